Source: an optimization exercise on an open RTL-to-GDS flow (aim: small area). Production flows keep margins and buffers that such runs may drop.
Where RTL was checked, it was by simulation tests only, not by an equivalence proof against the original.
The runs stand in the order in which they began. Some may have run side by side, so a run need not build on the results above it, and the first need not be the original design.
Not every run is shown, and edits may drop behaviour that the tests do not exercise.
Function not checked in runs 6, 7, 12, 13 and 15: the RTL went through the layout flow alone.

### flow/design.v
module PCaddconstant(r, c);
    input [3:0] r;
    output [7:0] c;
    assign c = {~r, r};
endmodule
module PSsubstitutionlayer(sin, sout);
    input [319:0] sin;
    output [319:0] sout;
    wire [63:0] x0 = sin[319:256], x1 = sin[255:192], x2 = sin[191:128],
                x3 = sin[127:64], x4 = sin[63:0];
    wire [63:0] a0 = x0 ^ x4, a1 = x1, a2 = x2 ^ x1, a3 = x3, a4 = x4 ^ x3;
    wire [63:0] c0 = a0 ^ (~a1 & a2);
    wire [63:0] c1 = a1 ^ (~a2 & a3);
    wire [63:0] c2 = a2 ^ (~a3 & a4);
    wire [63:0] c3 = a3 ^ (~a4 & a0);
    wire [63:0] c4 = a4 ^ (~a0 & a1);
    assign sout = {c0 ^ c4, c1 ^ c0, ~c2, c3 ^ c2, c4};
endmodule
module PLlineardiffusion(sin, sout);
    input [319:0] sin;
    output [319:0] sout;
    wire [63:0] x0 = sin[319:256], x1 = sin[255:192], x2 = sin[191:128],
                x3 = sin[127:64], x4 = sin[63:0];
    wire [63:0] b0 = x0 ^ {x0[18:0], x0[63:19]} ^ {x0[27:0], x0[63:28]};
    wire [63:0] b1 = x1 ^ {x1[60:0], x1[63:61]} ^ {x1[38:0], x1[63:39]};
    wire [63:0] b2 = x2 ^ {x2[0:0],  x2[63:1]}  ^ {x2[5:0],  x2[63:6]};
    wire [63:0] b3 = x3 ^ {x3[9:0],  x3[63:10]} ^ {x3[16:0], x3[63:17]};
    wire [63:0] b4 = x4 ^ {x4[6:0],  x4[63:7]}  ^ {x4[40:0], x4[63:41]};
    assign sout = {b0, b1, b2, b3, b4};
endmodule
module Permutation(sin, sout);
    input [319:0] sin;
    output [319:0] sout;
    wire [319:0] d;
    PSsubstitutionlayer P2(sin, d);
    PLlineardiffusion P3(d, sout);
endmodule
module counter(clk, rst, count);
    input clk, rst;
    output reg [6:0] count;
    always @(posedge clk)
        if (rst)
            count <= 7'd1;
        else if (count != 7'd101)
            count <= count + 7'd1;
endmodule
module Ascon_Encryption(K,N,A,P,Encryption,C,T,clk,rst,count,Decryption,Tin,Hashing);
    input [127:0] K, N, Tin;
    input [255:0] A, P;
    input Encryption, Decryption, Hashing, clk, rst;
    input [6:0] count;
    output [255:0] C;
    output [127:0] T;
    localparam [63:0]  IV   = 64'h80400c0600000000;
    localparam [63:0]  PAD  = 64'h8000000000000000;
    localparam [319:0] HIV  = 320'hee9398aadb67f03d8bb21831c60f1002b48a92db98d5da6243189921b8f8e3e8348fa5c9d525e140;
    reg [319:0] s;
    reg [255:0] C1;
    reg [3:0] r;
    assign C = C1;
    assign T = s[127:0];
    wire aead = Encryption | Decryption;
    wire [6:0] c = count;
    wire ld   = c == 7'd1;
    wire sA0  = aead & (c == 7'd13);
    wire sA1  = aead & (c == 7'd19);
    wire sA2  = aead & (c == 7'd25);
    wire sA3  = aead & (c == 7'd31);
    wire sP0  = aead & (c == 7'd43) | Hashing & ld;
    wire sP1  = aead & (c == 7'd49) | Hashing & (c == 7'd13);
    wire sP2  = aead & (c == 7'd55) | Hashing & (c == 7'd25);
    wire sP3  = aead & (c == 7'd61) | Hashing & (c == 7'd37);
    wire sPad = aead & ((c == 7'd37) | (c == 7'd67)) | Hashing & (c == 7'd49);
    wire drep = Decryption & ((c == 7'd43) | (c == 7'd49) | (c == 7'd55) | (c == 7'd61));
    wire kK   = aead & ((c == 7'd13) | (c == 7'd79));
    wire kF   = aead & (c == 7'd67);
    wire kT   = aead & ((c == 7'd80) | (c == 7'd81));
    wire dsep = aead & (c == 7'd43);
    wire byp  = (c >= 7'd97) | aead & (c >= 7'd79);
    wire z    = |s[127:0];
    wire clr  = Decryption & (c == 7'd81) & z;
    wire [3:0] en;
    assign en[0] = aead & (c == 7'd43) | Hashing & (c == 7'd61) | clr;
    assign en[1] = aead & (c == 7'd49) | Hashing & (c == 7'd73) | clr;
    assign en[2] = aead & (c == 7'd55) | Hashing & (c == 7'd85) | clr;
    assign en[3] = aead & (c == 7'd61) | Hashing & (c == 7'd97) | clr;
    wire six  = aead & (c >= 7'd12) & (c < 7'd66);
    wire [63:0] din = {64{sA0}} & A[255:192] | {64{sA1}} & A[191:128] |
                      {64{sA2}} & A[127:64]  | {64{sA3}} & A[63:0] |
                      {64{sP0}} & P[255:192] | {64{sP1}} & P[191:128] |
                      {64{sP2}} & P[127:64]  | {64{sP3}} & P[63:0] |
                      {64{sPad}} & PAD;
    wire [63:0] s0 = s[319:256], s1 = s[255:192], s2 = s[191:128], s3 = s[127:64], s4 = s[63:0];
    wire [63:0] y  = (s0 & {64{~clr}}) ^ din;
    wire [63:0] u0 = ld ? ((Hashing ? HIV[319:256] : IV) ^ din) : (drep ? din : y);
    wire [63:0] u1 = ld ? (Hashing ? HIV[255:192] : K[127:64]) : s1 ^ ({64{kF}} & K[127:64]);
    wire [63:0] u2 = ld ? (Hashing ? HIV[191:128] : K[63:0])   : s2 ^ ({64{kF}} & K[63:0]);
    wire [63:0] u3 = ld ? (Hashing ? HIV[127:64]  : N[127:64]) :
                     s3 ^ ({64{kK}} & K[127:64] | {64{kT}} & Tin[127:64]);
    wire [63:0] u4 = ld ? (Hashing ? HIV[63:0]    : N[63:0]) :
                     s4 ^ ({64{kK}} & K[63:0] | {64{kT}} & Tin[63:0]) ^ {63'd0, dsep};
    wire [7:0] rc;
    PCaddconstant P1(r, rc);
    wire [319:0] u = {u0, u1, u2 ^ {56'd0, rc}, u3, u4};
    wire [319:0] v;
    Permutation P4(u, v);
    always @(posedge clk) begin
        s[319:128] <= v[319:128];
        s[127:0]   <= byp ? {u3, u4} : v[127:0];
        if (rst)
            r <= 4'd0;
        else if (r == 4'd11)
            r <= six ? 4'd6 : 4'd0;
        else
            r <= r + 4'd1;
        if (en[0]) C1[255:192] <= y;
        if (en[1]) C1[191:128] <= y;
        if (en[2]) C1[127:64]  <= y;
        if (en[3]) C1[63:0]    <= y;
    end
endmodule
module Ascon_Encryption_upper(clk,rst,Encryption,C,T,Decryption,Hashing,K,N,A,P,Tin);
    input clk, rst, Encryption, Decryption, Hashing;
    input [127:0] K, N, Tin;
    input [255:0] A, P;
    output [255:0] C;
    output [127:0] T;
    wire [6:0] count;
    counter c1(clk, rst, count);
    Ascon_Encryption A1(K, N, A, P, Encryption, C, T, clk, rst, count, Decryption, Tin, Hashing);
endmodule
### flow/run.sh
#!/bin/bash
# synth_recipe.tcl (not shown) runs the flow's synth.tcl, then flattens the netlist and writes it again
# the make line also repeats each setting of config.mk as NAME=value (left out here)
make -C /OpenROAD-flow-scripts/flow DESIGN_CONFIG=/design/flow/config.mk WORK_HOME=/design/flow/orfs CLKGATE_MAP_FILE= SYNTH_SCRIPT=/design/flow/synth_recipe.tcl finish
### flow/config.mk
export PLATFORM = sky130hd
export DESIGN_NAME = Ascon_Encryption_upper
export DESIGN_NICKNAME = Ascon_Encryption_upper
export VERILOG_FILES = /design/flow/design.v
export SDC_FILE = /design/flow/constraint.sdc
export NUM_CORES = 4
export LEC_CHECK = 0
export CAP_MARGIN = 20
export CORE_MARGIN = 2
export CORE_UTILIZATION = 30
export PLACE_DENSITY = 0.45
export SLEW_MARGIN = 20
### flow/constraint.sdc
create_clock -name core_clock -period 10.0 [get_ports {clk}]
set_input_delay 2.0000 -clock core_clock [delete_from_list [all_inputs] [get_ports {clk}]]
set_output_delay 2.0000 -clock core_clock [all_outputs]
set_load 0.01 [all_outputs]
==> results of run 1 <==
-- metal layers --
metal	global-route usage [%]	up-vias
met5	0	-
li1	-	18610
met4	26.2	74
met3	16.9	765
met1	54.8	22729
met2	70.5	3164
-- stage by stage --
stage	instances	setup slack, ps	cell area, sq um
finish	7776	2630	61900
global route	7727	2620	61800
CTS	7681	2900	61700
detailed placement	7544	2220	59100
global placement	7544	2210	59000
floorplan	4522	4480	43900
-- final timing paths --
kind / to / cells past startpoint / start
worst max-delay path: A1.s[59] / 13 / Decryption
worst min-delay path: A1.r[1] / 2 / A1.r[3]
worst max register to register: A1.s[244] / 11 / A1.s[105]
worst min register to register: A1.r[1] / 2 / A1.r[3]
-- layout by cell type (no fill, tap or decap), types with 91 or more instances in the layout --
master	synthesis	layout
clkdlybuf4s50_1	0	1283
xnor2_1	890	867
xor2_1	376	373
dfxtp_1	331	331
nand2_1	300	295
edfxtp_1	256	256
o21ai_0	250	247
a22oi_1	196	196
buf_4	137	190
nor2_1	171	167
ha_1	132	132
mux2i_1	127	127
nand3_1	101	99
inv_1	95	95
diode_2	0	93
a222oi_1	91	91
-- critical path: stages --
cell	delay [ps]
clkdlybuf4s50_1	560
or2_4	450
nand4_1	430
nand2_4	410
buf_4	400
a22o_1	290
a211oi_1	620
xor2_1	970
xnor2_1	290
nor2_1	90
xnor2_1	740
xor3_1	570
o21ai_0	140
-- sequential cells by signal, summed over array words and instances, names as in the netlist --
register  flops
A1.s        320
A1.r          4
A1.C1       256
c1.count      7
-- cell type report --
type	instances	area [sq um]	share of cell area (%)
Timing Repair Buffer	1481	14400	23.3
Inverter	95	357	0.576
Sequential cell	587	14300	23.1
Multi-Input combinational cell	3466	27600	44.6
Clock inverter	39	492	0.794
Tap cell	1917	2400	3.87
Clock buffer	98	2090	3.37
Antenna cell	93	233	0.376
-- logic make-up (layout without fill, tap and decap cells) --
group           after synthesis  after routing
xor+xnor                   1336           1336
compound gates              961            961
simple gates                843            843
flops                       587            587
buf+inv                     469           1713
fa+ha+maj                   192            192
mux                         134            134
other cells                   0             93
==> run_results.csv, run 1 <==
group,metric,value,unit
sta,period_minus_slack,7370,ps
sta,relSlewSlack,8.42,%
detailed_routing,topRoutingLayerUsed,"met5",
logic_synthesis,synth.area.mux_share,3.11,%
detailed_routing,firstDrtPassIters,11,
floorplan,die-height,387,um
detailed_routing,avgViaCountPerCell,5.83,
logic_synthesis,synth_nets,5555,
logic_synthesis,synth_edf_count,256,
logic_synthesis,synth_seq_cells,587,
sta,rsz0062_at_grt,"false",
logic_synthesis,synthArstFlopShare,0,%
placement,port_buffers,1284,
logic_synthesis,synth.most_common_cell,"xnor2_1",
logic_synthesis,synth_top_area_share,17.7,%
logic_synthesis,syn-cell-area,43900,sq um
cells_and_area,fin_nets,6740,
clock_network,htreeDepth,3,
sta,tns,0,ps
logic_synthesis,synthXorXnorAreaFrac,28.7,%
critical_path,crit_fanout,37,
clock_network,cts_buffer_depth,3,
logic_synthesis,ys_top_cells_by_count,"xnor2_1 (890), xor2_1 (376), dfxtp_1 (331)",
logic_synthesis,yosys.area.top_type,"xnor2_1",
logic_synthesis,yosysUniqueCellTypes,91,
logic_synthesis,synthCells,4522,
detailed_routing,remaining_drc_errors,0,
outcome,status,"complete, no violations",
critical_path,crit_required,10620,ps
placement,dp_hpwl,302,mm
critical_path,r2r_setup_slack,2770,ps
floorplan,ios,1285,
cells_and_area,areaGrowthSynthToFinish,40.9,%
detailed_routing,wl_met2,156,mm
sta,holdWs,528,ps
sta,tightest_slew,1360,ps
logic_synthesis,ys.warnings.count,2,
detailed_routing,drtIter0Drc,6606,
sta,fmax,0.136,GHz
logic_synthesis,yosysSeqAreaShare,32.6,%
logic_synthesis,synthTopCellsByArea,"xnor2_1 (18%), edfxtp_1 (17%), dfxtp_1 (15%)",
critical_path,cp-start-kind,"primary input",
clock_network,clkSinkCount,587,
placement,gp_congestion,1.06,
critical_path,worst_setup_path_end_kind,"flop",
critical_path,worstPathArrival,7980,ps
clock_network,cts-root-buf,"clkbuf_16",
global_route,first_global_vias,42227,
sta,clock-skew-final,26.6,ps
floorplan,dieWidth,387,um
sta,final-max-slew-violation-count,0,
sta,hold_viol_final,0,
detailed_routing,wirelength,357,mm
clock_network,cts_buffers,76,
sta,period_share,73.7,%
logic_synthesis,synthFlopType,"dfxtp_1",
clock_network,ctsHoldBuffers,0,
logic_synthesis,synthSimpleGateAreaFrac,9.40,%
detailed_routing,met1Wirelength,134,mm
logic_synthesis,synth-compound-area-share,15.6,%
critical_path,crit_type,"in -> reg",
detailed_routing,antenna_left,0,
detailed_routing,vias,45342,
clock_network,cts_tree,"yes",
flow_run,max-cap-violations,0,
cells_and_area,num-fill-cells,14497,
global_route,antenna_found_initial,166,
floorplan,die-area,150000,sq um
clock_network,insertion_delay,700,ps
clock_network,cts_setup_buffers,0,
hold_path,hold_class,"reg -> reg",
clock_network,clk_pin_slew_worst_paths,60,ps
sta,setup_viol,0,
logic_synthesis,synth_top_family_by_area,"XOR/XNOR gates",
cells_and_area,postLayoutCoreUtil,42.5,%
global_route,grt_pass1_wl,449,mm
cells_and_area,drive_above_1_share,7.08,%
floorplan,std_cell_rows,140,
detailed_routing,wl_met3,42.5,mm
logic_synthesis,synth_area_per_cell,9.72,sq um
clock_network,cts_resized,0,
global_route,grt_usage,45.8,%
global_route,grt_start_max_net_pins,120,
detailed_routing,wire_per_inst,45.9,um
floorplan,core,146000,sq um
logic_synthesis,synth_fa_ha_area_share,5.12,%
floorplan,start_util,30.2,%
global_route,grt-ovfl-total,0,
Power of run 1 is not shown: the default activity estimate is doubtful for this run.
==> inputs of run 2 (changes only) <==
==> flow/flow/run.sh (new file) <==
#!/bin/bash
set -euo pipefail
W=$(pwd)
export FLOW_WORK="$W"
export MY_ABC_SCRIPT="$W/flow/abc_area.script"
export BUFFER_PORTS_ARGS="-buffer_cell sky130_fd_sc_hd__buf_1"
bash standard.sh SYNTH_SCRIPT="$W/flow/synth.tcl" \
  "BUFFER_PORTS_ARGS=-buffer_cell sky130_fd_sc_hd__buf_1" finish > "$W/flow_standard.log" 2>&1
==> flow/flow/abc_area.script (new file) <==
&get -n
&st
&dch
&nf -R 1000
&put
topo
==> flow/flow/synth.tcl (new file) <==
proc abc {args} {
  set i [lsearch -exact $args -script]
  if {$i >= 0} { set args [lreplace $args $i [expr {$i+1}] -script $::env(MY_ABC_SCRIPT)] }
  yosys abc {*}$args
}
source $::env(FLOW_WORK)/synth_recipe.tcl
==> flow/standard.sh (new file) <==
#!/bin/bash
# synth_recipe.tcl (not shown) runs the flow's synth.tcl, then flattens the netlist and writes it again
# the make line also repeats each setting of config.mk as NAME=value (left out here)
make -C /OpenROAD-flow-scripts/flow DESIGN_CONFIG=/design/flow/config.mk WORK_HOME=/design/flow/orfs CLKGATE_MAP_FILE= SYNTH_SCRIPT=/design/flow/synth_recipe.tcl "${@:-finish}"
--- a/flow/config.mk
+++ b/flow/config.mk
@@ -9,4 +9,4 @@
 export CORE_MARGIN = 2
-export CORE_UTILIZATION = 30
-export PLACE_DENSITY = 0.45
+export CORE_UTILIZATION = 60
+export PLACE_DENSITY = 0.7
 export SLEW_MARGIN = 20
removed: flow/run.sh
==> run_results.csv, run 2 <==
group,metric,value,unit
floorplan,die-height,261,um
logic_synthesis,synth_top_area_share,19.3,%
floorplan,dieWidth,261,um
floorplan,std_cell_rows,94,
logic_synthesis,yosysSeqAreaShare,36.0,%
outcome,status,"stopped before the end",
outcome,haltStage,"I/O pin placement",
logic_synthesis,synthArstFlopShare,0,%
logic_synthesis,ys_top_cells_by_count,"xnor2_1 (858), xor2_1 (479), nand2_1 (431)",
outcome,error_line,"[ERROR PPL-0024] Number of IO pins (1285) exceeds maximum number of available positions (940). Increase the die perimeter from 1045.98um to 1747.60um.",
logic_synthesis,yosysUniqueCellTypes,45,
logic_synthesis,synth_area_per_cell,9.59,sq um
logic_synthesis,synthFlopType,"dfxtp_1",
logic_synthesis,synth.most_common_cell,"xnor2_1",
logic_synthesis,synth_edf_count,256,
logic_synthesis,ys.warnings.count,2,
logic_synthesis,synth_seq_cells,587,
logic_synthesis,synthTopCellsByArea,"edfxtp_1 (19%), xnor2_1 (19%), dfxtp_1 (17%)",
logic_synthesis,yosys.area.top_type,"edfxtp_1",
logic_synthesis,synth_nets,5182,
floorplan,start_util,60.5,%
logic_synthesis,syn-cell-area,39800,sq um
logic_synthesis,synthCells,4149,
-- run 2: cell count changes after synthesis, moves of 45 or more --
cell	previous run	this run
a21oi_1	64	298
a22o_1	78	4
a32oi_1	71	0
buf_2	86	0
clkbuf_1	123	0
inv_1	95	0
mux2i_1	127	82
nand2_1	300	431
nand3_1	101	28
nor2_1	171	268
o21ai_0	250	202
xnor3_1	56	0
xor2_1	376	479
-- run 2: kinds of logic after synthesis --
kind of cell	count (synthesis)	synth area share (%)
and+or+nand+nor	858	8.99
muxes	89	2.26
adders and majority gates	155	4.73
DFF	587	36.0
buffers and inverters	163	2.75
AOI/OAI and AO/OA	960	15.9
xor gates and xnor gates	1337	29.4
==> inputs of run 3 (changes only) <==
==> flow/flow/run.sh (replaced) <==
#!/bin/bash
set -euo pipefail
W=$(pwd)
export FLOW_WORK="$W"
export MY_ABC_SCRIPT="$W/flow/abc_area.script"
export BUFFER_PORTS_ARGS="-buffer_cell sky130_fd_sc_hd__buf_1"
export PLACE_PINS_ARGS="-min_distance 1 -min_distance_in_tracks"
bash standard.sh SYNTH_SCRIPT="$W/flow/synth.tcl" \
  "BUFFER_PORTS_ARGS=-buffer_cell sky130_fd_sc_hd__buf_1" \
  "PLACE_PINS_ARGS=-min_distance 1 -min_distance_in_tracks" finish > "$W/flow_standard.log" 2>&1
==> run_results.csv, run 3 <==
group,metric,value,unit
logic_synthesis,synthSimpleGateAreaFrac,8.99,%
logic_synthesis,ys.warnings.count,2,
logic_synthesis,synthFlopType,"dfxtp_1",
clock_network,cts-root-buf,"clkbuf_16",
logic_synthesis,yosys.area.top_type,"edfxtp_1",
logic_synthesis,ys_top_cells_by_count,"xnor2_1 (858), xor2_1 (479), nand2_1 (431)",
logic_synthesis,synth.area.mux_share,2.26,%
clock_network,cts_buffer_depth,3,
placement,gp_congestion,1.16,
clock_network,cts_resized,0,
clock_network,clkSinkCount,587,
logic_synthesis,synth_nets,5182,
global_route,grt_usage,63.6,%
outcome,error_line,"[ERROR GRT-0116] Global routing finished with congestion. Check the congestion regions in the DRC Viewer.",
logic_synthesis,yosysSeqAreaShare,36.0,%
floorplan,dieWidth,261,um
clock_network,htreeDepth,3,
global_route,grt-ovfl-total,32,
placement,dp_hpwl,165,mm
global_route,grt_start_max_net_pins,129,
logic_synthesis,synthCells,4149,
logic_synthesis,synth_edf_count,256,
global_route,grt_pass1_wl,304,mm
clock_network,ctsHoldBuffers,0,
floorplan,start_util,60.5,%
outcome,status,"stopped before the end",
clock_network,cts_setup_buffers,0,
logic_synthesis,synth_top_family_by_area,"XOR/XNOR gates",
logic_synthesis,synth_seq_cells,587,
clock_network,cts_buffers,66,
placement,port_buffers,1284,
logic_synthesis,synthArstFlopShare,0,%
logic_synthesis,synth_area_per_cell,9.59,sq um
global_route,first_global_vias,41429,
logic_synthesis,synth_top_area_share,19.3,%
logic_synthesis,synthXorXnorAreaFrac,29.4,%
logic_synthesis,synth-compound-area-share,15.9,%
outcome,haltStage,"global routing",
floorplan,die-height,261,um
floorplan,std_cell_rows,94,
logic_synthesis,synth_fa_ha_area_share,4.73,%
logic_synthesis,yosysUniqueCellTypes,45,
logic_synthesis,syn-cell-area,39800,sq um
logic_synthesis,synth.most_common_cell,"xnor2_1",
logic_synthesis,synthTopCellsByArea,"edfxtp_1 (19%), xnor2_1 (19%), dfxtp_1 (17%)",
floorplan,ios,1285,
## run 3: cell families after synthesis
| group | Yosys count |
|---|---|
| AOI/OAI and AO/OA | 960 |
| xor gates and xnor gates | 1337 |
| muxes | 89 |
| adders and majority gates | 155 |
| DFF | 587 |
| and+or+nand+nor | 858 |
| buffers and inverters | 163 |
## run 3: layer usage
layer	overflow	GRT usage, %
met5	0	7.50
met4	6	60.0
met3	1	34.9
met2	24	84.4
met1	1	70.9
## run 3: worst min path at each step
stage,start,endpoint,slack [ps],depth (start not counted)
2_1_floorplan,A1.r[0],A1.r[0],460,1
3_3_place_gp,c1.count[1],c1.count[1],530,2
3_5_place_dp,c1.count[1],c1.count[1],530,2
4_1_cts,c1.count[1],c1.count[1],560,2
## run 3: through the flow
stage	hold WS (ps)	setup WS [ps]	area (sq um)	utilization, %	std cells
after global placement	526	2150	45600	69.3	6251
after detailed placement	530	2120	45600	69.4	6251
after CTS	559	2720	47900	72.8	6371
after floorplan	461	271	39800	-	4149
==> inputs of run 4 (changes only) <==
--- a/flow/config.mk
+++ b/flow/config.mk
@@ -9,4 +9,4 @@
 export CORE_MARGIN = 2
-export CORE_UTILIZATION = 60
-export PLACE_DENSITY = 0.7
+export CORE_UTILIZATION = 45
+export PLACE_DENSITY = 0.6
 export SLEW_MARGIN = 20
==> run_results.csv, run 4 <==
group,metric,value,unit
critical_path,crit_start,"Decryption",
detailed_routing,vias,41620,
critical_path,worst_setup_path_end_kind,"flop",
sta,fmax,0.132,GHz
logic_synthesis,synth_fa_ha_area_share,4.73,%
critical_path,r2r-end,"A1.s[31]",
clock_network,htreeDepth,3,
detailed_routing,wirelength,224,mm
cells_and_area,layout_commonest_cell,"buf_1",
critical_path,cp-endpoint,"A1.s[31]",
detailed_routing,wire_per_inst,33.4,um
logic_synthesis,synthArstFlopShare,0,%
sta,setup_viol,0,
sta,clock-skew-final,51.8,ps
logic_synthesis,ys.warnings.count,2,
critical_path,worstPathArrival,8020,ps
floorplan,start_util,45.2,%
global_route,grt-ovfl-total,0,
sta,tns,0,ps
logic_synthesis,yosys.area.top_type,"edfxtp_1",
clock_network,ctsHoldBuffers,0,
detailed_routing,firstDrtPassIters,22,
global_route,grt_pass1_wl,297,mm
cells_and_area,areaGrowthSynthToFinish,22.2,%
logic_synthesis,synthSimpleGateAreaFrac,8.99,%
critical_path,r2r_setup_slack,2630,ps
critical_path,crit_required,10460,ps
cells_and_area,ff_latch_area,14300,sq um
sta,setup_ws,2440,ps
clock_network,cts_buffers,69,
logic_synthesis,synthCells,4149,
cells_and_area,num-fill-cells,8461,
sta,tightest_slew,1290,ps
logic_synthesis,synth_top_area_share,19.3,%
floorplan,die-area,90800,sq um
placement,gp_congestion,1.14,
flow_run,max-cap-violations,0,
global_route,grt_start_max_net_pins,175,
logic_synthesis,synthFlopType,"dfxtp_1",
cells_and_area,top_register,"A1.s",
global_route,antenna_found_initial,32,
detailed_routing,antenna_left,0,
logic_synthesis,yosysUniqueCellTypes,45,
sta,rsz0062_at_grt,"false",
critical_path,crit_fanout,22,
clock_network,cts_tree,"yes",
floorplan,std_cell_rows,109,
logic_synthesis,yosysSeqAreaShare,36.0,%
logic_synthesis,syn-cell-area,39800,sq um
global_route,first_global_vias,37151,
detailed_routing,remaining_drc_errors,0,
logic_synthesis,synth.area.mux_share,2.26,%
critical_path,regToRegStartpoint,"A1.s[17]",
placement,place_ws,2160,ps
sta,hold_viol_final,0,
clock_network,cts-root-buf,"clkbuf_16",
global_route,grt_usage,47.1,%
cells_and_area,postLayoutCoreUtil,55.3,%
floorplan,dieWidth,301,um
cells_and_area,fin_nets,6508,
floorplan,die-height,301,um
critical_path,reg2reg_depth,15,
cells_and_area,multi_input_area,24600,sq um
hold_path,min_from,"c1.count[1]",
logic_synthesis,synth.most_common_cell,"xnor2_1",
logic_synthesis,synth_seq_cells,587,
cells_and_area,drive_above_1_share,4.30,%
hold_path,min_path_cells,2,
detailed_routing,drtIter0Drc,6500,
logic_synthesis,synthTopCellsByArea,"edfxtp_1 (19%), xnor2_1 (19%), dfxtp_1 (17%)",
hold_path,hold_class,"reg -> reg",
sta,final-max-slew-violation-count,0,
cells_and_area,largest_reg_flops,320,
sta,period_minus_slack,7560,ps
clock_network,clk_pin_slew_worst_paths,60,ps
floorplan,ios,1285,
clock_network,cts_setup_buffers,0,
logic_synthesis,synth_edf_count,256,
sta,period_share,75.6,%
logic_synthesis,synth-compound-area-share,15.9,%
sta,relSlewSlack,13.4,%
logic_synthesis,synth_nets,5182,
clock_network,clkSinkCount,587,
cells_and_area,top_regs,"A1.s x320, A1.C1 x256, c1.count x7",
critical_path,crit_type,"in -> reg",
logic_synthesis,synth_top_family_by_area,"XOR/XNOR gates",
cells_and_area,most-common-layout-cells,"buf_1 (1284), xnor2_1 (848), xor2_1 (478), nand2_1 (425), dfxtp_1 (331)",
outcome,status,"complete, no violations",
floorplan,core,88000,sq um
placement,dp_hpwl,181,mm
clock_network,insertion_delay,670,ps
clock_network,cts_buffer_depth,3,
clock_network,cts_resized,0,
detailed_routing,avgViaCountPerCell,6.19,
placement,port_buffers,1284,
logic_synthesis,synthXorXnorAreaFrac,29.4,%
logic_synthesis,synth_area_per_cell,9.59,sq um
critical_path,cp-start-kind,"primary input",
logic_synthesis,ys_top_cells_by_count,"xnor2_1 (858), xor2_1 (479), nand2_1 (431)",
[run 4: worst max-delay path: stages]
cell	delay, ps
buf_1	210
or2_0	420
nand3_1	280
nor2_4	620
buf_4	410
buf_4	250
a222oi_1	100
and3_1	220
xor2_1	230
o21ai_0	990
xor2_1	220
nand2_1	160
xor2_1	710
xor2_1	280
xnor2_1	730
a21oi_1	150
[run 4: how the worst min path moves through the flow]
stage | to | slack [ps]
final | c1.count[1] | 560
after global routing | c1.count[1] | 580
after CTS | c1.count[1] | 550
after detailed placement | c1.count[1] | 530
after global placement | c1.count[1] | 530
after floorplan | A1.r[0] | 460
[run 4: cells by family after synthesis]
logic type,after synthesis
xor gates and xnor gates,1337
AOI/OAI and AO/OA,960
and+or+nand+nor,858
DFF,587
buffers and inverters,163
adders and majority gates,155
muxes,89
[run 4: final cells by class]
type | instances | share of cell area [%]
multi-input cells | 3399 | 50.7
clock buffers | 99 | 4.03
repair buffers | 1383 | 11.6
well taps | 1165 | 3.00
diodes | 28 | 0.144
clock inverters | 27 | 0.834
flip-flops and latches | 587 | 29.4
inverters | 35 | 0.270
[run 4: metal layers]
metal | global-route usage [%] | routed length [um]
met1 | 58.7 | 83000
met2 | 69.7 | 95000
met3 | 11.0 | 24800
met4 | 37.4 | 21500
met5 | 0.317 | 73
[run 4: stage by stage]
stage / instance area (sq um) / cells / hold slack (ps)
finish: 48600 / 6723 / 559
detailed placement: 46200 / 6569 / 534
global route: 48600 / 6719 / 582
CTS: 48500 / 6695 / 545
floorplan: 39800 / 4149 / 461
global placement: 46100 / 6567 / 532
Power of run 4 is not shown: default switching activity piles up to over one toggle a cycle in this logic, so the estimate is an artifact.
==> inputs of run 5 (changes only) <==
--- a/flow/config.mk
+++ b/flow/config.mk
@@ -10,2 +10,3 @@
 export CORE_UTILIZATION = 45
+export CTS_BUF_LIST = sky130_fd_sc_hd__clkbuf_4 sky130_fd_sc_hd__clkbuf_8
 export PLACE_DENSITY = 0.6
==> run_results.csv, run 5 <==
group,metric,value,unit
sta,hold_viol_final,0,
global_route,grt-ovfl-total,0,
clock_network,cts_setup_buffers,0,
floorplan,core,88000,sq um
logic_synthesis,ys.warnings.count,2,
floorplan,dieWidth,301,um
sta,relSlewSlack,10.6,%
floorplan,die-height,301,um
logic_synthesis,ys_top_cells_by_count,"xnor2_1 (858), xor2_1 (479), nand2_1 (431)",
floorplan,die-area,90800,sq um
global_route,first_global_vias,37336,
logic_synthesis,synth_top_area_share,19.3,%
logic_synthesis,synth_edf_count,256,
cells_and_area,most-common-layout-cells,"buf_1 (1284), xnor2_1 (850), xor2_1 (478), nand2_1 (425), dfxtp_1 (331)",
logic_synthesis,synthSimpleGateAreaFrac,8.99,%
floorplan,ios,1285,
sta,period_share,74.8,%
logic_synthesis,yosysSeqAreaShare,36.0,%
detailed_routing,avgViaCountPerCell,6.16,
detailed_routing,drtIter0Drc,6482,
critical_path,worst_setup_path_end_kind,"flop",
critical_path,cp-start-kind,"flop",
cells_and_area,fin_nets,6541,
sta,fmax,0.134,GHz
clock_network,cts_tree,"yes",
critical_path,crit_type,"reg -> reg",
detailed_routing,antenna_left,0,
global_route,antenna_found_initial,36,
detailed_routing,wire_per_inst,33.2,um
logic_synthesis,yosys.area.top_type,"edfxtp_1",
detailed_routing,wirelength,225,mm
critical_path,worstPathArrival,8110,ps
clock_network,cts_buffer_depth,3,
sta,clock-skew-final,50.8,ps
logic_synthesis,syn-cell-area,39800,sq um
sta,tightest_slew,1330,ps
logic_synthesis,synth_top_family_by_area,"XOR/XNOR gates",
critical_path,reg2reg_depth,15,
logic_synthesis,synthXorXnorAreaFrac,29.4,%
clock_network,ctsHoldBuffers,0,
sta,period_minus_slack,7480,ps
cells_and_area,drive_above_1_share,5.49,%
sta,rsz0062_at_grt,"false",
cells_and_area,top_register,"A1.s",
critical_path,crit_fanout,26,
cells_and_area,areaGrowthSynthToFinish,22.0,%
clock_network,clkSinkCount,587,
detailed_routing,remaining_drc_errors,0,
cells_and_area,multi_input_area,24600,sq um
logic_synthesis,synthArstFlopShare,0,%
logic_synthesis,synthTopCellsByArea,"edfxtp_1 (19%), xnor2_1 (19%), dfxtp_1 (17%)",
floorplan,start_util,45.2,%
critical_path,r2r_setup_slack,2520,ps
hold_path,hold_class,"reg -> reg",
sta,tns,0,ps
logic_synthesis,synthFlopType,"dfxtp_1",
global_route,grt_usage,47.1,%
global_route,grt_pass1_wl,297,mm
logic_synthesis,synth_area_per_cell,9.59,sq um
cells_and_area,largest_reg_flops,320,
logic_synthesis,synth.most_common_cell,"xnor2_1",
sta,final-max-slew-violation-count,0,
critical_path,crit_required,10630,ps
detailed_routing,vias,41824,
placement,port_buffers,1284,
critical_path,r2r-end,"A1.s[288]",
logic_synthesis,synth_nets,5182,
sta,setup_viol,0,
hold_path,min_from,"c1.count[1]",
placement,gp_congestion,1.14,
flow_run,max-cap-violations,0,
hold_path,min_path_cells,2,
clock_network,cts_buffers,102,
logic_synthesis,synth.area.mux_share,2.26,%
logic_synthesis,yosysUniqueCellTypes,45,
outcome,status,"complete, no violations",
placement,dp_hpwl,181,mm
clock_network,cts_resized,0,
cells_and_area,num-fill-cells,8515,
logic_synthesis,synth_seq_cells,587,
logic_synthesis,synth-compound-area-share,15.9,%
floorplan,std_cell_rows,109,
cells_and_area,top_regs,"A1.s x320, A1.C1 x256, c1.count x7",
global_route,grt_start_max_net_pins,175,
critical_path,regToRegStartpoint,"A1.s[17]",
cells_and_area,ff_latch_area,14300,sq um
logic_synthesis,synthCells,4149,
clock_network,cts-root-buf,"clkbuf_8",
hold_path,hold_end,"c1.count[1]",
logic_synthesis,synth_fa_ha_area_share,4.73,%
clock_network,insertion_delay,780,ps
clock_network,clk_pin_slew_worst_paths,70,ps
clock_network,htreeDepth,3,
cells_and_area,layout_commonest_cell,"buf_1",
detailed_routing,firstDrtPassIters,17,
-- run 5: cell type report --
cell class / count / share of cell area [%]
Antenna cell: 32 / 0.165
Clock buffer: 148 / 3.85
Clock inverter: 38 / 0.871
Inverter: 35 / 0.271
Multi-Input combinational cell: 3399 / 50.7
Sequential cell: 587 / 29.5
Tap cell: 1165 / 3.00
Timing Repair Buffer: 1383 / 11.6
-- run 5: cell families after synthesis --
logic type,after synthesis
AOI/OAI and AO/OA,960
xor gates and xnor gates,1337
adders and majority gates,155
buffers and inverters,163
DFF,587
muxes,89
and+or+nand+nor,858
-- run 5: worst max-delay path by stage --
stage	depth (start not counted)	start	to	slack, ps
CTS	17	Decryption	A1.s[263]	2950
floorplan	11	c1.count[4]	A1.s[75]	270
global route	17	Decryption	A1.s[312]	2560
detailed placement	17	Decryption	A1.s[282]	2160
finish	15	A1.s[17]	A1.s[288]	2520
global placement	18	Decryption	A1.s[31]	1790
-- run 5: through the flow --
| step | utilization, % | area [sq um] | instances | setup slack (ps) | hold WS (ps) |
|---|---|---|---|---|---|
| finish | 55.2 | 48500 | 6787 | 2520 | 557 |
| global route | 55.2 | 48500 | 6782 | 2560 | 582 |
| CTS | 55.1 | 48500 | 6755 | 2950 | 545 |
| detailed placement | 52.5 | 46200 | 6569 | 2160 | 534 |
| global placement | 52.4 | 46100 | 6567 | 1790 | 532 |
| floorplan | - | 39800 | 4149 | 271 | 461 |
-- run 5: worst max-delay path: stages, from the launching register on --
cell     delay, ps
dfxtp_1        410
nor4_1         930
nand4_1        400
nor4_1         630
nand2_1        290
nand3_2        580
buf_4          390
nand2_1        190
xor2_1         500
o21ai_0        450
xor2_1         430
nand2_1        120
xor2_1         940
xor2_1         720
xor2_1         160
xnor2_1        170
-- run 5: routing by layer --
| metal | vias up | wire [um] | GRT usage [%] |
|---|---|---|---|
| met2 | 3368 | 96100 | 70.2 |
| li1 | 17617 | - | - |
| met3 | 814 | 25800 | 11.5 |
| met4 | 14 | 20600 | 36.7 |
| met5 | - | 116 | 0 |
| met1 | 20011 | 82700 | 58.5 |
Power of run 5 is left out for the same reason.
==> inputs of run 6 (changes only) <==
==> flow/design.v (replaced) <==
module PCaddconstant(r, c);
    input [3:0] r;
    output [7:0] c;
    assign c = {~r, r};
endmodule
module PSsubstitutionlayer(sin, sout);
    input [319:0] sin;
    output [319:0] sout;
    wire [63:0] x0 = sin[319:256], x1 = sin[255:192], x2 = sin[191:128],
                x3 = sin[127:64], x4 = sin[63:0];
    wire [63:0] a0 = x0 ^ x4, a1 = x1, a2 = x2 ^ x1, a3 = x3, a4 = x4 ^ x3;
    wire [63:0] c0 = a0 ^ (~a1 & a2);
    wire [63:0] c1 = a1 ^ (~a2 & a3);
    wire [63:0] c2 = a2 ^ (~a3 & a4);
    wire [63:0] c3 = a3 ^ (~a4 & a0);
    wire [63:0] c4 = a4 ^ (~a0 & a1);
    assign sout = {c0 ^ c4, c1 ^ c0, ~c2, c3 ^ c2, c4};
endmodule
module PLlineardiffusion(sin, sout);
    input [319:0] sin;
    output [319:0] sout;
    wire [63:0] x0 = sin[319:256], x1 = sin[255:192], x2 = sin[191:128],
                x3 = sin[127:64], x4 = sin[63:0];
    wire [63:0] b0 = x0 ^ {x0[18:0], x0[63:19]} ^ {x0[27:0], x0[63:28]};
    wire [63:0] b1 = x1 ^ {x1[60:0], x1[63:61]} ^ {x1[38:0], x1[63:39]};
    wire [63:0] b2 = x2 ^ {x2[0:0],  x2[63:1]}  ^ {x2[5:0],  x2[63:6]};
    wire [63:0] b3 = x3 ^ {x3[9:0],  x3[63:10]} ^ {x3[16:0], x3[63:17]};
    wire [63:0] b4 = x4 ^ {x4[6:0],  x4[63:7]}  ^ {x4[40:0], x4[63:41]};
    assign sout = {b0, b1, b2, b3, b4};
endmodule
module Permutation(sin, sout);
    input [319:0] sin;
    output [319:0] sout;
    wire [319:0] d;
    PSsubstitutionlayer P2(sin, d);
    PLlineardiffusion P3(d, sout);
endmodule
module counter(clk, rst, count);
    input clk, rst;
    output reg [6:0] count;
    always @(posedge clk)
        if (rst)
            count <= 7'd1;
        else if (count != 7'd101)
            count <= count + 7'd1;
endmodule
module Ascon_Encryption(count, Encryption, Decryption, Hashing, z,
                        ld, sA, sP, sPad, drep, kK, kF, kT, dsep, byp, clr, en, six);
    input [6:0] count;
    input Encryption, Decryption, Hashing, z;
    output ld, sPad, drep, kK, kF, kT, dsep, byp, clr, six;
    output [3:0] sA, sP, en;
    wire aead = Encryption | Decryption;
    wire [6:0] c = count;
    assign ld    = c == 7'd1;
    assign sA[0] = aead & (c == 7'd13);
    assign sA[1] = aead & (c == 7'd19);
    assign sA[2] = aead & (c == 7'd25);
    assign sA[3] = aead & (c == 7'd31);
    assign sP[0] = aead & (c == 7'd43) | Hashing & ld;
    assign sP[1] = aead & (c == 7'd49) | Hashing & (c == 7'd13);
    assign sP[2] = aead & (c == 7'd55) | Hashing & (c == 7'd25);
    assign sP[3] = aead & (c == 7'd61) | Hashing & (c == 7'd37);
    assign sPad  = aead & ((c == 7'd37) | (c == 7'd67)) | Hashing & (c == 7'd49);
    assign drep  = Decryption & ((c == 7'd43) | (c == 7'd49) | (c == 7'd55) | (c == 7'd61));
    assign kK    = aead & ((c == 7'd13) | (c == 7'd79));
    assign kF    = aead & (c == 7'd67);
    assign kT    = aead & ((c == 7'd80) | (c == 7'd81));
    assign dsep  = aead & (c == 7'd43);
    assign byp   = (c >= 7'd97) | aead & (c >= 7'd79);
    assign clr   = Decryption & (c == 7'd81) & z;
    assign en[0] = aead & (c == 7'd43) | Hashing & (c == 7'd61) | clr;
    assign en[1] = aead & (c == 7'd49) | Hashing & (c == 7'd73) | clr;
    assign en[2] = aead & (c == 7'd55) | Hashing & (c == 7'd85) | clr;
    assign en[3] = aead & (c == 7'd61) | Hashing & (c == 7'd97) | clr;
    assign six   = aead & (c >= 7'd12) & (c < 7'd66);
endmodule
module Ascon_Encryption_upper(clk,rst,Encryption,C,T,Decryption,Hashing,K,N,A,P,Tin);
    input clk, rst, Encryption, Decryption, Hashing;
    input [127:0] K, N, Tin;
    input [255:0] A, P;
    output reg [255:0] C;
    output reg [127:0] T;
    localparam [63:0]  IV  = 64'h80400c0600000000;
    localparam [63:0]  PAD = 64'h8000000000000000;
    localparam [319:0] HIV = 320'hee9398aadb67f03d8bb21831c60f1002b48a92db98d5da6243189921b8f8e3e8348fa5c9d525e140;
    wire [6:0] count;
    counter c1(clk, rst, count);
    reg [191:0] sh;
    reg [3:0] r;
    wire z = |T;
    wire ld, sPad, drep, kK, kF, kT, dsep, byp, clr, six;
    wire [3:0] sA, sP, en;
    Ascon_Encryption A1(count, Encryption, Decryption, Hashing, z,
                        ld, sA, sP, sPad, drep, kK, kF, kT, dsep, byp, clr, en, six);
    wire [63:0] din = {64{sA[0]}} & A[255:192] | {64{sA[1]}} & A[191:128] |
                      {64{sA[2]}} & A[127:64]  | {64{sA[3]}} & A[63:0] |
                      {64{sP[0]}} & P[255:192] | {64{sP[1]}} & P[191:128] |
                      {64{sP[2]}} & P[127:64]  | {64{sP[3]}} & P[63:0] |
                      {64{sPad}} & PAD;
    wire [63:0] s0 = sh[191:128], s1 = sh[127:64], s2 = sh[63:0];
    wire [63:0] y  = (s0 & {64{~clr}}) ^ din;
    wire [63:0] u0 = ld ? ((Hashing ? HIV[319:256] : IV) ^ din) : (drep ? din : y);
    wire [63:0] u1 = ld ? (Hashing ? HIV[255:192] : K[127:64]) : s1 ^ ({64{kF}} & K[127:64]);
    wire [63:0] u2 = ld ? (Hashing ? HIV[191:128] : K[63:0])   : s2 ^ ({64{kF}} & K[63:0]);
    wire [63:0] u3 = ld ? (Hashing ? HIV[127:64]  : N[127:64]) :
                     T[127:64] ^ ({64{kK}} & K[127:64] | {64{kT}} & Tin[127:64]);
    wire [63:0] u4 = ld ? (Hashing ? HIV[63:0]    : N[63:0]) :
                     T[63:0] ^ ({64{kK}} & K[63:0] | {64{kT}} & Tin[63:0]) ^ {63'd0, dsep};
    wire [7:0] rc;
    PCaddconstant P1(r, rc);
    wire [319:0] v;
    Permutation P4({u0, u1, u2 ^ {56'd0, rc}, u3, u4}, v);
    always @(posedge clk) begin
        sh <= v[319:128];
        T  <= byp ? {u3, u4} : v[127:0];
        if (rst)
            r <= 4'd0;
        else if (r == 4'd11)
            r <= six ? 4'd6 : 4'd0;
        else
            r <= r + 4'd1;
        if (en[0]) C[255:192] <= y;
        if (en[1]) C[191:128] <= y;
        if (en[2]) C[127:64]  <= y;
        if (en[3]) C[63:0]    <= y;
    end
endmodule
--- a/flow/config.mk
+++ b/flow/config.mk
@@ -10,3 +10,5 @@
 export CORE_UTILIZATION = 45
-export CTS_BUF_LIST = sky130_fd_sc_hd__clkbuf_4 sky130_fd_sc_hd__clkbuf_8
+export CTS_BUF_LIST = sky130_fd_sc_hd__clkbuf_8 sky130_fd_sc_hd__clkbuf_16
+export CTS_CLUSTER_DIAMETER = 60
+export CTS_CLUSTER_SIZE = 20
 export PLACE_DENSITY = 0.6
==> run_results.csv, run 6 <==
group,metric,value,unit
detailed_routing,antenna_left,0,
detailed_routing,remaining_drc_errors,0,
logic_synthesis,synthTopCellsByArea,"edfxtp_1 (20%), xnor2_1 (20%), dfxtp_1 (17%)",
detailed_routing,vias,41558,
clock_network,cts_buffers,58,
placement,gp_congestion,1.11,
global_route,first_global_vias,37679,
logic_synthesis,synth_top_area_share,19.7,%
logic_synthesis,yosys.area.top_type,"edfxtp_1",
placement,dp_hpwl,179,mm
clock_network,cts_setup_buffers,0,
clock_network,cts_resized,0,
floorplan,ios,1285,
logic_synthesis,ys.warnings.count,2,
cells_and_area,top_register,"C",
sta,relSlewSlack,10.7,%
global_route,grt_usage,47.2,%
logic_synthesis,synth_edf_count,256,
critical_path,crit_type,"reg -> reg",
critical_path,worst_setup_path_end_kind,"flop",
global_route,grt-ovfl-total,0,
cells_and_area,final_area,48500,sq um
flow_run,max-cap-violations,0,
cells_and_area,multi_input_area,24800,sq um
cells_and_area,areaGrowthSynthToFinish,24.4,%
floorplan,start_util,45.6,%
sta,holdWs,541,ps
floorplan,core,85500,sq um
cells_and_area,layout_commonest_cell,"buf_1",
sta,period_minus_slack,7930,ps
detailed_routing,avgViaCountPerCell,6.21,
logic_synthesis,syn-cell-area,39000,sq um
placement,place_area,46300,sq um
cells_and_area,ff_latch_area,14300,sq um
outcome,status,"complete, no violations",
sta,clock-skew-final,33.1,ps
placement,port_buffers,1284,
logic_synthesis,synthArstFlopShare,0,%
clock_network,ctsHoldBuffers,0,
global_route,grt_pass1_wl,296,mm
critical_path,crit_fanout,51,
detailed_routing,wire_per_inst,33.1,um
logic_synthesis,synth.most_common_cell,"xnor2_1",
detailed_routing,wirelength,222,mm
detailed_routing,drtIter0Drc,6461,
clock_network,cts_buffer_depth,3,
critical_path,worstPathArrival,8480,ps
clock_network,htreeDepth,2,
logic_synthesis,yosysSeqAreaShare,36.7,%
logic_synthesis,synth_seq_cells,587,
sta,fmax,0.126,GHz
global_route,grt_start_max_net_pins,99,
sta,final-max-slew-violation-count,0,
cells_and_area,largest_reg_flops,256,
hold_path,hold_class,"reg -> reg",
clock_network,cts_tree,"yes",
cells_and_area,most-common-layout-cells,"buf_1 (1284), xnor2_1 (870), xor2_1 (449), nand2_1 (405), a21oi_1 (332)",
floorplan,std_cell_rows,107,
logic_synthesis,synthFlopType,"dfxtp_1",
floorplan,dieWidth,298,um
sta,setup_viol,0,
detailed_routing,firstDrtPassIters,12,
critical_path,cp-start-kind,"flop",
cells_and_area,num-fill-cells,8044,
floorplan,die-area,89000,sq um
global_route,antenna_found_initial,42,
clock_network,clk_pin_slew_worst_paths,80,ps
floorplan,die-height,298,um
sta,rsz0062_at_grt,"false",
clock_network,insertion_delay,680,ps
critical_path,crit_required,10550,ps
sta,period_share,79.3,%
clock_network,clkSinkCount,587,
logic_synthesis,synth_nets,5047,
logic_synthesis,yosysUniqueCellTypes,46,
cells_and_area,drive_above_1_share,4.11,%
logic_synthesis,ys_top_cells_by_count,"xnor2_1 (876), xor2_1 (450), nand2_1 (410)",
cells_and_area,fin_nets,6485,
sta,tightest_slew,1330,ps
logic_synthesis,synthCells,4014,
logic_synthesis,synth_area_per_cell,9.72,sq um
sta,hold_viol_final,0,
clock_network,cts-root-buf,"clkbuf_16",
cells_and_area,top_regs,"C x256, sh x192, T x128",
run 6: cell count changes in the layout (fill, tap and decap cells not counted), moves of 20 or more:
cell | previous run | this run
clkbuf_16 | 0 | 59
xnor2_1 | 850 | 870
nor2_1 | 262 | 233
xor2_1 | 478 | 449
nand2_1 | 425 | 405
o21ai_0 | 197 | 123
clkbuf_8 | 121 | 4
o211ai_1 | 20 | 90
maj3_1 | 23 | 46
clkbuf_4 | 27 | 0
a21oi_1 | 298 | 332
run 6: logic make-up after synthesis:
family,Yosys count,synth area share [%]
buffers and inverters,36,0.346
multiplexers,63,1.62
AO/OA/AOI/OAI,996,17.1
flip-flops,587,36.7
AND/OR/NAND/NOR,828,9.00
adder cells (fa/ha/maj),178,5.41
XOR/XNOR,1326,29.8
run 6: area by class of cell:
type,instances,share of cell area (%)
tap,1144,2.95
clock inverter,45,1.16
clock buffer,63,3.16
antenna,49,0.253
timing repair buffer,1378,11.5
inverter,36,0.333
sequential,587,29.5
multi-input combinational,3391,51.1
run 6: path summary, 6_finish.rpt:
check,start,endpoint,slack (ps),depth (start not counted)
worst min register to register,r[0],r[0],540,1
worst max-delay path,T[34],sh[169],2070,17
worst min-delay path,r[0],r[0],540,1
worst max register to register,T[34],sh[169],2070,17
run 6: per-stage QoR:
step                      std cells  setup slack [ps]  utilization (%)  TNS [ps]
after floorplan                4014              -142                -     -9120
after global placement         6535              1830             54.1         0
after detailed placement       6535              1990             54.1         0
after CTS                      6643              2420             56.6         0
after global routing           6679              2330             56.7         0
final                          6693              2070             56.7         0
run 6: critical path: stages (launching register included):
cell and delay (ps):
dfxtp_1 410, nor4_1 760, nand4_1 430, nor4_1 1050
nand2_1 270, nand3_2 490, buf_4 560, nand2_1 250
xor2_1 370, nor2_1 70, a21oi_1 660, nand2_1 170
nand2b_1 150, nor2_1 60, xnor2_1 990, xnor2_1 520
xnor2_1 270, xnor2_1 290
run 6: routing by layer:
layer | GRT usage (%) | vias to the layer above | wire (um)
met4 | 37.2 | 6 | 20700
met1 | 58.5 | 19764 | 81300
met3 | 9.63 | 774 | 24400
li1 | - | 17633 | -
met2 | 71.6 | 3381 | 95200
met5 | 0 | - | 34
Power of run 6 is left out for the same reason.
==> inputs of run 7 (changes only) <==
--- a/flow/config.mk
+++ b/flow/config.mk
@@ -11,4 +11,4 @@
 export CTS_BUF_LIST = sky130_fd_sc_hd__clkbuf_8 sky130_fd_sc_hd__clkbuf_16
-export CTS_CLUSTER_DIAMETER = 60
-export CTS_CLUSTER_SIZE = 20
+export CTS_CLUSTER_DIAMETER = 45
+export CTS_CLUSTER_SIZE = 28
 export PLACE_DENSITY = 0.6
==> run_results.csv, run 7 <==
group,metric,value,unit
sta,hold_viol_final,0,
logic_synthesis,synth_nets,5047,
floorplan,die-height,298,um
clock_network,htreeDepth,3,
clock_network,clk_pin_slew_worst_paths,60,ps
detailed_routing,remaining_drc_errors,0,
sta,setup_viol,0,
detailed_routing,antenna_left,0,
detailed_routing,avgViaCountPerCell,6.18,
global_route,grt_start_max_net_pins,99,
floorplan,dieWidth,298,um
global_route,first_global_vias,38290,
logic_synthesis,synthFlopType,"dfxtp_1",
cells_and_area,top_regs,"C x256, sh x192, T x128",
logic_synthesis,synth_edf_count,256,
global_route,antenna_found_initial,37,
critical_path,cp-start-kind,"flop",
floorplan,std_cell_rows,107,
clock_network,cts_buffers,91,
clock_network,insertion_delay,660,ps
flow_run,max-cap-violations,0,
sta,relSlewSlack,14.4,%
clock_network,ctsHoldBuffers,0,
global_route,grt_usage,47.4,%
global_route,grt_pass1_wl,298,mm
cells_and_area,multi_input_area,24800,sq um
critical_path,crit_required,10540,ps
clock_network,cts_resized,0,
logic_synthesis,syn-cell-area,39000,sq um
logic_synthesis,synth_area_per_cell,9.72,sq um
placement,port_buffers,1284,
clock_network,clkSinkCount,587,
cells_and_area,most-common-layout-cells,"buf_1 (1284), xnor2_1 (870), xor2_1 (448), nand2_1 (405), a21oi_1 (332)",
sta,clock-skew-final,31.2,ps
cells_and_area,drive_above_1_share,5.27,%
critical_path,worstPathArrival,8490,ps
sta,period_minus_slack,7950,ps
logic_synthesis,synthArstFlopShare,0,%
placement,dp_hpwl,179,mm
floorplan,start_util,45.6,%
detailed_routing,wire_per_inst,32.9,um
floorplan,die-area,89000,sq um
cells_and_area,layout_commonest_cell,"buf_1",
cells_and_area,num-fill-cells,7935,
logic_synthesis,yosysSeqAreaShare,36.7,%
cells_and_area,top_register,"C",
hold_path,hold_class,"reg -> reg",
detailed_routing,vias,41722,
sta,final-max-slew-violation-count,0,
clock_network,cts_setup_buffers,0,
sta,period_share,79.5,%
sta,rsz0062_at_grt,"false",
logic_synthesis,ys.warnings.count,2,
cells_and_area,fin_cells,6746,
clock_network,cts_buffer_depth,3,
placement,placed_cells,6535,
detailed_routing,firstDrtPassIters,12,
cells_and_area,areaGrowthSynthToFinish,27.4,%
clock_network,cts_tree,"yes",
floorplan,core,85500,sq um
global_route,grt-ovfl-total,0,
logic_synthesis,synth_seq_cells,587,
sta,tightest_slew,1270,ps
logic_synthesis,synth.most_common_cell,"xnor2_1",
critical_path,crit_fanout,51,
outcome,status,"complete, no violations",
floorplan,ios,1285,
clock_network,cts-root-buf,"clkbuf_16",
detailed_routing,drtIter0Drc,6409,
critical_path,crit_type,"reg -> reg",
cells_and_area,postLayoutCoreUtil,58.1,%
logic_synthesis,yosys.area.top_type,"edfxtp_1",
logic_synthesis,synthCells,4014,
sta,tns,0,ps
logic_synthesis,synth_top_area_share,19.7,%
detailed_routing,wirelength,222,mm
logic_synthesis,ys_top_cells_by_count,"xnor2_1 (876), xor2_1 (450), nand2_1 (410)",
cells_and_area,ff_latch_area,14300,sq um
critical_path,worst_setup_path_end_kind,"flop",
cells_and_area,largest_reg_flops,256,
cells_and_area,fin_nets,6517,
logic_synthesis,yosysUniqueCellTypes,46,
sta,fmax,0.126,GHz
sta,holdWs,535,ps
placement,gp_congestion,1.11,
logic_synthesis,synthTopCellsByArea,"edfxtp_1 (20%), xnor2_1 (20%), dfxtp_1 (17%)",
run 7: cell counts after synthesis:
No cell type changed its count.
run 7: cell families (layout without fill, tap and decap cells):
logic type	Yosys count	count (layout)	share of synthesized area (%)
flip-flops	587	587	36.7
buffers and inverters	36	1583	0.346
multiplexers	63	63	1.62
other	0	41	0
AO/OA/AOI/OAI	996	996	17.1
XOR/XNOR	1326	1326	29.8
AND/OR/NAND/NOR	828	828	9.00
adder cells (fa/ha/maj)	178	178	5.41
run 7: layer usage:
metal	track usage [%]	vias to the layer above	part of all wire, %
met5	0.0529	-	0.035
met4	38.5	12	9.6
met3	10.4	809	11
met2	71.9	3283	43
met1	58.1	19896	37
li1	-	17722	-
run 7: path summary, 6_finish.rpt:
kind	start	to	slack, ps	cells past startpoint
max	T[34]	sh[169]	2050	17
max reg2reg	T[34]	sh[169]	2050	17
min reg2reg	r[0]	r[0]	540	1
min	r[0]	r[0]	540	1
run 7: layout make-up:
cell class | count | area share, %
Clock buffer | 95 | 4.74
Clock inverter | 75 | 1.86
Sequential cell | 587 | 28.8
Timing Repair Buffer | 1377 | 11.3
Inverter | 36 | 0.325
Antenna cell | 41 | 0.206
Multi-Input combinational cell | 3391 | 49.9
Tap cell | 1144 | 2.88
run 7: worst max-delay path, cell delays in order, from the launching register on:
cell and delay [ps]:
dfxtp_1 410, nor4_1 770, nand4_1 440, nor4_1 1160, nand2_1 280, nand3_2 480
buf_4 550, nand2_1 260, xor2_1 350, nor2_1 70, a21oi_1 630, nand2_1 160
nand2b_1 150, nor2_1 60, xnor2_1 960, xnor2_1 510, xnor2_1 270, xnor2_1 290
run 7: stage by stage:
stage | cell area, sq um | worst slack, ps
CTS | 49600 | 2420
floorplan | 39000 | -142
global route | 49700 | 2240
detailed placement | 46300 | 1990
finish | 49700 | 2050
global placement | 46200 | 1830
Power of run 7 is left out for the same reason.
==> inputs of run 8 (changes only) <==
--- a/flow/design.v
+++ b/flow/design.v
@@ -102,9 +102,9 @@
     wire [63:0] y  = (s0 & {64{~clr}}) ^ din;
-    wire [63:0] u0 = ld ? ((Hashing ? HIV[319:256] : IV) ^ din) : (drep ? din : y);
-    wire [63:0] u1 = ld ? (Hashing ? HIV[255:192] : K[127:64]) : s1 ^ ({64{kF}} & K[127:64]);
-    wire [63:0] u2 = ld ? (Hashing ? HIV[191:128] : K[63:0])   : s2 ^ ({64{kF}} & K[63:0]);
-    wire [63:0] u3 = ld ? (Hashing ? HIV[127:64]  : N[127:64]) :
-                     T[127:64] ^ ({64{kK}} & K[127:64] | {64{kT}} & Tin[127:64]);
-    wire [63:0] u4 = ld ? (Hashing ? HIV[63:0]    : N[63:0]) :
-                     T[63:0] ^ ({64{kK}} & K[63:0] | {64{kT}} & Tin[63:0]) ^ {63'd0, dsep};
+    wire ldA = ld & ~Hashing, ldH = ld & Hashing;
+    wire kx = kF | ldA;
+    wire [63:0] u0 = (s0 & {64{~(ld | drep | clr)}}) ^ din ^ ({64{ldA}} & IV) ^ ({64{ldH}} & HIV[319:256]);
+    wire [63:0] u1 = (s1 & {64{~ld}}) ^ ({64{kx}} & K[127:64]) ^ ({64{ldH}} & HIV[255:192]);
+    wire [63:0] u2 = (s2 & {64{~ld}}) ^ ({64{kx}} & K[63:0])   ^ ({64{ldH}} & HIV[191:128]);
+    wire [63:0] u3 = (T[127:64] & {64{~ld}}) ^ ({64{kK}} & K[127:64] | {64{kT}} & Tin[127:64] | {64{ldA}} & N[127:64] | {64{ldH}} & HIV[127:64]);
+    wire [63:0] u4 = (T[63:0] & {64{~ld}}) ^ ({64{kK}} & K[63:0] | {64{kT}} & Tin[63:0] | {64{ldA}} & N[63:0] | {64{ldH}} & HIV[63:0]) ^ {63'd0, dsep};
     wire [7:0] rc;
--- a/flow/config.mk
+++ b/flow/config.mk
@@ -10,5 +10,5 @@
 export CORE_UTILIZATION = 45
-export CTS_BUF_LIST = sky130_fd_sc_hd__clkbuf_8 sky130_fd_sc_hd__clkbuf_16
-export CTS_CLUSTER_DIAMETER = 45
-export CTS_CLUSTER_SIZE = 28
+export CTS_BUF_LIST = sky130_fd_sc_hd__clkbuf_16
+export CTS_CLUSTER_DIAMETER = 80
+export CTS_CLUSTER_SIZE = 30
 export PLACE_DENSITY = 0.6
==> run_results.csv, run 8 <==
group,metric,value,unit
critical_path,worst_setup_path_end_kind,"flop",
floorplan,std_cell_rows,107,
global_route,grt-ovfl-total,0,
global_route,grt_usage,45.6,%
placement,port_buffers,1284,
floorplan,dieWidth,297,um
hold_path,hold_class,"reg -> reg",
floorplan,die-area,88100,sq um
cells_and_area,layout_commonest_cell,"buf_1",
sta,tns,0,ps
sta,tightest_slew,1270,ps
logic_synthesis,synth_area_per_cell,9.72,sq um
logic_synthesis,synthTopCellsByArea,"xnor2_1 (22%), edfxtp_1 (20%), dfxtp_1 (17%)",
logic_synthesis,synthFlopType,"dfxtp_1",
logic_synthesis,synth_seq_cells,587,
detailed_routing,wirelength,211,mm
logic_synthesis,synth_nets,5006,
logic_synthesis,yosysUniqueCellTypes,39,
flow_run,max-cap-violations,0,
detailed_routing,avgViaCountPerCell,5.98,
clock_network,cts_tree,"yes",
sta,fmax,0.128,GHz
clock_network,ctsHoldBuffers,0,
sta,hold_viol_final,0,
floorplan,ios,1285,
sta,relSlewSlack,14.4,%
detailed_routing,firstDrtPassIters,17,
floorplan,core,85100,sq um
detailed_routing,drtIter0Drc,7078,
critical_path,crit_required,10450,ps
logic_synthesis,yosys.area.top_type,"xnor2_1",
global_route,met3_usage,8.84,%
logic_synthesis,synth_top_area_share,22.3,%
sta,setup_viol,0,
global_route,grt_start_max_net_pins,175,
logic_synthesis,syn-cell-area,38600,sq um
detailed_routing,antenna_left,0,
detailed_routing,vias,39502,
placement,place_ws,1810,ps
placement,dp_hpwl,172,mm
sta,period_share,78.1,%
critical_path,worstPathArrival,8260,ps
global_route,use_met1,57.2,%
clock_network,htreeDepth,2,
logic_synthesis,ys_top_cells_by_count,"xnor2_1 (981), nand2_1 (757), xor2_1 (454)",
clock_network,cts-root-buf,"clkbuf_16",
detailed_routing,wire_per_inst,31.9,um
logic_synthesis,ys.warnings.count,2,
floorplan,start_util,45.3,%
cells_and_area,drive_above_1_share,3.49,%
detailed_routing,remaining_drc_errors,0,
placement,gp_congestion,1.10,
sta,clock-skew-final,31.1,ps
cells_and_area,most-common-layout-cells,"buf_1 (1284), xnor2_1 (969), nand2_1 (751), xor2_1 (452), dfxtp_1 (331)",
global_route,grt_pass1_wl,284,mm
critical_path,crit_family,"XOR/XNOR gates",
critical_path,crit_slowest_cell,"xor2_1",
global_route,first_global_vias,36385,
sta,rsz0062_at_grt,"false",
floorplan,die-height,297,um
clock_network,cts_buffers,39,
global_route,grt_busiest_layer,"met2",
sta,final-max-slew-violation-count,0,
critical_path,crit_fanout,30,
outcome,status,"complete, no violations",
global_route,grtUsageMet2,69.0,%
critical_path,path_cells,"buf_1, or2_0, nand2_1, nand2_2, buf_4, a222oi_1, nand3_1, xnor2_1, mux2i_1, a21oi_1, xnor2_1, xor2_1, xor2_1, xnor2_1, xor2_1",
cells_and_area,largest_reg_flops,256,
critical_path,crit_type,"in -> reg",
cells_and_area,top_register,"C",
critical_path,cp-start-kind,"primary input",
critical_path,critPathBufInv,2,
critical_path,critPathMaxStageDelay,1020,ps
logic_synthesis,synthArstFlopShare,0,%
logic_synthesis,yosysSeqAreaShare,37.1,%
logic_synthesis,synth.most_common_cell,"xnor2_1",
cells_and_area,areaGrowthSynthToFinish,22.7,%
global_route,antenna_found_initial,42,
clock_network,cts_resized,0,
cells_and_area,fin_nets,6416,
logic_synthesis,synth_edf_count,256,
cells_and_area,top_regs,"C x256, sh x192, T x128",
logic_synthesis,synthCells,3973,
clock_network,cts_buffer_depth,3,
sta,setup_ws,2190,ps
sta,period_minus_slack,7810,ps
clock_network,cts_setup_buffers,0,
clock_network,clk_pin_slew_worst_paths,110,ps
clock_network,clkSinkCount,587,
clock_network,insertion_delay,630,ps
[run 8: worst paths after layout]
| path | startpoint | to | slack, ps | depth (start not counted) |
|---|---|---|---|---|
| max | Decryption | sh[66] | 2190 | 15 |
| min reg2reg | c1.count[1] | c1.count[1] | 540 | 2 |
| min | c1.count[1] | c1.count[1] | 540 | 2 |
| max reg2reg | T[102] | sh[138] | 2420 | 15 |
[run 8: cells by family after synthesis]
group,after synthesis,share of synthesized area [%]
fa+ha+maj,153,4.82
buf+inv,70,0.681
flops,587,37.1
mux,80,2.11
compound gates,680,12.6
xor+xnor,1435,32.6
simple gates,968,10.1
[run 8: final cells by class]
class	instances	area (sq um)
diodes	48	120
clock buffers	41	1030
clock inverters	27	407
inverters	70	263
fillers	8205	37800
well taps	1144	1430
flip-flops and latches	587	14300
multi-input cells	3316	24300
repair buffers	1369	5530
[run 8: per-stage QoR]
stage,cells,instance area [sq um],hold WS (ps),utilization [%]
2_1_floorplan,3973,38600,461,-
5_1_grt,6587,47300,539,55.6
3_5_place_dp,6485,45800,508,53.8
6_report,6602,47400,539,55.6
3_3_place_gp,6485,45700,496,53.7
4_1_cts,6553,47300,525,55.5
[run 8: worst min-delay path, delay by kind of cell (launching register included)]
family | cells | cell delay [ps]
buffers and inverters | 1 | 90
DFF | 1 | 350
AOI/OAI and AO/OA | 1 | 70
[run 8: routing by layer]
metal  wire, um  vias to the layer above
met5         42                        -
met4      19700                        6
met3      21700                      709
met2      90300                     3098
met1      78900                    18713
li1           -                    16976
Power of run 8 is left out for the same reason.
==> inputs of run 9 (changes only) <==
--- a/flow/config.mk
+++ b/flow/config.mk
@@ -11,4 +11,4 @@
 export CTS_BUF_LIST = sky130_fd_sc_hd__clkbuf_16
-export CTS_CLUSTER_DIAMETER = 80
-export CTS_CLUSTER_SIZE = 30
+export CTS_CLUSTER_DIAMETER = 100
+export CTS_CLUSTER_SIZE = 24
 export PLACE_DENSITY = 0.6
==> run_results.csv, run 9 <==
group,metric,value,unit
outcome,status,"complete, no violations",
sta,hold_viol_final,0,
critical_path,cp-start-kind,"primary input",
global_route,grt_pass1_wl,284,mm
critical_path,r2r_setup_slack,2470,ps
clock_network,cts_buffer_depth,3,
cells_and_area,top_register,"C",
global_route,grt-ovfl-total,0,
critical_path,crit_required,10510,ps
detailed_routing,wire_per_inst,32.0,um
detailed_routing,wirelength,211,mm
logic_synthesis,synth_nets,5006,
sta,fmax,0.129,GHz
critical_path,path_cells,"buf_1, or2_0, nand2_1, nand2_2, buf_4, a222oi_1, nand3_1, xnor2_1, mux2i_1, a21oi_1, xnor2_1, xor2_1, xor2_1, xnor2_1, xor2_1",
cells_and_area,areaGrowthSynthToFinish,21.6,%
logic_synthesis,synthArstFlopShare,0,%
logic_synthesis,synth_edf_count,256,
sta,setup_viol,0,
detailed_routing,vias,39425,
logic_synthesis,synthCells,3973,
sta,final-max-slew-violation-count,0,
clock_network,clk_pin_slew_worst_paths,110,ps
sta,period_minus_slack,7780,ps
detailed_routing,drtIter0Drc,6907,
flow_run,max-cap-violations,0,
clock_network,ctsHoldBuffers,0,
detailed_routing,avgViaCountPerCell,5.98,
critical_path,worstPathArrival,8300,ps
cells_and_area,layout_commonest_cell,"buf_1",
logic_synthesis,ys.warnings.count,2,
logic_synthesis,synthFlopType,"dfxtp_1",
sta,clock-skew-final,29.4,ps
sta,relSlewSlack,12.8,%
sta,tightest_slew,1300,ps
logic_synthesis,syn-cell-area,38600,sq um
logic_synthesis,yosysUniqueCellTypes,39,
clock_network,cts_resized,0,
logic_synthesis,synth_seq_cells,587,
hold_path,hold_class,"reg -> reg",
floorplan,ios,1285,
cells_and_area,most-common-layout-cells,"buf_1 (1284), xnor2_1 (968), nand2_1 (751), xor2_1 (452), dfxtp_1 (331)",
cells_and_area,top_regs,"C x256, sh x192, T x128",
placement,gp_congestion,1.10,
detailed_routing,antenna_left,0,
detailed_routing,remaining_drc_errors,0,
global_route,grt_start_max_net_pins,175,
floorplan,core,85100,sq um
logic_synthesis,synthTopCellsByArea,"xnor2_1 (22%), edfxtp_1 (20%), dfxtp_1 (17%)",
clock_network,cts-root-buf,"clkbuf_16",
detailed_routing,firstDrtPassIters,14,
sta,tns,0,ps
logic_synthesis,ys_top_cells_by_count,"xnor2_1 (981), nand2_1 (757), xor2_1 (454)",
floorplan,std_cell_rows,107,
critical_path,crit_family,"XOR/XNOR gates",
placement,dp_hpwl,172,mm
cells_and_area,largest_reg_flops,256,
critical_path,critPathMaxStageDelay,1060,ps
sta,rsz0062_at_grt,"false",
placement,port_buffers,1284,
logic_synthesis,synth_top_area_share,22.3,%
critical_path,worst_setup_path_end_kind,"flop",
global_route,grt_usage,45.4,%
logic_synthesis,yosysSeqAreaShare,37.1,%
clock_network,htreeDepth,1,
floorplan,start_util,45.3,%
sta,period_share,77.8,%
cells_and_area,num-fill-cells,8246,
cells_and_area,drive_above_1_share,3.09,%
logic_synthesis,yosys.area.top_type,"xnor2_1",
logic_synthesis,synth_area_per_cell,9.72,sq um
global_route,antenna_found_initial,45,
clock_network,cts_tree,"yes",
clock_network,cts_setup_buffers,0,
logic_synthesis,synth.most_common_cell,"xnor2_1",
critical_path,crit_slowest_cell,"xor2_1",
critical_path,crit_fanout,30,
floorplan,die-area,88100,sq um
clock_network,clkSinkCount,587,
floorplan,die-height,297,um
clock_network,cts_buffers,31,
global_route,first_global_vias,36385,
cells_and_area,fin_nets,6408,
clock_network,insertion_delay,690,ps
critical_path,critPathBufInv,2,
floorplan,dieWidth,297,um
critical_path,crit_type,"in -> reg",
-- run 9: cell counts after synthesis --
No cell type changed its count.
-- run 9: logic make-up after synthesis --
kind of cell	Yosys count	synth area share, %
compound gates	680	12.6
flops	587	37.1
fa+ha+maj	153	4.82
xor+xnor	1435	32.6
mux	80	2.11
simple gates	968	10.1
buf+inv	70	0.681
-- run 9: through the flow --
stage / instances / worst slack [ps] / util, % / hold WS, ps / cell area [sq um]
after floorplan: 3973 / 338 / - / 461 / 38600
after global placement: 6485 / 1730 / 53.7 / 496 / 45700
after detailed placement: 6485 / 1810 / 53.8 / 508 / 45800
after CTS: 6543 / 2500 / 55.0 / 528 / 46800
after global routing: 6579 / 2270 / 55.1 / 543 / 46900
final: 6590 / 2220 / 55.1 / 537 / 46900
-- run 9: per-layer routing --
metal | track usage [%] | vias up | part of all wire [%]
li1 | - | 16947 | -
met1 | 56.8 | 18642 | 37
met2 | 68.9 | 3114 | 43
met3 | 9.14 | 714 | 11
met4 | 34.9 | 8 | 9.4
met5 | 0 | - | 0.023
-- run 9: worst register-to-register path, cell delays in order, from the launching register on --
cell     delay [ps]
dfxtp_1         350
nor4_1          670
nand4_1         480
nor4_1          990
nand2_1         290
nand3_4         440
nor2b_4         580
buf_4           330
buf_4           250
nand2_1         100
o21ai_0        1000
xor2_1          290
nand2_1         100
xor2_1          260
xnor2_1         910
xnor2_1         200
xnor2_1         170
-- run 9: worst paths after layout --
check / startpoint / to / cells past startpoint
setup / recovery: Decryption / sh[66] / 15
hold / removal: r[0] / r[0] / 1
setup reg to reg: T[102] / sh[163] / 16
hold reg to reg: r[0] / r[0] / 1
-- run 9: layout make-up --
type / instances / area (sq um) / area share, %
Antenna cell: 46 / 115 / 0.245
Sequential cell: 587 / 14300 / 30.5
Multi-Input combinational cell: 3316 / 24300 / 51.8
Timing Repair Buffer: 1369 / 5530 / 11.8
Clock inverter: 27 / 220 / 0.469
Inverter: 70 / 263 / 0.560
Tap cell: 1144 / 1430 / 3.05
Clock buffer: 31 / 776 / 1.65
Power of run 9 is left out for the same reason.
==> inputs of run 10 (changes only) <==
--- a/flow/config.mk
+++ b/flow/config.mk
@@ -7,3 +7,3 @@
 export LEC_CHECK = 0
-export CAP_MARGIN = 20
+export CAP_MARGIN = 0
 export CORE_MARGIN = 2
@@ -14,2 +14,2 @@
 export PLACE_DENSITY = 0.6
-export SLEW_MARGIN = 20
+export SLEW_MARGIN = 0
==> run_results.csv, run 10 <==
group,metric,value,unit
floorplan,std_cell_rows,107,
hold_path,hold_class,"reg -> reg",
global_route,first_global_vias,36382,
logic_synthesis,synthArstFlopShare,0,%
detailed_routing,vias,39376,
cells_and_area,largest_reg_flops,256,
clock_network,cts_buffer_depth,3,
logic_synthesis,synth_nets,5006,
critical_path,crit_fanout,30,
detailed_routing,topRoutingLayerUsed,"met5",
critical_path,worstPathArrival,8360,ps
clock_network,cts-root-buf,"clkbuf_16",
sta,holdWs,533,ps
placement,gp_congestion,1.10,
sta,hold_viol_final,0,
placement,dp_hpwl,172,mm
floorplan,ios,1285,
placement,port_buffers,1284,
detailed_routing,wirelength,210,mm
cells_and_area,drive_above_1_share,2.82,%
critical_path,crit_required,10510,ps
sta,period_minus_slack,7850,ps
logic_synthesis,synth.most_common_cell,"xnor2_1",
cells_and_area,top_register,"C",
global_route,grt-ovfl-total,0,
critical_path,cp-start-kind,"primary input",
clock_network,insertion_delay,690,ps
clock_network,cts_resized,0,
detailed_routing,wl_met2,91.2,mm
detailed_routing,firstDrtPassIters,22,
floorplan,die-height,297,um
clock_network,cts_setup_buffers,0,
logic_synthesis,ys_top_cells_by_count,"xnor2_1 (981), nand2_1 (757), xor2_1 (454)",
logic_synthesis,yosysSeqAreaShare,37.1,%
logic_synthesis,syn-cell-area,38600,sq um
detailed_routing,met1Wirelength,77.2,mm
outcome,status,"finished with violations",
cells_and_area,layout_commonest_cell,"buf_1",
clock_network,clkSinkCount,587,
detailed_routing,avgViaCountPerCell,5.98,
logic_synthesis,yosysUniqueCellTypes,39,
logic_synthesis,ys.warnings.count,2,
logic_synthesis,synth_seq_cells,587,
cells_and_area,areaGrowthSynthToFinish,21.3,%
logic_synthesis,synthCells,3973,
sta,fmax,0.127,GHz
logic_synthesis,synth_area_per_cell,9.72,sq um
outcome,check.faults,"capacitance limit, slew limit",
cells_and_area,top_regs,"C x256, sh x192, T x128",
detailed_routing,remaining_drc_errors,0,
global_route,grt_start_max_net_pins,175,
floorplan,dieWidth,297,um
cells_and_area,fin_nets,6407,
sta,clock-skew-final,33.1,ps
global_route,grt_pass1_wl,284,mm
flow_run,max-cap-violations,1,
logic_synthesis,yosys.area.top_type,"xnor2_1",
cells_and_area,num-fill-cells,8233,
clock_network,clk_pin_slew_worst_paths,100,ps
sta,relSlewSlack,-6.41,%
logic_synthesis,synthTopCellsByArea,"xnor2_1 (22%), edfxtp_1 (20%), dfxtp_1 (17%)",
global_route,antenna_found_initial,45,
clock_network,cts_tree,"yes",
logic_synthesis,synth_edf_count,256,
critical_path,crit_type,"in -> reg",
detailed_routing,drtIter0Drc,7049,
floorplan,core,85100,sq um
cells_and_area,postLayoutCoreUtil,55.0,%
sta,tns,0,ps
critical_path,worst_setup_path_end_kind,"flop",
sta,period_share,78.5,%
detailed_routing,wire_per_inst,32.0,um
sta,setup_viol,0,
floorplan,start_util,45.3,%
sta,tightest_slew,1580,ps
clock_network,htreeDepth,1,
logic_synthesis,synth_top_area_share,22.3,%
floorplan,die-area,88100,sq um
cells_and_area,most-common-layout-cells,"buf_1 (1284), xnor2_1 (977), nand2_1 (751), xor2_1 (454), dfxtp_1 (331)",
clock_network,ctsHoldBuffers,0,
global_route,grt_usage,45.3,%
logic_synthesis,synthFlopType,"dfxtp_1",
detailed_routing,wl_met3,22.8,mm
sta,rsz0062_at_grt,"false",
clock_network,cts_buffers,31,
sta,final-max-slew-violation-count,4,
detailed_routing,antenna_left,0,
-- run 10: layout make-up --
class                      instances  area (sq um)  area share [%]
timing repair buffer            1368          5530            11.8
clock inverter                    26           185           0.396
multi-input combinational       3316         24200            51.7
clock buffer                      31           776            1.66
sequential                       587         14300            30.6
inverter                          70           263           0.561
tap                             1144          1430            3.06
antenna                           44           110           0.235
-- run 10: layer usage --
metal,track usage (%),vias up
met4,33.9,16
met1,55.7,18692
met3,10.3,730
met2,69.5,2987
li1,-,16951
met5,0,-
-- run 10: path summary, 6_finish.rpt --
| kind | to | slack (ps) | from | depth (start not counted) |
|---|---|---|---|---|
| worst min register to register | r[0] | 530 | r[0] | 1 |
| worst max-delay path | sh[66] | 2150 | Decryption | 15 |
| worst max register to register | sh[138] | 2270 | T[102] | 15 |
| worst min-delay path | r[0] | 530 | r[0] | 1 |
-- run 10: logic make-up after synthesis --
family,share of synthesized area [%]
flops,37.1
simple gates,10.1
mux,2.11
fa+ha+maj,4.82
compound gates,12.6
buf+inv,0.681
xor+xnor,32.6
-- run 10: critical path: stages --
cell and delay (ps):
buf_1 180, or2_0 460, nand2_1 240, nand2_2 520
buf_4 480, a222oi_1 460, nand3_1 190, xnor2_1 410
mux2i_1 160, a21oi_1 510, xnor2_1 250, xor2_1 550
xor2_1 1040, xnor2_1 280, xor2_1 600
-- run 10: per-stage QoR --
| stage | worst slack [ps] | std cells | area (sq um) |
|---|---|---|---|
| after floorplan | 338 | 3973 | 38600 |
| after global placement | 1730 | 6485 | 45700 |
| after detailed placement | 1750 | 6485 | 45700 |
| after CTS | 2440 | 6542 | 46700 |
| after global routing | 2190 | 6576 | 46800 |
| final | 2150 | 6586 | 46800 |
Power of run 10 is left out for the same reason.
==> inputs of run 11 (changes only) <==
--- a/flow/config.mk
+++ b/flow/config.mk
@@ -7,5 +7,5 @@
 export LEC_CHECK = 0
-export CAP_MARGIN = 0
+export CAP_MARGIN = 20
 export CORE_MARGIN = 2
-export CORE_UTILIZATION = 45
+export CORE_UTILIZATION = 52
 export CTS_BUF_LIST = sky130_fd_sc_hd__clkbuf_16
@@ -13,3 +13,3 @@
 export CTS_CLUSTER_SIZE = 24
-export PLACE_DENSITY = 0.6
-export SLEW_MARGIN = 0
+export PLACE_DENSITY = 0.68
+export SLEW_MARGIN = 20
==> run_results.csv, run 11 <==
group,metric,value,unit
outcome,status,"complete, no violations",
logic_synthesis,synth_edf_count,256,
placement,port_buffers,1284,
clock_network,cts_tree,"yes",
clock_network,cts_setup_buffers,0,
critical_path,r2r_setup_slack,2370,ps
cells_and_area,top_register,"C",
sta,setup_viol,0,
cells_and_area,most-common-layout-cells,"buf_1 (1284), xnor2_1 (977), nand2_1 (751), xor2_1 (452), dfxtp_1 (331)",
sta,final-max-slew-violation-count,0,
clock_network,cts-root-buf,"clkbuf_16",
global_route,grt_start_max_net_pins,248,
cells_and_area,drive_above_1_share,2.84,%
clock_network,cts_buffers,35,
clock_network,cts_buffer_depth,3,
clock_network,clkSinkCount,587,
sta,rsz0062_at_grt,"false",
cells_and_area,areaGrowthSynthToFinish,20.9,%
logic_synthesis,yosysSeqAreaShare,37.1,%
critical_path,worstPathArrival,8120,ps
floorplan,dieWidth,276,um
clock_network,htreeDepth,2,
global_route,grt_usage,51.7,%
critical_path,crit_type,"reg -> reg",
global_route,grt_pass1_wl,281,mm
logic_synthesis,ys_top_cells_by_count,"xnor2_1 (981), nand2_1 (757), xor2_1 (454)",
critical_path,worst_setup_path_end_kind,"flop",
sta,relSlewSlack,12.0,%
global_route,first_global_vias,37396,
detailed_routing,wirelength,206,mm
placement,gp_congestion,1.14,
logic_synthesis,synth_top_area_share,22.3,%
cells_and_area,layout_commonest_cell,"buf_1",
cells_and_area,fin_nets,6400,
critical_path,crit_required,10490,ps
logic_synthesis,syn-cell-area,38600,sq um
detailed_routing,firstDrtPassIters,17,
sta,hold_viol_final,0,
floorplan,std_cell_rows,99,
clock_network,insertion_delay,630,ps
cells_and_area,top_regs,"C x256, sh x192, T x128",
sta,fmax,0.131,GHz
floorplan,die-height,276,um
logic_synthesis,synthArstFlopShare,0,%
floorplan,start_util,52.7,%
clock_network,ctsHoldBuffers,0,
sta,tns,0,ps
global_route,grt-ovfl-total,0,
sta,tightest_slew,1310,ps
floorplan,ios,1285,
critical_path,crit_fanout,38,
logic_synthesis,synth_area_per_cell,9.72,sq um
placement,dp_hpwl,165,mm
floorplan,die-area,76400,sq um
detailed_routing,vias,40698,
critical_path,cp-start-kind,"flop",
sta,period_share,76.3,%
cells_and_area,postLayoutCoreUtil,63.8,%
clock_network,clk_pin_slew_worst_paths,100,ps
logic_synthesis,synthCells,3973,
logic_synthesis,synth.most_common_cell,"xnor2_1",
logic_synthesis,ys.warnings.count,2,
sta,setup_ws,2370,ps
flow_run,max-cap-violations,0,
cells_and_area,largest_reg_flops,256,
logic_synthesis,yosys.area.top_type,"xnor2_1",
placement,place_ws,2150,ps
logic_synthesis,synth_seq_cells,587,
logic_synthesis,synth_nets,5006,
hold_path,hold_class,"reg -> reg",
sta,period_minus_slack,7630,ps
clock_network,cts_resized,0,
detailed_routing,drtIter0Drc,7948,
detailed_routing,remaining_drc_errors,0,
logic_synthesis,synthFlopType,"dfxtp_1",
floorplan,core,73200,sq um
detailed_routing,antenna_left,0,
detailed_routing,avgViaCountPerCell,6.36,
global_route,antenna_found_initial,51,
logic_synthesis,synthTopCellsByArea,"xnor2_1 (22%), edfxtp_1 (20%), dfxtp_1 (17%)",
logic_synthesis,yosysUniqueCellTypes,39,
sta,clock-skew-final,44.4,ps
detailed_routing,wire_per_inst,32.1,um
[run 11: cell counts after synthesis]
No cell type changed its count.
[run 11: worst paths after layout]
check,depth (start not counted),from,endpoint
worst max-delay path,15,T[96],sh[138]
worst min-delay path,2,c1.count[1],c1.count[1]
worst max register to register,15,T[96],sh[138]
worst min register to register,2,c1.count[1],c1.count[1]
[run 11: layout make-up]
class	instances	area, sq um
fillers	6482	26500
inverters	70	263
diodes	53	133
multi-input cells	3316	24200
clock buffers	37	926
well taps	959	1200
flip-flops and latches	587	14300
clock inverters	25	213
repair buffers	1357	5420
[run 11: metrics by stage]
stage | std cells | cell area [sq um] | hold slack (ps)
6_report | 6404 | 46700 | 540
5_1_grt | 6396 | 46700 | 557
4_1_cts | 6351 | 46500 | 532
3_5_place_dp | 6289 | 45400 | 521
3_3_place_gp | 6289 | 45400 | 514
2_1_floorplan | 3973 | 38600 | 461
[run 11: per-layer routing]
| layer | part of all wire, % | wire, um | vias to the layer above | GRT usage [%] |
|---|---|---|---|---|
| met1 | 35 | 71100 | 18948 | 61.7 |
| li1 | - | - | 16952 | - |
| met4 | 11 | 22100 | 38 | 47.2 |
| met2 | 41 | 84800 | 3792 | 74.1 |
| met3 | 13 | 27300 | 968 | 16.2 |
| met5 | 0.16 | 339 | - | 1.13 |
[run 11: cell families after synthesis]
group	after synthesis	share of synthesized area [%]
flops	587	37.1
fa+ha+maj	153	4.82
compound gates	680	12.6
buf+inv	70	0.681
simple gates	968	10.1
mux	80	2.11
xor+xnor	1435	32.6
[run 11: critical path, stage by stage, from the launching register on]
cell     delay, ps
dfxtp_1        340
nor4_1         720
nand4_1        360
nor4_1        1170
nand2_1        360
nand3_4        550
buf_4          490
nand2_1        230
xnor2_1        230
mux2i_1        700
xnor2_1        240
nand2_1        100
xor2_1         910
xnor2_1        610
xor2_1         300
xnor2_1        180
Power of run 11 is left out for the same reason.
==> inputs of run 12 (changes only) <==
--- a/flow/design.v
+++ b/flow/design.v
@@ -43,3 +43,3 @@
             count <= 7'd1;
-        else if (count != 7'd101)
+        else if (count != 7'd127)
             count <= count + 7'd1;
--- a/flow/config.mk
+++ b/flow/config.mk
@@ -9,3 +9,3 @@
 export CORE_MARGIN = 2
-export CORE_UTILIZATION = 52
+export CORE_UTILIZATION = 45
 export CTS_BUF_LIST = sky130_fd_sc_hd__clkbuf_16
@@ -13,3 +13,3 @@
 export CTS_CLUSTER_SIZE = 24
-export PLACE_DENSITY = 0.68
+export PLACE_DENSITY = 0.6
 export SLEW_MARGIN = 20
==> run_results.csv, run 12 <==
group,metric,value,unit
clock_network,cts_resized,0,
hold_path,min_from,"r[0]",
placement,dp_hpwl,173,mm
critical_path,critPathMaxStageDelay,800,ps
cells_and_area,num-fill-cells,7764,
logic_synthesis,ys_top_cells_by_count,"xnor2_1 (875), nand2_1 (696), xor2_1 (544)",
global_route,first_global_vias,36339,
clock_network,ctsHoldBuffers,0,
logic_synthesis,yosysSeqAreaShare,37.1,%
cells_and_area,ff_latch_area,14300,sq um
floorplan,die-height,297,um
sta,setup_viol,0,
detailed_routing,wire_per_inst,32.3,um
cells_and_area,most-common-layout-cells,"buf_1 (1284), xnor2_1 (737), nand2_1 (692), xor2_1 (384), dfxtp_1 (328)",
floorplan,std_cell_rows,107,
sta,tightest_slew,1250,ps
cells_and_area,multi_input_area,27500,sq um
logic_synthesis,synthTopCellsByArea,"edfxtp_1 (20%), xnor2_1 (20%), dfxtp_1 (17%)",
cells_and_area,areaGrowthSynthToFinish,29.4,%
critical_path,cpMostUsedCell,"xor2_1",
critical_path,crit_fanout,44,
floorplan,die-area,88000,sq um
critical_path,regToRegStartpoint,"T[96]",
global_route,antenna_found_initial,39,
placement,gp_congestion,1.11,
sta,clock-skew-final,34.8,ps
logic_synthesis,synthArstFlopShare,0,%
detailed_routing,avgViaCountPerCell,6.05,
placement,port_buffers,1284,
detailed_routing,drtIter0Drc,6032,
logic_synthesis,ys.warnings.count,2,
logic_synthesis,yosysUniqueCellTypes,40,
flow_run,max-cap-violations,0,
clock_network,cts-root-buf,"clkbuf_16",
logic_synthesis,synth_seq_cells,587,
clock_network,cts_tree,"yes",
critical_path,path_cells,"buf_1, or2_0, and2_2, o21bai_4, buf_4, buf_4, a222oi_1, xor2_1, xor2_1, xnor2_1, nand2_1, xor2_2, xor2_1, xnor2_1, o21ai_0",
logic_synthesis,synth.most_common_cell,"xnor2_1",
global_route,grt_usage,45.5,%
hold_path,hold_class,"reg -> reg",
sta,period_minus_slack,7560,ps
sta,fmax,0.132,GHz
critical_path,crit_slowest_cell,"and2_2",
logic_synthesis,synth_area_per_cell,9.80,sq um
sta,holdWs,520,ps
outcome,status,"complete, no violations",
floorplan,dieWidth,297,um
global_route,grt-ovfl-total,0,
detailed_routing,vias,39450,
floorplan,ios,1285,
critical_path,worst_setup_path_end_kind,"flop",
logic_synthesis,synth_nets,4966,
logic_synthesis,syn-cell-area,38600,sq um
logic_synthesis,yosys.area.top_type,"edfxtp_1",
clock_network,cts_buffers,31,
placement,placed_cells,6421,
critical_path,crit_type,"in -> reg",
cells_and_area,top_register,"C",
clock_network,cts_setup_buffers,0,
cells_and_area,fin_nets,6343,
critical_path,cp-start-kind,"primary input",
floorplan,start_util,45.3,%
logic_synthesis,synth_edf_count,256,
clock_network,insertion_delay,690,ps
cells_and_area,top_regs,"C x256, sh x192, T x128",
cells_and_area,drive_above_1_share,8.55,%
sta,hold_viol_final,0,
logic_synthesis,synthCells,3933,
detailed_routing,remaining_drc_errors,0,
global_route,grt_pass1_wl,278,mm
clock_network,cts_buffer_depth,3,
sta,rsz0062_at_grt,"false",
critical_path,crit_start,"Encryption",
detailed_routing,wirelength,211,mm
cells_and_area,layout_commonest_cell,"buf_1",
clock_network,clk_pin_slew_worst_paths,100,ps
global_route,grt_start_max_net_pins,168,
floorplan,core,85000,sq um
detailed_routing,firstDrtPassIters,22,
sta,final-max-slew-violation-count,0,
cells_and_area,fin_cells,6516,
detailed_routing,antenna_left,0,
sta,period_share,75.6,%
cells_and_area,largest_reg_flops,256,
clock_network,htreeDepth,1,
logic_synthesis,synthFlopType,"dfxtp_1",
critical_path,crit_required,10530,ps
critical_path,worstPathArrival,8090,ps
sta,relSlewSlack,16.1,%
clock_network,clkSinkCount,587,
logic_synthesis,synth_top_area_share,19.9,%
[run 12: cell types whose count changed after synthesis, sizes merged, moves of 25 or more]
| cell | change |
|---|---|
| xnor2 | -106 |
| xor2 | +90 |
| nand2 | -61 |
| o21ai | -38 |
| nor2 | +26 |
| a221oi | +25 |
[run 12: routing by layer]
layer	track usage (%)	vias to the layer above	share of wire (%)
met5	0.0554	-	0.026
met4	35.3	8	8.9
met3	9.65	764	11
met2	69.3	3109	43
met1	56.4	18855	36
li1	-	16714	-
[run 12: cell families (layout without fill, tap and decap cells)]
family	count (synthesis)	in the layout	synth area share, %
fa+ha+maj	165	165	5.14
buf+inv	60	1461	0.584
mux	85	85	2.21
simple gates	942	942	9.92
flops	587	587	37.1
xor+xnor	1419	1419	32.2
other cells	0	38	0
compound gates	675	675	12.8
[run 12: final timing paths]
path / to / slack, ps / depth (start not counted)
hold reg to reg: r[0] / 520 / 1
hold / removal: r[0] / 520 / 1
setup / recovery: T[22] / 2440 / 15
setup reg to reg: sh[170] / 2750 / 15
[run 12: area by class of cell]
| cell class | count | share of cell area [%] |
|---|---|---|
| Antenna cell | 38 | 0.191 |
| Clock buffer | 31 | 1.56 |
| Clock inverter | 26 | 0.384 |
| Inverter | 60 | 0.459 |
| Multi-Input combinational cell | 3286 | 55.1 |
| Sequential cell | 587 | 28.7 |
| Tap cell | 1144 | 2.87 |
| Timing Repair Buffer | 1344 | 10.7 |
[run 12: worst max-delay path, delay by kind of cell]
family	cells	cell delay, ps
simple gates	3	1470
buf+inv	3	1190
xor+xnor	6	2680
compound gates	3	640
[run 12: stage by stage]
stage          util [%]  instance area, sq um  setup slack, ps  TNS, ps
2_1_floorplan         -                 41900             -715   -86740
3_3_place_gp       57.4                 48800             1940        0
3_5_place_dp       57.4                 48800             1930        0
4_1_cts            58.6                 49800             2610        0
5_1_grt            58.6                 49900             2350        0
6_report           58.7                 49900             2440        0
Power of run 12 is left out for the same reason.
==> inputs of run 13 (changes only) <==
--- a/flow/config.mk
+++ b/flow/config.mk
@@ -13,2 +13,3 @@
 export CTS_CLUSTER_SIZE = 24
+export GPL_TIMING_DRIVEN = 0
 export PLACE_DENSITY = 0.6
==> run_results.csv, run 13 <==
group,metric,value,unit
detailed_routing,met1Wirelength,74.6,mm
global_route,antenna_found_initial,46,
hold_path,hold_class,"reg -> reg",
global_route,grt-ovfl-total,0,
cells_and_area,top_register,"C",
critical_path,crit_slowest_cell,"a221oi_1",
cells_and_area,layout_commonest_cell,"buf_1",
sta,period_minus_slack,7440,ps
logic_synthesis,synth.most_common_cell,"xnor2_1",
critical_path,crit_family,"XOR/XNOR gates",
cells_and_area,top_regs,"C x256, sh x192, T x128",
floorplan,start_util,45.3,%
logic_synthesis,ys.warnings.count,2,
critical_path,worstPathArrival,7920,ps
cells_and_area,most-common-layout-cells,"buf_1 (1284), xnor2_1 (735), nand2_1 (691), xor2_1 (383), dfxtp_1 (328)",
critical_path,reg2reg_depth,16,
sta,clock-skew-final,32.3,ps
sta,setup_viol,0,
floorplan,ios,1285,
logic_synthesis,synthCells,3933,
detailed_routing,wirelength,201,mm
floorplan,die-area,88000,sq um
logic_synthesis,synthTopCellsByArea,"edfxtp_1 (20%), xnor2_1 (20%), dfxtp_1 (17%)",
critical_path,crit_required,10480,ps
global_route,first_global_vias,35556,
placement,placed_cells,6417,
critical_path,path_depth,17,
cells_and_area,drive_above_1_share,8.71,%
floorplan,dieWidth,297,um
cells_and_area,fin_nets,6343,
placement,dp_hpwl,167,mm
critical_path,cp-start-kind,"primary input",
floorplan,std_cell_rows,107,
detailed_routing,drtIter0Drc,5367,
sta,final-max-slew-violation-count,0,
clock_network,cts_setup_buffers,0,
clock_network,cts_tree,"yes",
detailed_routing,firstDrtPassIters,22,
hold_path,min_path_cells,1,
global_route,grt_start_max_net_pins,81,
placement,port_buffers,1284,
floorplan,die-height,297,um
sta,tightest_slew,1240,ps
global_route,grt_pass1_wl,267,mm
logic_synthesis,synth_nets,4966,
logic_synthesis,synth_seq_cells,587,
sta,period_share,74.4,%
floorplan,core,85000,sq um
clock_network,cts_buffer_depth,3,
placement,place_ws,2180,ps
critical_path,critPathMaxStageDelay,750,ps
detailed_routing,wl_met2,89.1,mm
clock_network,cts-root-buf,"clkbuf_16",
cells_and_area,areaGrowthSynthToFinish,31.6,%
global_route,grt_usage,43.5,%
cells_and_area,postLayoutCoreUtil,59.7,%
critical_path,crit_type,"in -> reg",
logic_synthesis,synthFlopType,"dfxtp_1",
logic_synthesis,ys_top_cells_by_count,"xnor2_1 (875), nand2_1 (696), xor2_1 (544)",
detailed_routing,antenna_left,0,
critical_path,cpMostUsedCell,"xnor2_1",
logic_synthesis,yosysUniqueCellTypes,40,
clock_network,insertion_delay,620,ps
logic_synthesis,synth_top_area_share,19.9,%
logic_synthesis,syn-cell-area,38600,sq um
critical_path,crit_fanout,34,
flow_run,max-cap-violations,0,
logic_synthesis,yosysSeqAreaShare,37.1,%
logic_synthesis,yosys.area.top_type,"edfxtp_1",
placement,gp_congestion,1.04,
detailed_routing,wl_met3,21.0,mm
logic_synthesis,synth_area_per_cell,9.80,sq um
clock_network,cts_resized,0,
critical_path,critPathBufInv,3,
detailed_routing,vias,38685,
clock_network,clk_pin_slew_worst_paths,100,ps
detailed_routing,topRoutingLayerUsed,"met5",
detailed_routing,wire_per_inst,30.7,um
sta,relSlewSlack,17.3,%
outcome,status,"complete, no violations",
sta,fmax,0.134,GHz
clock_network,htreeDepth,2,
critical_path,path_cells,"buf_1, nor2_1, nor2_4, buf_12, buf_12, a222oi_1, nand3_1, a221oi_1, xnor2_1, nand2_1, o21ai_1, xor2_1, nand2_1, xor2_2, xor2_2, xnor2_1, xnor2_1",
logic_synthesis,synthArstFlopShare,0,%
detailed_routing,avgViaCountPerCell,5.92,
logic_synthesis,synth_edf_count,256,
clock_network,ctsHoldBuffers,0,
clock_network,clkSinkCount,587,
sta,setup_ws,2560,ps
cells_and_area,fin_cells,6531,
sta,rsz0062_at_grt,"false",
sta,hold_viol_final,0,
critical_path,worst_setup_path_end_kind,"flop",
cells_and_area,largest_reg_flops,256,
clock_network,cts_buffers,35,
detailed_routing,remaining_drc_errors,0,
run 13: worst register-to-register path, stage by stage, from the launching register on:
cell and delay (ps):
dfxtp_1 370, nor4_1 440, nand4_1 450, nor4_2 960, nand2_1 270, nand3_4 340, buf_16 280, nor2b_4 640
buf_12 270, nand2_1 110, o21ai_1 750, xor2_1 430, nand2_1 160, xor2_2 730, xor2_2 740, xnor2_1 180
xnor2_1 160
run 13: cell families after synthesis:
| logic type | count (synthesis) | synth area share [%] |
|---|---|---|
| mux | 85 | 2.21 |
| compound gates | 675 | 12.8 |
| xor+xnor | 1419 | 32.2 |
| buf+inv | 60 | 0.584 |
| simple gates | 942 | 9.92 |
| fa+ha+maj | 165 | 5.14 |
| flops | 587 | 37.1 |
run 13: worst paths after layout:
| path | end | start | slack, ps |
|---|---|---|---|
| worst max-delay path | sh[128] | Decryption | 2560 |
| worst min-delay path | r[0] | r[0] | 520 |
| worst max register to register | sh[128] | T[96] | 2600 |
| worst min register to register | r[0] | r[0] | 520 |
run 13: routing by layer:
| layer | vias to the layer above | global-route usage, % |
|---|---|---|
| met4 | 16 | 30.2 |
| met3 | 674 | 9.19 |
| met2 | 2710 | 67.8 |
| li1 | 16750 | - |
| met1 | 18535 | 54.1 |
| met5 | - | 0.333 |
run 13: layout make-up:
type	instances	area, sq um
Sequential cell	587	14300
Fill cell	7787	34300
Clock inverter	28	225
Timing Repair Buffer	1340	5950
Multi-Input combinational cell	3286	27600
Antenna cell	50	125
Clock buffer	36	901
Inverter	60	229
Tap cell	1144	1430
run 13: metrics by stage:
stage	TNS (ps)	hold slack, ps	instance area [sq um]
floorplan	-86740	461	41900
global placement	-2748360	496	48100
detailed placement	0	497	49500
CTS	0	521	50600
global route	0	553	50700
finish	0	516	50700
Power of run 13 is left out for the same reason.
==> inputs of run 14 (changes only) <==
--- a/flow/design.v
+++ b/flow/design.v
@@ -43,3 +43,3 @@
             count <= 7'd1;
-        else if (count != 7'd127)
+        else if (count != 7'd101)
             count <= count + 7'd1;
==> flow/flow/run.sh (replaced) <==
#!/bin/bash
# Own layout flow: the standard ORFS flow (standard.sh) with these changes:
#  * IO pins may sit one routing track apart (place_pins -min_distance 1 track), so the
#    1285 ports do not set the die size;
#  * the port buffers that placement inserts on every input and output are buf_1 cells;
#  * floorplan does not size up gates for timing before placement (REMOVE_ABC_BUFFERS=1:
#    there, unplaced high-fanout nets look slow and make it upsize hundreds of gates).
# Each tool's full output is in orfs/logs/ (ORFS) and flow_*.log here.
set -euo pipefail
W=$(pwd)
export FLOW_WORK="$W"
export MY_ABC_SCRIPT="$W/flow/abc_area.script"
export BUFFER_PORTS_ARGS="-buffer_cell sky130_fd_sc_hd__buf_1"
export PLACE_PINS_ARGS="-min_distance 1 -min_distance_in_tracks"
export REMOVE_ABC_BUFFERS=1
bash standard.sh SYNTH_SCRIPT="$W/flow/synth.tcl" \
  "BUFFER_PORTS_ARGS=-buffer_cell sky130_fd_sc_hd__buf_1" \
  "PLACE_PINS_ARGS=-min_distance 1 -min_distance_in_tracks" REMOVE_ABC_BUFFERS=1 finish > "$W/flow_standard.log" 2>&1
--- a/flow/config.mk
+++ b/flow/config.mk
@@ -13,3 +13,2 @@
 export CTS_CLUSTER_SIZE = 24
-export GPL_TIMING_DRIVEN = 0
 export PLACE_DENSITY = 0.6
==> run_results.csv, run 14 <==
group,metric,value,unit
critical_path,worstPathArrival,8000,ps
logic_synthesis,synth.most_common_cell,"xnor2_1",
clock_network,ctsHoldBuffers,0,
critical_path,cp-start-kind,"flop",
cells_and_area,layout_commonest_cell,"buf_1",
critical_path,crit_family,"simple AND/OR/NAND/NOR gates",
placement,place_ws,2390,ps
floorplan,start_util,45.3,%
global_route,antenna_found_initial,53,
logic_synthesis,synth_area_per_cell,9.72,sq um
placement,dp_hpwl,174,mm
clock_network,cts_tree,"yes",
critical_path,crit_required,10430,ps
detailed_routing,wirelength,213,mm
clock_network,cts_setup_buffers,0,
floorplan,core,85100,sq um
sta,clock-skew-final,35.2,ps
hold_path,hold_class,"reg -> reg",
floorplan,die-area,88100,sq um
floorplan,die-height,297,um
sta,tightest_slew,1280,ps
detailed_routing,remaining_drc_errors,0,
global_route,grt_usage,45.8,%
placement,gp_congestion,1.11,
detailed_routing,antenna_left,0,
sta,relSlewSlack,14.4,%
logic_synthesis,synth_edf_count,256,
critical_path,crit_type,"reg -> reg",
clock_network,cts_buffers,37,
critical_path,critPathBufInv,1,
logic_synthesis,yosysUniqueCellTypes,39,
global_route,grt_pass1_wl,285,mm
outcome,status,"complete, no violations",
logic_synthesis,synth_top_area_share,22.3,%
clock_network,insertion_delay,640,ps
clock_network,clk_pin_slew_worst_paths,90,ps
cells_and_area,most-common-layout-cells,"buf_1 (1284), xnor2_1 (973), nand2_1 (751), xor2_1 (454), dfxtp_1 (331)",
flow_run,max-cap-violations,0,
sta,setup_viol,0,
logic_synthesis,syn-cell-area,38600,sq um
clock_network,htreeDepth,2,
global_route,first_global_vias,36501,
critical_path,critPathMaxStageDelay,1080,ps
sta,fmax,0.132,GHz
logic_synthesis,synthCells,3973,
detailed_routing,avgViaCountPerCell,5.97,
logic_synthesis,synthArstFlopShare,0,%
critical_path,path_cells,"nor4_1, nand4_1, nor4_1, nand2_1, nand3_4, nor2b_4, buf_4, nand2_1, xnor2_1, xnor2_1, xnor2_1, xor2_1, xnor2_1, xnor2_1",
floorplan,std_cell_rows,107,
logic_synthesis,ys.warnings.count,2,
sta,period_minus_slack,7570,ps
logic_synthesis,yosysSeqAreaShare,37.1,%
floorplan,dieWidth,297,um
floorplan,ios,1285,
cells_and_area,fin_nets,6410,
clock_network,cts_buffer_depth,3,
critical_path,cpMostUsedCell,"xnor2_1",
sta,period_share,75.7,%
clock_network,cts_resized,0,
sta,final-max-slew-violation-count,0,
cells_and_area,top_register,"C",
detailed_routing,drtIter0Drc,6479,
detailed_routing,wire_per_inst,32.2,um
sta,setup_ws,2430,ps
cells_and_area,top_regs,"C x256, sh x192, T x128",
sta,rsz0062_at_grt,"false",
logic_synthesis,synthTopCellsByArea,"xnor2_1 (22%), edfxtp_1 (20%), dfxtp_1 (17%)",
cells_and_area,drive_above_1_share,3.13,%
cells_and_area,fin_cells,6598,
critical_path,worst_setup_path_end_kind,"flop",
logic_synthesis,yosys.area.top_type,"xnor2_1",
placement,placed_cells,6482,
critical_path,crit_fanout,34,
cells_and_area,postLayoutCoreUtil,55.2,%
cells_and_area,areaGrowthSynthToFinish,21.8,%
global_route,grt_start_max_net_pins,138,
placement,port_buffers,1284,
detailed_routing,vias,39395,
cells_and_area,largest_reg_flops,256,
logic_synthesis,synth_seq_cells,587,
global_route,grt-ovfl-total,0,
sta,hold_viol_final,0,
detailed_routing,firstDrtPassIters,14,
clock_network,clkSinkCount,587,
logic_synthesis,synthFlopType,"dfxtp_1",
logic_synthesis,ys_top_cells_by_count,"xnor2_1 (981), nand2_1 (757), xor2_1 (454)",
clock_network,cts-root-buf,"clkbuf_16",
critical_path,crit_slowest_cell,"nor4_1",
run 14: path summary, 6_finish.rpt:
path	from	to	slack, ps	cells after the start
hold / removal	r[0]	r[0]	530	1
setup reg to reg	T[98]	sh[117]	2430	14
hold reg to reg	r[0]	r[0]	530	1
setup / recovery	T[98]	sh[117]	2430	14
run 14: layout make-up:
cell class              count  area, sq um
diodes                     49          123
clock buffers              37          926
clock inverters            30          259
fillers                  8265        38100
inverters                  70          263
multi-input cells        3316        24200
flip-flops and latches    587        14300
well taps                1144         1430
repair buffers           1365         5490
run 14: metrics by stage:
| stage | TNS, ps | instance area, sq um | hold slack (ps) |
|---|---|---|---|
| 3_5_place_dp | 0 | 45700 | 507 |
| 5_1_grt | 0 | 47000 | 558 |
| 4_1_cts | 0 | 46900 | 529 |
| 2_1_floorplan | -1502370 | 38600 | 461 |
| 6_report | 0 | 47000 | 535 |
| 3_3_place_gp | 0 | 45700 | 504 |
run 14: kinds of logic after synthesis:
group / count (synthesis) / share of synthesized area, %
AOI/OAI and AO/OA: 680 / 12.6
xor gates and xnor gates: 1435 / 32.6
adders and majority gates: 153 / 4.82
buffers and inverters: 70 / 0.681
DFF: 587 / 37.1
muxes: 80 / 2.11
and+or+nand+nor: 968 / 10.1
run 14: per-layer routing:
metal,track usage [%],up-vias,wire length (um)
li1,-,16972,-
met4,37.6,14,20700
met3,10.8,729,22500
met2,68.9,2908,91000
met1,55.9,18772,78400
met5,0,-,73
Power of run 14 is left out for the same reason.
==> inputs of run 15 (changes only) <==
--- a/flow/design.v
+++ b/flow/design.v
@@ -43,3 +43,3 @@
             count <= 7'd1;
-        else if (count != 7'd101)
+        else if (count != 7'd127)
             count <= count + 7'd1;
==> run_results.csv, run 15 <==
group,metric,value,unit
sta,fmax,0.132,GHz
floorplan,start_util,45.3,%
critical_path,crit_family,"XOR/XNOR gates",
floorplan,die-height,297,um
sta,period_share,75.8,%
cells_and_area,top_register,"C",
critical_path,worstPathArrival,8070,ps
logic_synthesis,synthArstFlopShare,0,%
placement,gp_congestion,1.10,
placement,dp_hpwl,174,mm
logic_synthesis,synthFlopType,"dfxtp_1",
logic_synthesis,syn-cell-area,38600,sq um
cells_and_area,most-common-layout-cells,"buf_1 (1284), xnor2_1 (865), nand2_1 (692), xor2_1 (539), dfxtp_1 (331)",
global_route,first_global_vias,35528,
floorplan,die-area,88000,sq um
logic_synthesis,synth_top_area_share,19.9,%
sta,hold_viol_final,0,
sta,clock-skew-final,32.0,ps
logic_synthesis,yosysSeqAreaShare,37.1,%
critical_path,r2r_setup_slack,2750,ps
cells_and_area,fin_nets,6380,
clock_network,ctsHoldBuffers,0,
clock_network,cts_buffers,35,
critical_path,cp-start-kind,"primary input",
detailed_routing,antenna_left,0,
critical_path,crit_fanout,69,
floorplan,std_cell_rows,107,
global_route,grt_usage,45.3,%
detailed_routing,wirelength,211,mm
detailed_routing,firstDrtPassIters,22,
clock_network,cts_resized,0,
detailed_routing,remaining_drc_errors,0,
clock_network,cts_setup_buffers,0,
cells_and_area,top_regs,"C x256, sh x192, T x128",
clock_network,insertion_delay,620,ps
logic_synthesis,synth_edf_count,256,
global_route,grt-ovfl-total,0,
logic_synthesis,synthTopCellsByArea,"edfxtp_1 (20%), xnor2_1 (20%), dfxtp_1 (17%)",
floorplan,core,85000,sq um
global_route,grt_start_max_net_pins,189,
critical_path,critPathBufInv,3,
logic_synthesis,synth.most_common_cell,"xnor2_1",
cells_and_area,postLayoutCoreUtil,55.4,%
floorplan,dieWidth,297,um
cells_and_area,areaGrowthSynthToFinish,22.2,%
sta,period_minus_slack,7580,ps
logic_synthesis,yosysUniqueCellTypes,40,
detailed_routing,vias,38929,
logic_synthesis,synth_seq_cells,587,
cells_and_area,largest_reg_flops,256,
critical_path,crit_slowest_cell,"xor2_1",
critical_path,crit_required,10490,ps
critical_path,crit_type,"in -> reg",
clock_network,htreeDepth,2,
logic_synthesis,ys_top_cells_by_count,"xnor2_1 (875), nand2_1 (696), xor2_1 (544)",
detailed_routing,avgViaCountPerCell,5.95,
flow_run,max-cap-violations,0,
outcome,status,"complete, no violations",
global_route,grt_pass1_wl,276,mm
critical_path,r2r-end,"T[125]",
clock_network,cts-root-buf,"clkbuf_16",
clock_network,cts_tree,"yes",
critical_path,cpMostUsedCell,"xor2_1",
critical_path,critPathMaxStageDelay,910,ps
placement,port_buffers,1284,
critical_path,crit_start,"Decryption",
sta,tightest_slew,1310,ps
sta,rsz0062_at_grt,"false",
logic_synthesis,ys.warnings.count,2,
critical_path,cp-endpoint,"sh[169]",
detailed_routing,drtIter0Drc,5891,
clock_network,clkSinkCount,587,
sta,setup_viol,0,
logic_synthesis,yosys.area.top_type,"edfxtp_1",
floorplan,ios,1285,
logic_synthesis,synthCells,3933,
critical_path,path_depth,15,
cells_and_area,drive_above_1_share,3.41,%
hold_path,min_path_cells,1,
critical_path,regToRegStartpoint,"T[38]",
hold_path,hold_class,"reg -> reg",
clock_network,clk_pin_slew_worst_paths,100,ps
detailed_routing,wire_per_inst,32.2,um
sta,final-max-slew-violation-count,0,
cells_and_area,layout_commonest_cell,"buf_1",
global_route,antenna_found_initial,27,
critical_path,reg2reg_depth,16,
clock_network,cts_buffer_depth,3,
critical_path,path_cells,"buf_1, or2_0, and2_2, o21bai_4, buf_4, buf_4, a222oi_1, xor2_1, xnor2_1, xnor2_1, nand2_1, xor2_1, xor2_1, xor2_1, xnor2_1",
critical_path,worst_setup_path_end_kind,"flop",
sta,relSlewSlack,11.7,%
logic_synthesis,synth_area_per_cell,9.80,sq um
[run 15: cell types whose count changed after synthesis, sizes merged, moves of 9 or more]
cell	before	now
mux2i	69	85
nand2	757	696
o211ai	9	0
xnor2	981	875
a22oi	52	76
mux2	11	0
maj3	21	33
clkinv	70	60
xor2	454	544
o21ai	144	106
a31oi	36	49
a222oi	228	219
nor2	87	113
a221oi	4	29
[run 15: worst min-delay path by stage]
stage,startpoint,endpoint,slack [ps]
floorplan,r[0],r[0],460
global placement,r[0],r[0],500
detailed placement,r[0],r[0],500
CTS,r[0],r[0],520
global route,r[0],r[0],580
finish,r[0],r[0],520
[run 15: cell type report]
class / instances / area [sq um]
sequential: 587 / 14300
multi-input combinational: 3286 / 24300
fill: 8150 / 37900
tap: 1144 / 1430
clock inverter: 27 / 230
clock buffer: 37 / 926
antenna: 30 / 75.1
inverter: 60 / 225
timing repair buffer: 1377 / 5580
[run 15: kinds of logic (layout without fill, tap and decap cells)]
group	after synthesis	count (layout)	synth area share, %
AOI/OAI and AO/OA	675	675	12.8
xor gates and xnor gates	1419	1419	32.2
adders and majority gates	165	165	5.14
buffers and inverters	60	1501	0.584
DFF	587	587	37.1
muxes	85	85	2.21
other	0	30	0
and+or+nand+nor	942	942	9.92
[run 15: metrics by stage]
step	area (sq um)	std cells	hold slack [ps]	setup slack (ps)	TNS, ps
2_1_floorplan	38600	3933	461	-7270	-2139570
5_1_grt	47100	6540	581	2370	0
3_5_place_dp	45800	6451	502	2120	0
3_3_place_gp	45700	6447	504	1920	0
4_1_cts	47000	6515	519	2760	0
6_report	47100	6548	521	2420	0
[run 15: worst register-to-register path, cell delays in order, from the launching register on]
cell     delay, ps
dfxtp_1        400
nor4_1         880
nand4_1        450
nor4_1         480
nand2_1        250
nand3_4        400
nor2b_4        640
buf_4          430
nand2_1        140
xnor2_1        610
xnor2_1        280
nor2_1         140
a21oi_1         80
xnor2_2        630
xnor2_1        390
xnor2_1        750
o21ai_0        140
[run 15: metal layers]
metal	share of wire, %	GRT usage, %	wire length [um]	vias to the layer above
met5	0.015	0	31	-
met4	8.3	32.3	17500	4
li1	-	-	-	16898
met3	11	9.26	22200	631
met2	44	70.1	91900	2865
met1	38	56.2	79000	18531
Power of run 15 is left out for the same reason.

-- separate check: timing with driven ports --
How much do the figures lean on ideal ports? The routed layouts below were timed once more, with nothing changed but the port constraints.
Step 1 assumes that a clkbuf_16 drives the clock port and a buf_2 every other input.
Step 2 also shifts input and output timing later by t, the mid clock arrival at the registers, as if the neighbouring blocks saw the same clock.
Slacks: no drivers / after step 1 / after step 2; pairs: no drivers / after step 1.
run	shift t [ns]	slack for setup (ns)	hold WS [ns]
run 1	0.774	2.632 / 2.625 / 1.851	0.528 / 0.528 / 0.528
run 4	0.716	2.440 / 2.483 / 1.767	0.559 / 0.559 / 0.559
run 5	0.835	2.517 / 2.517 / 1.812	0.557 / 0.557 / 0.557
run 6	0.736	2.065 / 2.065 / 1.733	0.541 / 0.541 / 0.541
run 7	0.724	2.050 / 2.050 / 1.750	0.535 / 0.535 / 0.535
run 8	0.700	2.190 / 2.236 / 1.536	0.539 / 0.539 / 0.539
run 9	0.757	2.218 / 2.261 / 1.504	0.537 / 0.537 / 0.537
run 10	0.752	2.153 / 2.196 / 1.445	0.533 / 0.533 / 0.533
run 11	0.683	2.365 / 2.365 / 1.732	0.540 / 0.540 / 0.540
run 12	0.746	2.437 / 2.446 / 1.700	0.520 / 0.520 / 0.520
run 13	0.682	2.563 / 2.575 / 1.893	0.516 / 0.516 / 0.516
run 14	0.694	2.428 / 2.428 / 2.116	0.535 / 0.535 / 0.535
run 15	0.681	2.416 / 2.415 / 1.734	0.521 / 0.521 / 0.521
For run 1, which loses most, drivers alone change the setup slack by -0.007 ns; drivers and shift together by -0.781 ns.
